This design comes from an exercise in tuning for small area on the open sky130 flow, not from production work.
RTL that was checked went through simulation tests only; none was proved equivalent to the original.
The runs stand in the order in which they began. Some may have run side by side, so a run need not build on the results above it, and the first need not be the original design.
Not every run is shown, and edits may drop behaviour that the tests do not exercise.
Only the layout flow was run in runs 8, 13 and 14; the RTL was not checked for function there.
In runs 10 to 14 the design's own scripts or RTL, not TritonCTS, make the clock network.
The clock input has no modelled driver; a real chip could not lean on it and would need a root buffer or a full tree.
No activity file was given, so power comes from the tool's default toggle rates.

[flow/constraint.sdc]
create_clock -name core_clock -period 10.0 [get_ports {clk}]
set_input_delay 2.0000 -clock core_clock [delete_from_list [all_inputs] [get_ports {clk}]]
set_output_delay 2.0000 -clock core_clock [all_outputs]
set_load 0.01 [all_outputs]
[flow/config.mk]
export PLATFORM = sky130hd
export DESIGN_NAME = mainController
export DESIGN_NICKNAME = mainController
export VERILOG_FILES = /design/flow/design.v
export SDC_FILE = /design/flow/constraint.sdc
export NUM_CORES = 4
export LEC_CHECK = 0
export CAP_MARGIN = 20
export CORE_MARGIN = 2
export CORE_UTILIZATION = 40
export SLEW_MARGIN = 20
[flow/run.sh]
#!/bin/bash
# synth_recipe.tcl (not shown) runs the flow's synth.tcl, then flattens the netlist and writes it again
# the make line also repeats each setting of config.mk as NAME=value (left out here)
make -C /OpenROAD-flow-scripts/flow DESIGN_CONFIG=/design/flow/config.mk WORK_HOME=/design/flow/orfs CLKGATE_MAP_FILE= SYNTH_SCRIPT=/design/flow/synth_recipe.tcl finish
[flow/design.v]
module piezoController #(parameter FRQ = 1_000_000)
                        (input[2:0] octave,
                         input nOn,
                         input clk,
                         input nrst,
                         output reg piezo_wire);
    reg[29:0] cnt;
    localparam integer MATCH0 = FRQ / 262 / 2;
    localparam integer MATCH1 = FRQ / 294 / 2;
    localparam integer MATCH2 = FRQ / 330 / 2;
    localparam integer MATCH3 = FRQ / 349 / 2;
    localparam integer MATCH4 = FRQ / 392 / 2;
    localparam integer MATCH5 = FRQ / 440 / 2;
    localparam integer MATCH6 = FRQ / 494 / 2;
    localparam integer MATCH7 = FRQ / 523 / 2;
    reg[31:0] match_cnt;
    always @(*) begin
        case (octave)
            3'd0: match_cnt = MATCH0;
            3'd1: match_cnt = MATCH1;
            3'd2: match_cnt = MATCH2;
            3'd3: match_cnt = MATCH3;
            3'd4: match_cnt = MATCH4;
            3'd5: match_cnt = MATCH5;
            3'd6: match_cnt = MATCH6;
            default: match_cnt = MATCH7;
        endcase
    end
    always@(posedge clk)begin
        if (nrst == 0) begin
            piezo_wire <= 0;
            cnt        <= 0;
        end
        else if (nOn == 0)begin
            if (match_cnt < cnt) begin
                piezo_wire <= ~piezo_wire;
                cnt        <= 0;
            end
            else begin
                cnt <= cnt+1;
            end
        end
    end
endmodule
module displayController (input clk,
                          input nrst,
                          input[1:0]display,        
                          output reg[7:0] seg_com,
                          output reg[6:0] seg7);
    reg[6:0] segments[0:7];
    reg[2:0] cnt;
    always @(posedge clk) begin
        if (!nrst)
            cnt <= 0;
        else
            cnt <= cnt + 1;
        seg_com <= 8'b1111_1111 ^ (2 ** cnt);
        seg7    <= segments[7-cnt];
    end
    always @(*) begin
        if (!nrst)begin  
            segments[0] = 7'b000_0001;
            segments[1] = 7'b000_0001;
            segments[2] = 7'b000_0001;
            segments[3] = 7'b000_0101;
            segments[4] = 7'b100_1111;
            segments[5] = 7'b101_1011;
            segments[6] = 7'b100_1111;
            segments[7] = 7'b000_1111;
        end
        else begin
            case(display)
                2'd0:begin  
                    segments[0] = 7'b000_0001;
                    segments[1] = 7'b000_0001;
                    segments[2] = 7'b000_0001;
                    segments[3] = 7'b000_0001;
                    segments[4] = 7'b101_1011;
                    segments[5] = 7'b000_1111;
                    segments[6] = 7'b111_0111;
                    segments[7] = 7'b011_0011;
                end
                2'd1:begin  
                    segments[0] = 7'b000_0001;
                    segments[1] = 7'b000_0001;
                    segments[2] = 7'b000_0001;
                    segments[3] = 7'b000_0001;
                    segments[4] = 7'b110_0111;
                    segments[5] = 7'b000_1110;
                    segments[6] = 7'b111_0111;
                    segments[7] = 7'b011_0011;
                end
                2'd2:begin  
                    segments[0] = 7'b000_0001;
                    segments[1] = 7'b000_0001;
                    segments[2] = 7'b000_0001;
                    segments[3] = 7'b000_0001;
                    segments[4] = 7'b110_0111;
                    segments[5] = 7'b111_0111;
                    segments[6] = 7'b101_1011;
                    segments[7] = 7'b101_1011;
                end
                default:begin  
                    segments[0] = 7'b000_0001;
                    segments[1] = 7'b000_0001;
                    segments[2] = 7'b000_0001;
                    segments[3] = 7'b000_0001;
                    segments[4] = 7'b100_0111;
                    segments[5] = 7'b111_0111;
                    segments[6] = 7'b000_0110;
                    segments[7] = 7'b000_1110;
                end
            endcase
        end
    end
endmodule
module mainController #(parameter FRQ = 1_000_000)  
                       (input clk,
                        input[7:0] key,
                        input nrst,
                        output[7:0] seg_com,
                        output[6:0] seg7,
                        output piezo_wire);
    reg[2:0] state;
    reg[2:0] octave;  
    reg piezo_nOn;
    reg[1:0] display;  
    reg[29:0] cnt;
    reg[29:0] tmp_cnt;
    piezoController #(.FRQ(FRQ)) piezoController01(.octave(octave), .nOn(piezo_nOn), .clk(clk), .nrst(nrst), .piezo_wire(piezo_wire));
    displayController displayController01(.clk(clk), .nrst(nrst), .display(display), .seg_com(seg_com), .seg7(seg7));
    always @(posedge clk) begin
        if (nrst == 0) begin
            cnt       <= 0;
            tmp_cnt   <= 0;
            state     <= 0;
            octave    <= 0;
            piezo_nOn <= 1;
            display   <= 0;
        end
        else begin
            case(state)
                3'd0: begin
                    cnt <= cnt+1;
                    piezo_nOn <= 1;
                    display <= 0;
                    if (key[4] == 1) begin
                        state <= 1;
                    end
                end
                3'd1: begin
                    octave <= cnt % 8;
                    piezo_nOn <= 0;
                    tmp_cnt <= cnt;
                    state <= 2;
                    display <=1;
                end
                3'd2:begin
                    cnt <= cnt+1;
                    if((cnt-tmp_cnt) > FRQ)begin
                        state <=3;
                    end
                end
                3'd3: begin
                    piezo_nOn <= 1;
                    cnt <= cnt+1;
                    if(key != 0)begin
                        state <= 4;
                    end
                end
                3'd4: begin
                    tmp_cnt <= cnt;
                    if(key[octave] == 1) begin
                        display <=2;
                        state <=5;
                    end
                    else begin
                        display <=3;
                        state <=5;
                    end
                end
                3'd5:begin
                    cnt <= cnt+1;
                    if((cnt-tmp_cnt) > FRQ)begin
                        state <=1;
                    end
                end
            endcase
        end
    end
endmodule
==> results.cfg, run 1 <==
[die]
io_pins = 26
die_w_um = 139.4
dieHeight_um = 139.4
initial_core_util_pct = 40.82
core-area_um2 = 17960
rows = 49
design.die.area_um2 = 19430

[routing]
ant_nets = 0
dr_total_vias = 6396
dr.pass1.iters = 4
drtIter0Drc = 406
drcViolationCount = 0
drt_wl_total_mm = 16.44
post_drt_via_cell_ratio = 5.321
wl_per_cell_um = 13.67

[critical_path]
critPathLaunch = cnt[0]
worstPathArrival_ns = 4.17
crit_path_end_kind = register
path_cells = inv_1, ha_1, fa_1, nand2b_1, a21oi_2, o211ai_1, a2111oi_2, o211ai_1, or2_2, a21o_2, a2111oi_2, a21oi_1
crit_slowest_cell = a2111oi_2
cp_top_family = compound AO/OA/AOI/OAI gates
critPathKind = reg2reg
crit_path_max_fanout = 6
required_ns = 10.29
crit_buf_inv = 1
cpPeakStageDelay_ns = 0.54
start_kind = register
reg2reg_from = cnt[0]

[global_route]
use_met1_pct = 23.44
antenna_found_initial = 0
grt-ovfl-total = 0
grt.total_usage_pct = 17.63
grt_pass1_vias = 6051
grt_max_degree = 73
met2_usage_pct = 28.64
met3_usage_pct = 3.304
grt-busiest-layer = met2
grt_first_pass_wirelength_mm = 28.77

[final_layout]
final_cell_count_no_fill = 1202
drive_gt1_share_pct = 6.783
final_util_pct = 46.47
fillCellCount = 1807
final_nets = 1026
antenna-diode-count = 0
area_delta_synth_final_pct = 13.82

[placed_design]
placed_cells = 1170
post-place-ws_ns = 6.072
place.gp.congestion = 0.8397
dp_hpwl_mm = 12.08
port_buffers = 25

[synth]
synth_edf_count = 0
ys_seq_area_share_pct = 32.21
avgSynthCellArea_um2 = 7.768
yosys_warnings = 4
syn-num-nets = 1010
async_flop_share_pct = 0
synthFlopType = dfxtp_1
syn_inst = 944
synth_cell_type_count = 75
synth.cell_area_um2 = 7333
synth_seq_cells = 118

[clock_tree]
cts_tree = yes
post_cts_buffers = 0
clk_latency_ns = 0.42
cts_max_level = 4
root_buffer = clkbuf_16
holdBufCountCts = 0
clock_path_buffers = 2
cts_resized = 0
cts.clk_slew.worst_paths_ns = 0.06
numCtsBuffers = 17
cts_sinks = 118

[sta]
whs_ns = 0.4522
finalMaxSlewViolations = 0
fin_crit_sh_pct = 38.78
rsz0062_at_grt = no
fin_setup_tns_ns = 0
fmax_mhz = 257.9
slew-limit-headroom_pct = 38.60
setup_viol = 0
min_period_ns = 3.878
hold_viol = 0
worst_clock_skew_ns = 0.008639
worstMarginPinSlew_ns = 0.9126
setup_ws_ns = 6.122

[power_and_ir_drop]
p_leak_nw = 3.330
max-vdd-ir-drop_mv = 0.1289
p_per_area_nw_per_um2 = 170.7

[job]
max_cap_viol_count = 0

[outcome]
status = finished clean

[min_path]
min_path_type = reg2reg
min_from = tmp_cnt[3]
[synth_stat cells (5+ instances only)]
cell	instances	area [um2]
a211o_1	5	43.79
a211oi_1	5	37.54
a21o_1	11	82.58
a21oi_1	94	470.5
and2_1	7	43.79
and3_1	13	81.33
clkbuf_1	25	93.84
dfxtp_1	118	2362
ha_1	55	688.2
inv_1	72	270.3
nand2_1	129	484.2
nand2b_1	5	31.28
nand3_1	28	140.1
nand4_1	14	87.58
nor2_1	102	382.9
nor2b_1	8	50.05
nor3_1	14	70.07
nor4_1	10	62.56
o211ai_1	9	67.56
o21a_1	8	60.06
o21ai_0	40	200.2
o22ai_1	5	31.28
or3_1	9	56.30
xnor2_1	30	262.8
xor2_1	32	280.3
[cell type report]
cell class | instances | area [um2] | share of cell area [%]
Clock buffer | 17 | 425.4 | 5.097
Clock inverter | 15 | 167.7 | 2.009
Inverter | 72 | 270.3 | 3.238
Multi-Input combinational cell | 723 | 4562 | 54.65
Sequential cell | 118 | 2362 | 28.30
Tap cell | 229 | 286.5 | 3.433
Timing Repair Buffer | 28 | 272.8 | 3.268
[cell families (layout without fill, tap and decap cells)]
family | after synthesis | count (layout) | synth area share [%]
buffers and inverters | 103 | 132 | 5.818
XOR/XNOR | 62 | 62 | 7.405
adder cells (fa/ha/maj) | 56 | 56 | 9.657
flip-flops | 118 | 118 | 32.21
AO/OA/AOI/OAI | 225 | 225 | 19.25
AND/OR/NAND/NOR | 372 | 372 | 24.14
multiplexers | 8 | 8 | 1.518
[power breakdown]
group	internal [mW]	leakage [nW]	total [mW]	switching, mW
registers	0.488	0.956	0.509	0.0219
clock network	0.373	0.292	0.617	0.244
logic	0.127	2.08	0.299	0.171
[metal layers]
metal / up-vias / wire (um)
met5: - / 0
met4: 0 / 289
met3: 23 / 497
met2: 105 / 7528
met1: 2945 / 8121
li1: 3323 / -
[metrics by stage]
step | power, mW | cell area [um2]
4_1_cts | 1.442 | 8347
2_1_floorplan | 0.7364 | 7333
3_3_place_gp | 0.8159 | 7746
5_1_grt | 1.497 | 8347
3_5_place_dp | 0.8177 | 7754
6_report | 1.425 | 8347
[path summary, 6_finish.rpt]
kind,to,slack [ns],depth (start not counted)
setup / recovery,state[0],6.12,12
hold / removal,tmp_cnt[3],0.45,2
hold reg to reg,tmp_cnt[3],0.45,2
setup reg to reg,state[0],6.12,12
[state kept, by name, summed over array words and instances, names as in the netlist, 2 cells and up]
name and count:
displayController01.seg_com 8, displayController01.seg7 7, octave 3, displayController01.cnt 3, tmp_cnt 30, cnt 30
display 2, piezoController01.cnt 30, state 3
[worst register-to-register path: stages (launching register included)]
cell       delay (ns)
dfxtp_1          0.43
inv_1            0.10
ha_1             0.26
fa_1             0.41
nand2b_1         0.20
a21oi_2          0.30
o211ai_1         0.17
a2111oi_2        0.54
o211ai_1         0.17
or2_2            0.32
a21o_2           0.22
a2111oi_2        0.51
a21oi_1          0.12
[cells in the final DEF, fill, tap and decap left out, types with 4 or more instances in the layout]
cell type / count
a21oi_1: 94
nand3b_1: 4
a211oi_1: 5
a31oi_1: 4
dfxtp_1: 118
clkdlybuf4s50_1: 25
xnor2_1: 30
clkbuf_16: 17
nand4_1: 14
ha_1: 55
o211ai_1: 9
or4_1: 4
nor3_1: 14
a211o_1: 5
o22ai_1: 5
mux2i_1: 4
nor2_1: 101
nor4_1: 10
or2_2: 4
inv_1: 71
and4_1: 4
o21ai_0: 39
nor2b_1: 8
inv_6: 7
a41oi_1: 4
nand3_1: 28
a21o_1: 11
and2_1: 7
nand2b_1: 5
and3_1: 13
nand2_1: 129
xor2_1: 32
or3_1: 9
o21bai_1: 4
o21a_1: 8
==> run 2: changes to the inputs <==
==> flow/design.v (replaced) <==
module piezoController #(parameter FRQ = 1_000_000)
                        (input[2:0] octave,
                         input nOn,
                         input clk,
                         input nrst,
                         output reg piezo_wire);
    localparam integer MATCH0 = FRQ / 262 / 2;
    localparam integer MATCH1 = FRQ / 294 / 2;
    localparam integer MATCH2 = FRQ / 330 / 2;
    localparam integer MATCH3 = FRQ / 349 / 2;
    localparam integer MATCH4 = FRQ / 392 / 2;
    localparam integer MATCH5 = FRQ / 440 / 2;
    localparam integer MATCH6 = FRQ / 494 / 2;
    localparam integer MATCH7 = FRQ / 523 / 2;
    localparam integer W = (MATCH0 < 2047) ? 11 : 32;
    reg[W-1:0] cnt;
    reg[W-1:0] match_cnt;
    always @(*) begin
        case (octave)
            3'd0: match_cnt = MATCH0;
            3'd1: match_cnt = MATCH1;
            3'd2: match_cnt = MATCH2;
            3'd3: match_cnt = MATCH3;
            3'd4: match_cnt = MATCH4;
            3'd5: match_cnt = MATCH5;
            3'd6: match_cnt = MATCH6;
            default: match_cnt = MATCH7;
        endcase
    end
    always@(posedge clk)begin
        if (nrst == 0) begin
            piezo_wire <= 0;
            cnt        <= 0;
        end
        else if (nOn == 0)begin
            if (match_cnt < cnt) begin
                piezo_wire <= ~piezo_wire;
                cnt        <= 0;
            end
            else begin
                cnt <= cnt+1;
            end
        end
    end
endmodule
module displayController (input clk,
                          input nrst,
                          input[1:0]display,        
                          output[7:0] seg_com,
                          output reg[6:0] seg7);
    reg[2:0] cnt_d;
    reg nrst_d;
    reg[1:0] display_d;
    wire[2:0] cnt = nrst_d ? cnt_d + 3'd1 : 3'd0;
    always @(posedge clk) begin
        cnt_d     <= cnt;
        nrst_d    <= nrst;
        display_d <= display;
    end
    assign seg_com = 8'b1111_1111 ^ (8'd1 << cnt_d);
    always @(*) begin
        if (!nrst_d) begin  
            case (cnt_d)
                3'd7: seg7 = 7'b000_0001;
                3'd6: seg7 = 7'b000_0001;
                3'd5: seg7 = 7'b000_0001;
                3'd4: seg7 = 7'b000_0101;
                3'd3: seg7 = 7'b100_1111;
                3'd2: seg7 = 7'b101_1011;
                3'd1: seg7 = 7'b100_1111;
                default: seg7 = 7'b000_1111;
            endcase
        end
        else if (cnt_d[2])  
            seg7 = 7'b000_0001;
        else begin
            case ({display_d, cnt_d[1:0]})
                4'b00_11: seg7 = 7'b101_1011;  
                4'b00_10: seg7 = 7'b000_1111;
                4'b00_01: seg7 = 7'b111_0111;
                4'b00_00: seg7 = 7'b011_0011;
                4'b01_11: seg7 = 7'b110_0111;  
                4'b01_10: seg7 = 7'b000_1110;
                4'b01_01: seg7 = 7'b111_0111;
                4'b01_00: seg7 = 7'b011_0011;
                4'b10_11: seg7 = 7'b110_0111;  
                4'b10_10: seg7 = 7'b111_0111;
                4'b10_01: seg7 = 7'b101_1011;
                4'b10_00: seg7 = 7'b101_1011;
                4'b11_11: seg7 = 7'b100_0111;  
                4'b11_10: seg7 = 7'b111_0111;
                4'b11_01: seg7 = 7'b000_0110;
                default:  seg7 = 7'b000_1110;
            endcase
        end
    end
endmodule
module mainController #(parameter FRQ = 1_000_000)  
                       (input clk,
                        input[7:0] key,
                        input nrst,
                        output[7:0] seg_com,
                        output[6:0] seg7,
                        output piezo_wire);
    reg[2:0] state;
    reg[2:0] octave;
    reg piezo_nOn;
    reg[1:0] display;  
    reg[29:0] cnt;     
    reg wrap;          
    wire tload = (state == 3'd1) || (state == 3'd4);
    wire tdone;
    durationTimer #(.FRQ(FRQ)) timer01(.clk(clk), .load(tload), .done(tdone));
    piezoController #(.FRQ(FRQ)) piezoController01(.octave(octave), .nOn(piezo_nOn), .clk(clk), .nrst(nrst), .piezo_wire(piezo_wire));
    displayController displayController01(.clk(clk), .nrst(nrst), .display(display), .seg_com(seg_com), .seg7(seg7));
    wire inc = (state == 3'd0) || (state == 3'd2) || (state == 3'd3) || (state == 3'd5);
    always @(posedge clk) begin
        if (nrst == 0) begin
            cnt       <= 0;
            wrap      <= 0;
            state     <= 0;
            octave    <= 0;
            piezo_nOn <= 1;
            display   <= 0;
        end
        else begin
            wrap <= inc && (&cnt);
            if (inc)
                cnt <= cnt + 1;
            case(state)
                3'd0: begin
                    piezo_nOn <= 1;
                    display <= 0;
                    if (key[4] == 1)
                        state <= 1;
                end
                3'd1: begin
                    octave <= cnt[2:0];
                    piezo_nOn <= 0;
                    state <= 2;
                    display <= 1;
                end
                3'd2: begin
                    if (tdone || wrap)
                        state <= 3;
                end
                3'd3: begin
                    piezo_nOn <= 1;
                    if (key != 0)
                        state <= 4;
                end
                3'd4: begin
                    display <= key[octave] ? 2'd2 : 2'd3;
                    state <= 5;
                end
                3'd5: begin
                    if (tdone || wrap)
                        state <= 1;
                end
            endcase
        end
    end
endmodule
module durationTimer #(parameter FRQ = 1_000_000)
                      (input clk,
                       input load,
                       output done);
    generate
        if (FRQ == 1_000_000) begin : g_lfsr
            reg[19:0] e;
            always @(posedge clk)
                e <= load ? 20'hea668 : {e[18:0], e[19] ^ e[16]};
            assign done = &e;
        end
        else begin : g_bin
            reg[31:0] e;
            always @(posedge clk)
                e <= load ? 32'd0 : e + 1;
            assign done = (e > FRQ);
        end
    endgenerate
endmodule
==> run 2 against run 1 <==
Net effect: clock power fell by about 60%; global-route usage shrank 1.6 points; critical path depth fell by 5; utilization is 0.94 points higher; largest cell class unchanged; sequential share of layout area up 7.3 points; total power shrank 36%; largest power group is now sequential cells; die area down 47%; flip-flop and latch count down 40; first-iteration DRC count fell by 74%.
==> results.cfg, run 2 <==
[min_path]
min_from = display[1]
hold_depth = 0
min_path_type = reg2reg
hold-path-endpoint = displayController01.display_d[1]

[global_route]
grt_max_degree = 37
grt-ovfl-total = 0
grt_pass1_vias = 3091
grt.total_usage_pct = 16.03
antenna_found_initial = 0
grt_first_pass_wirelength_mm = 13.49

[power_and_ir_drop]
p_int_uw = 615.9
pwr-share-comb_pct = 24.7
p_leak_nw = 1.538
pwr-share-seq_pct = 48.3
clockPowerShare_pct = 27.1
max-vdd-ir-drop_mv = 0.06224
netSwitchingFraction_pct = 32.17
p_per_area_nw_per_um2 = 207.3
p_sw_uw = 292.1

[routing]
dr.pass1.iters = 4
met1_length_mm = 3.676
routed-wl-met2_mm = 3.476
post_drt_via_cell_ratio = 5.168
drt_wl_total_mm = 7.481
drcViolationCount = 0
wl_met3_um = 200
dr_total_vias = 3101
drtIter0Drc = 105
wl_per_cell_um = 12.47
ant_nets = 0
highest_layer = met4

[synth]
syn_inst = 447
synth.most_common_cell = dfxtp_1
yosys-top-cells-area = dfxtp_1 41%, ha_1 6.5%, a21oi_1 4.3%
yosys_warnings = 4
synth_edf_count = 0
synth_top_area_share_pct = 40.86
synth_commonest_cells = 78 x dfxtp_1, 44 x nor2_1, 35 x nand2_1, 33 x a21oi_1, 27 x inv_1
synth_cell_type_count = 54
synth_seq_cells = 78
synth.cell_area_um2 = 3821
synth_top_area_cell = dfxtp_1
syn-num-nets = 477
synthFlopType = dfxtp_1
ys_seq_area_share_pct = 40.86
avgSynthCellArea_um2 = 8.548
async_flop_share_pct = 0

[final_layout]
final_nets = 496
largest_reg_flops = 30
mostFrequentLayoutCells = 78 x dfxtp_1, 44 x nor2_1, 35 x nand2_1, 33 x a21oi_1, 27 x inv_1
drive_gt1_share_pct = 8.917
antenna-diode-count = 0
area_delta_synth_final_pct = 14.64
largest-register = cnt
largestRegisters = cnt (30), timer01.g_lfsr.e (20), piezoController01.cnt (11)
mostFrequentLayoutCell = dfxtp_1
final_util_pct = 47.41
finalInstanceArea_um2 = 4380

[critical_path]
reg2regPathDepth = 7
r2r_end = piezoController01.cnt[6]
crit_buf_inv = 2
worstPathArrival_ns = 2.39
crit_path_max_fanout = 9
start_kind = register
reg2reg_from = octave[1]
rrSetupSlack_ns = 7.09
path_cells = inv_1, ha_1, mux2i_1, o21ai_0, mux2i_1, o32ai_1, clkdlybuf4s50_1
cpPeakStageDelay_ns = 0.58
crit_path_end_kind = primary output
crit_slowest_cell = clkdlybuf4s50_1
cp_top_family = buffers and inverters
critPathKind = reg2out
required_ns = 8.00
cp_common_cell = mux2i_1
critPathLaunch = displayController01.cnt_d[1]

[sta]
finalMaxSlewViolations = 0
min_period_ns = 4.388
worst_clock_skew_ns = 0.01206
rsz0062_at_grt = no
fin_crit_sh_pct = 43.88
worstMarginPinSlew_ns = 0.9353
fin_setup_tns_ns = 0
fmax_mhz = 227.9
whs_ns = 0.3521
slew-limit-headroom_pct = 37.11
setup_ws_ns = 5.612
setup_viol = 0
hold_viol = 0

[clock_tree]
cts.clk_slew.worst_paths_ns = 0.09
cts_tree = yes
numCtsBuffers = 9
clk_latency_ns = 0.35
post_cts_buffers = 0
clock_path_buffers = 2
cts_resized = 0
cts_max_level = 3
holdBufCountCts = 0
cts_sinks = 78
root_buffer = clkbuf_8

[die]
rows = 35
core-area_um2 = 9240
io_pins = 26
initial_core_util_pct = 41.35
die_w_um = 101.7
design.die.area_um2 = 10350
dieHeight_um = 101.7

[job]
max_cap_viol_count = 0

[placed_design]
post-place-ws_ns = 5.965
dpl_cell_area_um2 = 4174
place.gp.congestion = 0.7745
port_buffers = 25
dp_hpwl_mm = 5.238

[outcome]
status = finished clean
## run 2: cell type report
| class | instances | area [um2] |
|---|---|---|
| clock inverters | 6 | 68.82 |
| repair buffers | 27 | 265.3 |
| inverters | 27 | 101.3 |
| multi-input cells | 323 | 2085 |
| flip-flops and latches | 78 | 1562 |
| clock buffers | 10 | 137.6 |
| well taps | 129 | 161.4 |
| fillers | 913 | 4860 |
## run 2: worst max path at each step
stage / to / slack, ns / cells past startpoint
floorplan: seg7[2] / 6.66 / 6
global placement: seg7[2] / 6.06 / 7
detailed placement: seg7[2] / 5.96 / 7
CTS: seg7[2] / 5.57 / 7
global route: seg7[2] / 5.45 / 7
finish: seg7[2] / 5.61 / 7
## run 2: worst reg2reg max path, cell delays in order (launching register included)
cell	delay, ns
dfxtp_1	0.59
o21ai_0	0.17
ha_1	0.31
a211oi_1	0.25
o211ai_1	0.13
a221o_1	0.43
o31ai_1	0.79
nor2_1	0.12
## run 2: power by group through the flow
stage	clock network, mW	registers (mW)	logic [mW]
after floorplan	0	0.409	0.198
after global placement	0	0.444	0.220
after detailed placement	0	0.445	0.225
after CTS	0.254	0.438	0.227
after global routing	0.265	0.450	0.259
final	0.246	0.438	0.224
## run 2: logic make-up after synthesis
| logic type | Yosys count | share of synthesized area, % |
|---|---|---|
| AND/OR/NAND/NOR | 182 | 25.51 |
| AO/OA/AOI/OAI | 89 | 14.21 |
| flip-flops | 78 | 40.86 |
| buffers and inverters | 46 | 4.584 |
| XOR/XNOR | 23 | 5.272 |
| adder cells (fa/ha/maj) | 20 | 6.549 |
| multiplexers | 9 | 3.012 |
## run 2: routing by layer
metal  global-route usage, %  vias to the layer above
li1                        -                     1605
met1                   20.05                     1445
met2                   27.18                       39
met3                   2.899                       12
met4                   6.549                        0
met5                       0                        -
## run 2: through the flow
| step | instances | power (mW) |
|---|---|---|
| 6_report | 600 | 0.9080 |
| 5_1_grt | 600 | 0.9739 |
| 4_1_cts | 600 | 0.9192 |
| 3_5_place_dp | 584 | 0.6701 |
| 3_3_place_gp | 584 | 0.6636 |
| 2_1_floorplan | 447 | 0.6079 |
==> run 3: changes to the inputs <==
==> flow/design.v (replaced) <==
module piezoController #(parameter FRQ = 1_000_000)
                        (input[2:0] octave,
                         input nOn,
                         input clk,
                         input nrst,
                         output reg piezo_wire);
    localparam integer MATCH0 = FRQ / 262 / 2;
    localparam integer MATCH1 = FRQ / 294 / 2;
    localparam integer MATCH2 = FRQ / 330 / 2;
    localparam integer MATCH3 = FRQ / 349 / 2;
    localparam integer MATCH4 = FRQ / 392 / 2;
    localparam integer MATCH5 = FRQ / 440 / 2;
    localparam integer MATCH6 = FRQ / 494 / 2;
    localparam integer MATCH7 = FRQ / 523 / 2;
    localparam integer W = (MATCH0 < 2047) ? 11 : 32;
    reg[W-1:0] cnt;
    reg[W-1:0] match_cnt;
    always @(*) begin
        case (octave)
            3'd0: match_cnt = MATCH0;
            3'd1: match_cnt = MATCH1;
            3'd2: match_cnt = MATCH2;
            3'd3: match_cnt = MATCH3;
            3'd4: match_cnt = MATCH4;
            3'd5: match_cnt = MATCH5;
            3'd6: match_cnt = MATCH6;
            default: match_cnt = MATCH7;
        endcase
    end
    reg gt;
    integer i;
    always @(*) begin
        gt = 1'b0;
        for (i = 0; i < W; i = i + 1)
            gt = match_cnt[i] ? (cnt[i] & gt) : (cnt[i] | gt);
    end
    reg[W-1:0] cnt_inc;
    reg c;
    always @(*) begin
        c = ~nOn;
        for (i = 0; i < W; i = i + 1) begin
            cnt_inc[i] = cnt[i] ^ c;
            c = c & cnt[i];
        end
    end
    wire clr = ~nrst | (~nOn & gt);
    always@(posedge clk)begin
        cnt <= clr ? {W{1'b0}} : cnt_inc;
        if (nrst == 0)
            piezo_wire <= 0;
        else if (~nOn & gt)
            piezo_wire <= ~piezo_wire;
    end
endmodule
module displayController (input clk,
                          input nrst,
                          input[1:0] display_d,  
                          output[7:0] seg_com,
                          output[6:0] seg7);
    reg[3:0] j;
    reg nrst_d;
    always @(posedge clk) begin
        j      <= {4{nrst_d}} & {j[2:0], ~j[3]};
        nrst_d <= nrst;
    end
    wire[7:0] dg;  
    assign dg[0] = ~j[0] & ~j[3];
    assign dg[1] = j[0] & ~j[1];
    assign dg[2] = j[1] & ~j[2];
    assign dg[3] = j[2] & ~j[3];
    assign dg[4] = j[3] & j[0];
    assign dg[5] = ~j[0] & j[1];
    assign dg[6] = ~j[1] & j[2];
    assign dg[7] = ~j[2] & j[3];
    assign seg_com = ~dg;
    wire[2:0] nd = {nrst_d, display_d};
    assign seg7[0] = (dg[0] & (nd == 3'd0 | nd == 3'd1 | nd == 3'd2 | nd == 3'd3 | nd == 3'd4 | nd == 3'd5 | nd == 3'd6)) |
                     (dg[1] & (nd == 3'd0 | nd == 3'd1 | nd == 3'd2 | nd == 3'd3 | nd == 3'd4 | nd == 3'd5 | nd == 3'd6)) |
                     (dg[2] & (nd == 3'd0 | nd == 3'd1 | nd == 3'd2 | nd == 3'd3 | nd == 3'd4 | nd == 3'd6 | nd == 3'd7)) |
                     dg[3] |
                     dg[4] |
                     dg[5] |
                     dg[6] |
                     dg[7];
    assign seg7[1] = dg[0] |
                     dg[1] |
                     dg[2] |
                     dg[3];
    assign seg7[2] = (dg[0] & (nd == 3'd0 | nd == 3'd1 | nd == 3'd2 | nd == 3'd3 | nd == 3'd7)) |
                     (dg[1] & (nd == 3'd0 | nd == 3'd1 | nd == 3'd2 | nd == 3'd3 | nd == 3'd4 | nd == 3'd5 | nd == 3'd7)) |
                     (dg[2] & (nd == 3'd4 | nd == 3'd5 | nd == 3'd6 | nd == 3'd7)) |
                     (dg[3] & (nd == 3'd0 | nd == 3'd1 | nd == 3'd2 | nd == 3'd3 | nd == 3'd5 | nd == 3'd6 | nd == 3'd7)) |
                     (dg[4] & (nd == 3'd0 | nd == 3'd1 | nd == 3'd2 | nd == 3'd3));
    assign seg7[3] = (dg[0] & (nd == 3'd0 | nd == 3'd1 | nd == 3'd2 | nd == 3'd3 | nd == 3'd6 | nd == 3'd7)) |
                     (dg[1] & (nd == 3'd0 | nd == 3'd1 | nd == 3'd2 | nd == 3'd3 | nd == 3'd6)) |
                     (dg[2] & (nd == 3'd0 | nd == 3'd1 | nd == 3'd2 | nd == 3'd3 | nd == 3'd4 | nd == 3'd5)) |
                     (dg[3] & (nd == 3'd0 | nd == 3'd1 | nd == 3'd2 | nd == 3'd3 | nd == 3'd4));
    assign seg7[4] = (dg[0] & (nd == 3'd4 | nd == 3'd5 | nd == 3'd6)) |
                     (dg[1] & (nd == 3'd4 | nd == 3'd5 | nd == 3'd6)) |
                     (dg[2] & (nd == 3'd0 | nd == 3'd1 | nd == 3'd2 | nd == 3'd3 | nd == 3'd6 | nd == 3'd7)) |
                     (dg[3] & (nd == 3'd4));
    assign seg7[5] = (dg[0] & (nd == 3'd4 | nd == 3'd5)) |
                     (dg[1] & (nd == 3'd4 | nd == 3'd5)) |
                     (dg[2] & (nd == 3'd6 | nd == 3'd7)) |
                     (dg[3] & (nd == 3'd5 | nd == 3'd6));
    assign seg7[6] = (dg[0] & (nd == 3'd6)) |
                     (dg[1] & (nd == 3'd0 | nd == 3'd1 | nd == 3'd2 | nd == 3'd3 | nd == 3'd4 | nd == 3'd5 | nd == 3'd6)) |
                     (dg[2] & (nd == 3'd0 | nd == 3'd1 | nd == 3'd2 | nd == 3'd3 | nd == 3'd6 | nd == 3'd7)) |
                     dg[3];
endmodule
module mainController #(parameter FRQ = 1_000_000)  
                       (input clk,
                        input[7:0] key,
                        input nrst,
                        output[7:0] seg_com,
                        output[6:0] seg7,
                        output piezo_wire);
    localparam[3:0] S0   = 4'b0000, S5   = 4'b0001, S3   = 4'b0010, S5F  = 4'b0011,
                    S1A  = 4'b0100, S1B  = 4'b0101, S4   = 4'b0110,
                    S2FA = 4'b1000, S2FB = 4'b1001, S2   = 4'b1010, S3F  = 4'b1011;
    reg[3:0] state;
    reg pass;          
    reg[2:0] octave;   
    wire[2:0] cnt_lo;
    wire cnt_zero;
    runCounter runCounter01(.clk(clk), .nrst(nrst), .inc(~state[2]), .lo(cnt_lo), .zero(cnt_zero));
    wire tdone;
    durationTimer #(.FRQ(FRQ)) timer01(.clk(clk), .load(state[2]), .done(tdone));
    wire tend = tdone | cnt_zero;
    wire[1:0] display_d = state[1] ? 2'd1 : (state[0] ? {1'b1, ~pass} : 2'd0);
    piezoController #(.FRQ(FRQ)) piezoController01(.octave(octave), .nOn(~state[3]), .clk(clk), .nrst(nrst), .piezo_wire(piezo_wire));
    displayController displayController01(.clk(clk), .nrst(nrst), .display_d(display_d), .seg_com(seg_com), .seg7(seg7));
    always @(posedge clk) begin
        if (state[2])
            octave <= cnt_lo;
        if (state == S4)
            pass <= key[octave];
        if (nrst == 0)
            state <= S0;
        else begin
            case (state)
                S0:   state <= key[4] ? S1A : S0;
                S1A:  state <= S2FA;
                S1B:  state <= S2FB;
                S2FA: state <= S2;
                S2FB: state <= S2;
                S2:   state <= tend ? S3F : S2;
                S3F:  state <= (key != 0) ? S4 : S3;
                S3:   state <= (key != 0) ? S4 : S3;
                S4:   state <= S5F;
                S5F:  state <= S5;
                S5:   state <= tend ? S1B : S5;
                default: state <= S0;
            endcase
        end
    end
endmodule
module runCounter (input clk,
                   input nrst,
                   input inc,
                   output reg[2:0] lo,
                   output zero);
    reg[26:0] hi;
    wire step = inc & lo[2] & lo[1] & lo[0];
    wire low0 = ~|hi[25:0];
    wire fb = hi[26] ^ hi[25] ^ hi[24] ^ hi[21] ^ low0;
    assign zero = low0 & ~hi[26] & ~lo[2] & ~lo[1] & ~lo[0];
    wire sh = nrst & step;
    wire hd = nrst & ~step;
    always @(posedge clk) begin
        lo[0] <= nrst & (lo[0] ^ inc);
        lo[1] <= nrst & (lo[1] ^ (inc & lo[0]));
        lo[2] <= nrst & (lo[2] ^ (inc & lo[1] & lo[0]));
        hi    <= ({27{sh}} & {hi[25:0], fb}) | ({27{hd}} & hi);
    end
endmodule
module durationTimer #(parameter FRQ = 1_000_000)
                      (input clk,
                       input load,
                       output done);
    generate
        if (FRQ == 1_000_000) begin : g_lfsr
            localparam[19:0] P = 20'haaaaa;
            reg[19:0] es;
            wire[19:0] e = es ^ P;
            always @(posedge clk)
                es <= load ? (20'hea668 ^ P) : ({e[18:0], e[19] ^ e[16]} ^ P);
            assign done = &e;
        end
        else begin : g_bin
            reg[31:0] e;
            always @(posedge clk)
                e <= load ? 32'd0 : e + 1;
            assign done = (e > FRQ);
        end
    endgenerate
endmodule
--- a/flow/config.mk
+++ b/flow/config.mk
@@ -6,4 +6,5 @@
 export NUM_CORES = 4
 export LEC_CHECK = 0
+export ABC_AREA = 1
 export CAP_MARGIN = 20
 export CORE_MARGIN = 2
==> run 3 against run 2 <==
Net effect: wire length shrank 23%; non-clock buffer count shrank 2; final area down 16%; flip-flop and latch count down 3; global-route usage decreased by 1.2 points; clock-buffer cell count grew 1; critical endpoint is now seg7[5]; highest routed layer unchanged.
==> results.cfg, run 3 <==
[sta]
setup_viol = 0
hold_viol = 0
whs_ns = 0.3981
finalMaxSlewViolations = 0
fin_setup_tns_ns = 0
min_period_ns = 4.250
fmax_mhz = 235.3
worst_clock_skew_ns = 0.009266
slew-limit-headroom_pct = 41.72
fin_crit_sh_pct = 42.50
rsz0062_at_grt = no
worstMarginPinSlew_ns = 0.8721

[die]
die_w_um = 92.33
core-area_um2 = 7647
dieHeight_um = 92.33
design.die.area_um2 = 8524
initial_core_util_pct = 40.80
io_pins = 26
rows = 32

[final_layout]
antenna-diode-count = 0
drive_gt1_share_pct = 8.551
largest_reg_flops = 27
mostFrequentLayoutCell = inv_1
area_delta_synth_final_pct = 18.00
largestRegisters = runCounter01.hi (27), timer01.g_lfsr.es (20), piezoController01.cnt (11)
largest-register = runCounter01.hi
fillCellCount = 757
final_nets = 437
mostFrequentLayoutCells = 72 x inv_1, 71 x dfxtp_1, 53 x nand2_1, 40 x nor2_1, 27 x o22ai_1
finalInstanceArea_um2 = 3682

[synth]
synth_top_area_cell = dfxtp_1
avgSynthCellArea_um2 = 8.001
yosys-top-cells-area = dfxtp_1 46%, inv_1 8.7%, nand2_1 6.4%
synthFlopType = dfxtp_1
synth_seq_cells = 75
syn-num-nets = 411
synth_top_area_share_pct = 45.55
syn_inst = 390
synth_cell_type_count = 33
synth.most_common_cell = inv_1
synth_commonest_cells = 72 x inv_1, 71 x dfxtp_1, 53 x nand2_1, 40 x nor2_1, 27 x o22ai_1
synth.cell_area_um2 = 3120
synth_edf_count = 4
ys_seq_area_share_pct = 49.40
yosys_warnings = 5
async_flop_share_pct = 0

[critical_path]
start_kind = register
crit_path_max_fanout = 11
worstPathArrival_ns = 2.25
critPathKind = reg2out
crit_path_end_kind = primary output
required_ns = 8.00

[global_route]
grt_first_pass_wirelength_mm = 10.01
antenna_found_initial = 0
grt.total_usage_pct = 14.87
grt_max_degree = 28
grt_pass1_vias = 2268
grt-ovfl-total = 0

[clock_tree]
root_buffer = clkbuf_8
post_cts_buffers = 0
holdBufCountCts = 0
cts_max_level = 3
cts_sinks = 75
numCtsBuffers = 9
cts.clk_slew.worst_paths_ns = 0.08
clock_path_buffers = 2
cts_tree = yes
clk_latency_ns = 0.35
cts_resized = 0

[routing]
dr.pass1.iters = 4
post_drt_via_cell_ratio = 4.753
met1_length_mm = 2.848
dr_total_vias = 2486
drtIter0Drc = 80
ant_nets = 0
drt_wl_total_mm = 5.746
wl_met3_um = 271
wl_per_cell_um = 10.99
highest_layer = met4
drcViolationCount = 0
routed-wl-met2_mm = 2.519

[min_path]
min_path_type = reg2reg

[power_and_ir_drop]
p_per_area_nw_per_um2 = 194.4
netSwitchingFraction_pct = 25.48
max-vdd-ir-drop_mv = 0.1197
p_leak_nw = 1.522
p_sw_uw = 182.4
clockPowerShare_pct = 37.1
pwr-share-seq_pct = 52.2
p_int_uw = 533.3
pwr-share-comb_pct = 10.7

[outcome]
status = finished clean

[placed_design]
port_buffers = 25
dpl_cell_area_um2 = 3448
dp_hpwl_mm = 4.075
place.gp.congestion = 0.8323

[job]
max_cap_viol_count = 0
==> run 3: per-stage QoR <==
step	power, mW	worst slack (ns)	std cells	utilization, %
after floorplan	0.4272	6.771	390	-
after global placement	0.4558	5.919	507	45.09
after detailed placement	0.4573	5.885	507	45.09
after CTS	0.7263	5.750	523	48.15
after global routing	0.7572	5.505	523	48.15
final	0.7157	5.750	523	48.15
==> run 3: path summary, 6_finish.rpt <==
path | start | cells past startpoint | endpoint | slack, ns
setup / recovery | displayController01.nrst_d | 9 | seg7[5] | 5.75
hold / removal | timer01.g_lfsr.es[6] | 1 | timer01.g_lfsr.es[7] | 0.40
setup reg to reg | state[3] | 12 | piezoController01.cnt[10] | 7.41
hold reg to reg | timer01.g_lfsr.es[6] | 1 | timer01.g_lfsr.es[7] | 0.40
==> run 3: worst max-delay path: stages, from the launching register on <==
cell	delay (ns)
dfxtp_1	0.40
inv_1	0.17
nor3_1	0.17
inv_1	0.11
nor2_1	0.18
inv_1	0.07
o21ai_0	0.09
nand2_1	0.07
o221ai_1	0.07
clkdlybuf4s50_1	0.58
==> run 3: power groups by stage <==
stage | Clock [mW] | Sequential (mW) | Combinational [mW]
after CTS | 0.275 | 0.374 | 0.0779
after floorplan | 0 | 0.369 | 0.0580
after global routing | 0.288 | 0.379 | 0.0899
final | 0.266 | 0.373 | 0.0766
after detailed placement | 0 | 0.380 | 0.0774
after global placement | 0 | 0.380 | 0.0754
==> run 3: area by class of cell <==
type	instances	area, um2	area share [%]
Clock buffer	11	151.4	4.111
Clock inverter	5	82.58	2.243
Inverter	76	285.3	7.747
Multi-Input combinational cell	229	1244	33.77
Sequential cell	75	1541	41.86
Tap cell	102	127.6	3.466
Timing Repair Buffer	25	250.2	6.796
==> run 3: per-layer routing <==
layer	track usage, %	vias up
li1	-	1325
met1	19.31	1104
met2	22.51	48
met3	3.662	9
met4	8.582	0
met5	0	-
==> run 3: kinds of logic (layout without fill, tap and decap cells) <==
family / Yosys count / after routing / synth area share, %
simple gates: 140 / 140 / 20.05
buf+inv: 86 / 117 / 10.75
flops: 75 / 75 / 49.40
compound gates: 73 / 73 / 13.99
fa+ha+maj: 11 / 11 / 4.411
xor+xnor: 5 / 5 / 1.403
==> run 4: changes to the inputs <==
==> flow/flow/run.sh (new file) <==
#!/bin/bash
# Own layout flow: the standard ORFS flow (standard.sh), with these
# changes to how the layout is made:
#  - synthesis maps with ABC's amap (abc_area.script here) and without the
#    full/half-adder extraction (ADDER_MAP_FILE empty); the registers are
#    those of the standard synthesis, as the same script makes them;
#  - ports are buffered with the smallest buffer, sky130_fd_sc_hd__buf_1;
#  - clock tree synthesis adds no dummy loads.
# Every tool's output goes to the ORFS logs under orfs/logs, and make's own
# output to flow_make.log, in the folder this runs in.
set -euo pipefail
W=$(pwd)
rm -rf "$W/orfs_scripts"
cp -r "$FLOW_HOME/scripts" "$W/orfs_scripts"
cp "$W/flow/abc_area.script" "$W/orfs_scripts/abc_area.script"
export SCRIPTS_DIR="$W/orfs_scripts"
export ADDER_MAP_FILE=
export BUFFER_PORTS_ARGS="-buffer_cell sky130_fd_sc_hd__buf_1"
export CTS_ARGS="-sink_clustering_enable -repair_clock_nets -dont_use_dummy_load"
bash "$W/standard.sh" > "$W/flow_make.log" 2>&1
==> flow/flow/abc_area.script (new file) <==
strash
dch
amap
topo
==> flow/standard.sh (new file) <==
#!/bin/bash
# synth_recipe.tcl (not shown) runs the flow's synth.tcl, then flattens the netlist and writes it again
# the make line also repeats each setting of config.mk as NAME=value (left out here)
make -C /OpenROAD-flow-scripts/flow DESIGN_CONFIG=/design/flow/config.mk WORK_HOME=/design/flow/orfs CLKGATE_MAP_FILE= SYNTH_SCRIPT=/design/flow/synth_recipe.tcl "${@:-finish}"
removed: flow/run.sh
==> run 4 against run 3 <==
Net effect: wire length decreased by 8.0%; first-iteration DRC count decreased by 14%; synthesized cell count decreased by 11%; sequential share of layout area increased by 6.2 points; combinational power decreased by about 10%; global-route usage increased by 0.11 points; sequential power about the same; area after synthesis decreased by 8.3%; total power decreased by 15%; worst hold slack got worse by 0.020 ns; maximum frequency decreased by 4.8%; clock power decreased by 36%.
==> results.cfg, run 4 <==
[sta]
setup_viol = 0
rsz0062_at_grt = no
finalMaxSlewViolations = 0
fin_setup_tns_ns = 0
worst_clock_skew_ns = 0.01736
fin_crit_sh_pct = 44.66
fmax_mhz = 223.9
worstMarginPinSlew_ns = 0.9530
slew-limit-headroom_pct = 36.29
hold_viol = 0
min_period_ns = 4.466

[power_and_ir_drop]
p_sw_uw = 159.7
finalPower_uw = 611.0
pwr-share-seq_pct = 61.0
p_leak_nw = 1.095
max-vdd-ir-drop_mv = 0.07966
p_per_area_nw_per_um2 = 190.5
netSwitchingFraction_pct = 26.13
clockPowerShare_pct = 27.8
pwr-share-comb_pct = 11.3
p_int_uw = 451.4

[critical_path]
crit_path_max_fanout = 5
crit_path_end_kind = primary output
critPathKind = reg2out
reg2regPathDepth = 18
worstPathArrival_ns = 2.47
reg2reg_from = octave[2]
required_ns = 8.00
rrSetupSlack_ns = 6.91
start_kind = register
r2r_end = piezoController01.cnt[2]

[clock_tree]
holdBufCountCts = 0
numCtsBuffers = 9
cts_resized = 0
cts.clk_slew.worst_paths_ns = 0.08
cts_tree = yes
cts_sinks = 75
clock_path_buffers = 2
post_cts_buffers = 0
clk_latency_ns = 0.33
cts_max_level = 3
root_buffer = clkbuf_8

[global_route]
grt.total_usage_pct = 14.98
grt-ovfl-total = 0
grt_pass1_vias = 2179
antenna_found_initial = 0
grt_first_pass_wirelength_mm = 9.183
grt_max_degree = 29

[synth]
synth.most_common_cell = dfxtp_1
synth_edf_count = 4
synthFlopType = dfxtp_1
yosys_warnings = 5
synth_seq_cells = 75
synth_top_area_cell = dfxtp_1
synth_top_area_share_pct = 49.65
yosys-top-cells-area = dfxtp_1 50%, nor2_1 9.2%, clkinv_1 7.1%
syn_inst = 348
ys_seq_area_share_pct = 53.85
async_flop_share_pct = 0
syn-num-nets = 358
synth.cell_area_um2 = 2863
synth_cell_type_count = 30
synth_commonest_cells = 71 x dfxtp_1, 70 x nor2_1, 54 x clkinv_1, 32 x o22ai_1, 25 x nand2_1
avgSynthCellArea_um2 = 8.226

[final_layout]
fillCellCount = 714
antenna-diode-count = 0
area_delta_synth_final_pct = 12.06
mostFrequentLayoutCells = 71 x dfxtp_1, 70 x nor2_1, 54 x clkinv_1, 32 x o22ai_1
largest_reg_flops = 27
drive_gt1_share_pct = 2.611
final_nets = 395
final_util_pct = 46.70
final_cell_count_no_fill = 479
largest-register = runCounter01.hi
largestRegisters = runCounter01.hi (27), timer01.g_lfsr.es (20), piezoController01.cnt (11)
mostFrequentLayoutCell = dfxtp_1

[die]
dieHeight_um = 88.60
die_w_um = 88.60
io_pins = 26
rows = 30
initial_core_util_pct = 41.68
design.die.area_um2 = 7850
core-area_um2 = 6869

[routing]
drt_wl_total_mm = 5.284
wl_per_cell_um = 11.03
ant_nets = 0
drtIter0Drc = 69
wl_met3_um = 231
met1_length_mm = 2.703
highest_layer = met4
drcViolationCount = 0
routed-wl-met2_mm = 2.294
post_drt_via_cell_ratio = 4.983
dr_total_vias = 2387
dr.pass1.iters = 4

[min_path]
hold-path-endpoint = timer01.g_lfsr.es[10]
min_path_type = reg2reg
min_from = timer01.g_lfsr.es[9]
hold_depth = 1

[job]
max_cap_viol_count = 0

[placed_design]
placed_cells = 470
dp_hpwl_mm = 3.812
place.gp.congestion = 0.9318
port_buffers = 25

[outcome]
status = finished clean
[run 4: per-layer routing]
metal,vias to the layer above,global-route usage [%]
li1,1294,-
met1,1048,18.55
met2,41,24.20
met3,4,4.478
met4,0,6.612
met5,-,0
[run 4: power by group through the flow]
stage	clock network (mW)	logic [mW]	registers (mW)
floorplan	0	0.0536	0.371
global placement	0	0.0688	0.379
detailed placement	0	0.0698	0.379
CTS	0.178	0.0698	0.373
global route	0.190	0.0811	0.378
finish	0.170	0.0688	0.373
[run 4: cell type report]
class                           instances  area, um2  area share, %
Sequential cell                        75       1541          48.05
Multi-Input combinational cell        219       1119          34.87
Inverter                               54      202.7          6.318
Clock buffer                            9      123.9          3.861
Tap cell                               96      120.1          3.744
Timing Repair Buffer                   26      101.3          3.159
[run 4: worst max path at each step]
stage / from / to / slack [ns] / cells after the start
floorplan: state[0] / seg7[0] / 6.18 / 9
global placement: state[0] / seg7[0] / 5.92 / 10
detailed placement: state[0] / seg7[0] / 5.86 / 10
CTS: state[0] / seg7[0] / 5.50 / 10
global route: state[0] / seg7[0] / 5.29 / 10
finish: state[0] / seg7[0] / 5.53 / 10
[run 4: per-stage QoR]
step | instance area, um2 | hold slack [ns] | setup WS (ns)
3_5_place_dp | 3084 | 0.3772 | 5.863
5_1_grt | 3208 | 0.3909 | 5.286
6_report | 3208 | 0.3778 | 5.534
4_1_cts | 3208 | 0.3745 | 5.501
2_1_floorplan | 2863 | 0.3662 | 6.179
3_3_place_gp | 3084 | 0.3718 | 5.922
[run 4: worst max-delay path, cell delays in order, from the launching register on]
cell and delay [ns]:
dfxtp_1 0.38, clkinv_1 0.15, nor2_1 0.23, clkinv_1 0.16
nor2_1 0.18, clkinv_1 0.11, nor2_1 0.20, o22ai_1 0.12
a2111oi_0 0.36, nand3_1 0.12, buf_1 0.14
[run 4: kinds of logic after synthesis]
| group | after synthesis | share of synthesized area [%] |
|---|---|---|
| simple gates | 133 | 20.15 |
| compound gates | 86 | 18.93 |
| buf+inv | 54 | 7.080 |
| flops | 75 | 53.85 |
==> run 5: changes to the inputs <==
--- a/flow/flow/run.sh
+++ b/flow/flow/run.sh
@@ -17,4 +17,4 @@
 export ADDER_MAP_FILE=
 export BUFFER_PORTS_ARGS="-buffer_cell sky130_fd_sc_hd__buf_1"
-export CTS_ARGS="-sink_clustering_enable -repair_clock_nets -dont_use_dummy_load"
+export CTS_ARGS="-sink_clustering_enable -repair_clock_nets -dont_use_dummy_load -buf_list sky130_fd_sc_hd__clkbuf_16 -sink_clustering_size 80 -sink_clustering_max_diameter 500"
 bash "$W/standard.sh" > "$W/flow_make.log" 2>&1
==> run 5 against run 4 <==
Net effect: sequential share of layout area fell by 1.5 points; clock-buffer cell count stayed put; total power grew 14%; flip-flop and latch count unchanged; via count increased by 0.13%; final area is 3.2% higher; die area is the same; still clean; worst hold slack improved by 0.00063 ns; non-clock buffer count stayed put; area after synthesis unchanged; wire length is 0.13% lower.
==> results.cfg, run 5 <==
[final_layout]
final_nets = 395
largest-register = runCounter01.hi
drive_gt1_share_pct = 2.611
mostFrequentLayoutCells = 71 x dfxtp_1, 70 x nor2_1, 54 x clkinv_1, 32 x o22ai_1
largestRegisters = runCounter01.hi (27), timer01.g_lfsr.es (20), piezoController01.cnt (11)
area_delta_synth_final_pct = 15.60
largest_reg_flops = 27
final_util_pct = 48.18
final_cell_count_no_fill = 479
antenna-diode-count = 0
mostFrequentLayoutCell = dfxtp_1

[sta]
finalMaxSlewViolations = 0
whs_ns = 0.3784
hold_viol = 0
rsz0062_at_grt = no
worst_clock_skew_ns = 0.01058
min_period_ns = 4.458
slew-limit-headroom_pct = 36.67
fmax_mhz = 224.3
worstMarginPinSlew_ns = 0.9473
fin_crit_sh_pct = 44.58
setup_viol = 0
fin_setup_tns_ns = 0

[die]
rows = 30
initial_core_util_pct = 41.68
io_pins = 26
dieHeight_um = 88.60
core-area_um2 = 6869
die_w_um = 88.60
design.die.area_um2 = 7850

[synth]
synth_commonest_cells = 71 x dfxtp_1, 70 x nor2_1, 54 x clkinv_1, 32 x o22ai_1, 25 x nand2_1
synth_cell_type_count = 30
avgSynthCellArea_um2 = 8.226
synth.cell_area_um2 = 2863
syn-num-nets = 358
ys_seq_area_share_pct = 53.85
synth_top_area_cell = dfxtp_1
synthFlopType = dfxtp_1
syn_inst = 348
synth_edf_count = 4
synth.most_common_cell = dfxtp_1
yosys_warnings = 5
yosys-top-cells-area = dfxtp_1 50%, nor2_1 9.2%, clkinv_1 7.1%
synth_seq_cells = 75
async_flop_share_pct = 0
synth_top_area_share_pct = 49.65

[power_and_ir_drop]
p_leak_nw = 1.142
finalPower_uw = 698.5
p_per_area_nw_per_um2 = 211.1
max-vdd-ir-drop_mv = 0.09136

[critical_path]
crit_buf_inv = 4
critPathLaunch = state[0]
start_kind = register
cp_top_family = simple AND/OR/NAND/NOR gates
required_ns = 8.00
crit_slowest_cell = dfxtp_1
crit_path_max_fanout = 5
cpPeakStageDelay_ns = 0.38
worstPathArrival_ns = 2.46
critPathKind = reg2out
path_cells = clkinv_1, nor2_1, clkinv_1, nor2_1, clkinv_1, nor2_1, o22ai_1, a2111oi_0, nand3_1, buf_1
crit_path_end_kind = primary output
reg2reg_from = octave[2]

[global_route]
grt_pass1_vias = 2195
grt_first_pass_wirelength_mm = 9.266
grt.total_usage_pct = 15.19
grt_max_degree = 29
grt-ovfl-total = 0
antenna_found_initial = 0

[routing]
ant_nets = 0
post_drt_via_cell_ratio = 4.990
dr_total_vias = 2390
wl_per_cell_um = 11.02
dr.pass1.iters = 4
drtIter0Drc = 49
drcViolationCount = 0
drt_wl_total_mm = 5.277

[placed_design]
dp_hpwl_mm = 3.812
port_buffers = 25
placed_cells = 470
place.gp.congestion = 0.9318

[clock_tree]
cts_max_level = 3
cts_sinks = 75
root_buffer = clkbuf_16
cts.clk_slew.worst_paths_ns = 0.06
clock_path_buffers = 2
numCtsBuffers = 9
cts_resized = 0
post_cts_buffers = 0
clk_latency_ns = 0.32
cts_tree = yes
holdBufCountCts = 0

[outcome]
status = finished clean

[job]
max_cap_viol_count = 0

[min_path]
min_path_type = reg2reg
min_from = timer01.g_lfsr.es[9]
==> run 5: cell counts after synthesis <==
No cell type changed its count.
==> run 5: logic make-up (layout without fill, tap and decap cells) <==
kind of cell           count (synthesis)  after routing  share of synthesized area [%]
AOI/OAI and AO/OA                     86             86                          18.93
DFF                                   75             75                          53.85
and+or+nand+nor                      133            133                          20.15
buffers and inverters                 54             89                          7.080
==> run 5: final timing paths <==
kind | to | slack [ns] | depth (start not counted)
worst min-delay path | timer01.g_lfsr.es[10] | 0.38 | 1
worst min register to register | timer01.g_lfsr.es[10] | 0.38 | 1
worst max register to register | piezoController01.cnt[2] | 6.91 | 18
worst max-delay path | seg7[0] | 5.54 | 10
==> run 5: metal layers <==
layer | track usage [%] | part of all wire, % | vias to the layer above
li1 | - | - | 1294
met1 | 18.67 | 52 | 1051
met2 | 24.40 | 44 | 38
met3 | 4.198 | 2.9 | 7
met4 | 7.851 | 1.8 | 0
met5 | 0 | 0 | -
==> run 5: report_power, final <==
part | internal (mW) | switching (mW)
Combinational | 0.0273 | 0.0415
Clock | 0.157 | 0.0992
Sequential | 0.344 | 0.0288
Total | 0.529 | 0.170
==> run 5: area by class of cell <==
| class | instances | area, um2 |
|---|---|---|
| flip-flops and latches | 75 | 1541 |
| inverters | 54 | 202.7 |
| clock buffers | 9 | 225.2 |
| fillers | 704 | 3560 |
| well taps | 96 | 120.1 |
| multi-input cells | 219 | 1119 |
| repair buffers | 26 | 101.3 |
==> run 5: per-stage QoR <==
step	setup slack, ns	cell area (um2)
global route	5.304	3309
CTS	5.516	3309
detailed placement	5.863	3084
global placement	5.922	3084
finish	5.542	3309
floorplan	6.179	2863
==> run 6: changes to the inputs <==
--- a/flow/flow/run.sh
+++ b/flow/flow/run.sh
@@ -17,4 +17,4 @@
 export ADDER_MAP_FILE=
 export BUFFER_PORTS_ARGS="-buffer_cell sky130_fd_sc_hd__buf_1"
-export CTS_ARGS="-sink_clustering_enable -repair_clock_nets -dont_use_dummy_load -buf_list sky130_fd_sc_hd__clkbuf_16 -sink_clustering_size 80 -sink_clustering_max_diameter 500"
+export CTS_ARGS="-sink_clustering_enable -repair_clock_nets -dont_use_dummy_load -buf_list sky130_fd_sc_hd__clkbuf_4"
 bash "$W/standard.sh" > "$W/flow_make.log" 2>&1
==> run 6 against run 5 <==
Net effect: still clean on timing, DRC and antenna; register-to-register slack hardly changed; combinational power hardly changed; critical path depth stayed put; final area is 4.8% lower; area after synthesis stayed put; total power is 19% lower; wire length hardly changed; cell count stayed put; sequential share of layout area is 2.3 points higher; flip-flop and latch count stayed put; die area stayed put.
==> results.cfg, run 6 <==
[critical_path]
path_cells = clkinv_1, nor2_1, clkinv_1, nor2_1, clkinv_1, nor2_1, o22ai_1, a2111oi_0, nand3_1, buf_1
required_ns = 8.00
worstPathArrival_ns = 2.54
crit_slowest_cell = dfxtp_1
crit_path_end_kind = primary output
cpPeakStageDelay_ns = 0.39
crit_path_max_fanout = 5
critPathKind = reg2out
start_kind = register

[job]
max_cap_viol_count = 0

[clock_tree]
holdBufCountCts = 0
clk_latency_ns = 0.40
cts_tree = yes
root_buffer = clkbuf_4
cts_sinks = 75
cts.clk_slew.worst_paths_ns = 0.12
numCtsBuffers = 9
cts_max_level = 3
post_cts_buffers = 0
clock_path_buffers = 2
cts_resized = 0

[sta]
finalMaxSlewViolations = 0
worstMarginPinSlew_ns = 0.9587
hold_viol = 0
setup_ws_ns = 5.463
fin_setup_tns_ns = 0
min_period_ns = 4.537
fmax_mhz = 220.4
fin_crit_sh_pct = 45.37
worst_clock_skew_ns = 0.02998
rsz0062_at_grt = no
slew-limit-headroom_pct = 35.91
setup_viol = 0
whs_ns = 0.3727

[routing]
drtIter0Drc = 70
post_drt_via_cell_ratio = 5.008
ant_nets = 0
dr_total_vias = 2399
dr.pass1.iters = 4
drcViolationCount = 0
drt_wl_total_mm = 5.274
wl_per_cell_um = 11.01

[final_layout]
finalInstanceArea_um2 = 3152
largest_reg_flops = 27
largestRegisters = runCounter01.hi (27), timer01.g_lfsr.es (20), piezoController01.cnt (11)
mostFrequentLayoutCell = dfxtp_1
fillCellCount = 725
area_delta_synth_final_pct = 10.10
final_nets = 395
antenna-diode-count = 0
largest-register = runCounter01.hi
drive_gt1_share_pct = 2.611
mostFrequentLayoutCells = 71 x dfxtp_1, 70 x nor2_1, 54 x clkinv_1, 32 x o22ai_1

[die]
core-area_um2 = 6869
initial_core_util_pct = 41.68
dieHeight_um = 88.60
rows = 30
io_pins = 26
design.die.area_um2 = 7850
die_w_um = 88.60

[synth]
yosys_warnings = 5
synth_commonest_cells = 71 x dfxtp_1, 70 x nor2_1, 54 x clkinv_1, 32 x o22ai_1, 25 x nand2_1
syn_inst = 348
synth_edf_count = 4
yosys-top-cells-area = dfxtp_1 50%, nor2_1 9.2%, clkinv_1 7.1%
syn-num-nets = 358
synth_top_area_cell = dfxtp_1
synth_xor_area_share_pct = 0
synthFlopType = dfxtp_1
synth_compound_gate_area_share_pct = 18.92
ys_seq_area_share_pct = 53.85
synth_top_family_by_area = simple AND/OR/NAND/NOR gates
synth_cell_type_count = 30
async_flop_share_pct = 0
synth_top_area_share_pct = 49.65
synthMuxAreaShare_pct = 0
synthSimpleGateAreaFrac_pct = 20.15
synth.cell_area_um2 = 2863
synth_seq_cells = 75
avgSynthCellArea_um2 = 8.226
synth.most_common_cell = dfxtp_1
synth_fa_ha_area_share_pct = 0

[global_route]
grt_max_degree = 29
antenna_found_initial = 0
grt_pass1_vias = 2195
grt_first_pass_wirelength_mm = 9.197
grt-ovfl-total = 0
grt.total_usage_pct = 14.94

[power_and_ir_drop]
finalPower_uw = 567.0
max-vdd-ir-drop_mv = 0.08114
p_leak_nw = 1.072
p_per_area_nw_per_um2 = 179.9

[placed_design]
post-place-ws_ns = 5.863
port_buffers = 25
dpl_cell_area_um2 = 3084
dp_hpwl_mm = 3.812
place.gp.congestion = 0.9318

[min_path]
min_path_type = reg2reg

[outcome]
status = finished clean
==> run 6: per-stage QoR <==
stage | std cells | util (%)
after floorplan | 348 | -
after global placement | 470 | 44.90
after detailed placement | 470 | 44.90
after CTS | 479 | 45.88
after global routing | 479 | 45.88
final | 479 | 45.88
==> run 6: final cells by class <==
class	count	area (um2)	share of cell area, %
clock buffers	9	67.56	2.144
inverters	54	202.7	6.431
multi-input cells	219	1119	35.49
flip-flops and latches	75	1541	48.91
well taps	96	120.1	3.811
repair buffers	26	101.3	3.216
==> run 6: critical path: cells and delay by family (launching register included) <==
family / cells / cell delay, ns
AND/OR/NAND/NOR: 4 / 0.74
flip-flops: 1 / 0.39
AO/OA/AOI/OAI: 2 / 0.48
buffers and inverters: 4 / 0.56
==> run 6: cells by family (layout without fill, tap and decap cells) <==
family,count (synthesis),after routing
buffers and inverters,54,89
AND/OR/NAND/NOR,133,133
AO/OA/AOI/OAI,86,86
flip-flops,75,75
==> run 6: worst paths after layout <==
| kind | cells after the start | end | startpoint | slack [ns] |
|---|---|---|---|---|
| worst max-delay path | 10 | seg7[0] | state[0] | 5.46 |
| worst min-delay path | 1 | timer01.g_lfsr.es[10] | timer01.g_lfsr.es[9] | 0.37 |
| worst max register to register | 18 | piezoController01.cnt[2] | octave[2] | 6.90 |
| worst min register to register | 1 | timer01.g_lfsr.es[10] | timer01.g_lfsr.es[9] | 0.37 |
==> run 6: report_power, final <==
| part | total, mW | switching, mW | internal, mW | leakage [nW] |
|---|---|---|---|---|
| registers | 0.372 | 0.0288 | 0.343 | 0.619 |
| logic | 0.0688 | 0.0415 | 0.0273 | 0.411 |
| clock network | 0.126 | 0.0841 | 0.0419 | 0.0414 |
==> run 6: layer usage <==
metal  share of wire, %  vias to the layer above  global-route usage [%]
li1                   -                     1298                       -
met1                 51                     1054                   18.55
met2                 43                       38                   24.27
met3                3.5                        9                   3.358
met4                1.9                        0                   7.851
met5                  0                        -                       0
==> run 7: changes to the inputs <==
--- a/flow/flow/run.sh
+++ b/flow/flow/run.sh
@@ -17,4 +17,4 @@
 export ADDER_MAP_FILE=
 export BUFFER_PORTS_ARGS="-buffer_cell sky130_fd_sc_hd__buf_1"
-export CTS_ARGS="-sink_clustering_enable -repair_clock_nets -dont_use_dummy_load -buf_list sky130_fd_sc_hd__clkbuf_4"
+export CTS_ARGS="-sink_clustering_enable -repair_clock_nets -dont_use_dummy_load -root_buf sky130_fd_sc_hd__clkbuf_8 -buf_list sky130_fd_sc_hd__clkbuf_4"
 bash "$W/standard.sh" > "$W/flow_make.log" 2>&1
==> run 7 against run 6 <==
Net effect: clock power up 35%; flip-flop and latch count unchanged; still clean; largest power group unchanged; wire length up 0.19%.
==> results.cfg, run 7 <==
[sta]
fin_setup_tns_ns = 0
finalMaxSlewViolations = 0
min_period_ns = 4.466
fmax_mhz = 223.9
setup_viol = 0
slew-limit-headroom_pct = 36.29
whs_ns = 0.3778
rsz0062_at_grt = no
worstMarginPinSlew_ns = 0.9530
worst_clock_skew_ns = 0.01736
hold_viol = 0
fin_crit_sh_pct = 44.66

[min_path]
hold_depth = 1
min_path_type = reg2reg
min_from = timer01.g_lfsr.es[9]
hold-path-endpoint = timer01.g_lfsr.es[10]

[final_layout]
final_util_pct = 46.70
final_nets = 395
mostFrequentLayoutCell = dfxtp_1
drive_gt1_share_pct = 2.611
largestRegisters = runCounter01.hi (27), timer01.g_lfsr.es (20), piezoController01.cnt (11)
antenna-diode-count = 0
finalInstanceArea_um2 = 3208
area_delta_synth_final_pct = 12.06
final_cell_count_no_fill = 479
largest_reg_flops = 27
mostFrequentLayoutCells = 71 x dfxtp_1, 70 x nor2_1, 54 x clkinv_1, 32 x o22ai_1
largest-register = runCounter01.hi

[clock_tree]
cts_sinks = 75
clock_path_buffers = 2
cts_tree = yes
holdBufCountCts = 0
cts_max_level = 3
root_buffer = clkbuf_8
cts_resized = 0
numCtsBuffers = 9
cts.clk_slew.worst_paths_ns = 0.08
post_cts_buffers = 0
clk_latency_ns = 0.33

[synth]
synth_cell_type_count = 30
ys_seq_area_share_pct = 53.85
syn_inst = 348
avgSynthCellArea_um2 = 8.226
yosys_warnings = 5
synth_edf_count = 4
synth_top_area_cell = dfxtp_1
synth.most_common_cell = dfxtp_1
synth_seq_cells = 75
synth_commonest_cells = 71 x dfxtp_1, 70 x nor2_1, 54 x clkinv_1, 32 x o22ai_1, 25 x nand2_1
syn-num-nets = 358
synth.cell_area_um2 = 2863
synthFlopType = dfxtp_1
synth_top_area_share_pct = 49.65
async_flop_share_pct = 0
yosys-top-cells-area = dfxtp_1 50%, nor2_1 9.2%, clkinv_1 7.1%

[routing]
drtIter0Drc = 69
dr.pass1.iters = 4
drt_wl_total_mm = 5.284
dr_total_vias = 2387
drcViolationCount = 0
ant_nets = 0
post_drt_via_cell_ratio = 4.983
wl_per_cell_um = 11.03

[outcome]
status = finished clean

[die]
design.die.area_um2 = 7850
core-area_um2 = 6869
dieHeight_um = 88.60
die_w_um = 88.60
rows = 30
io_pins = 26
initial_core_util_pct = 41.68

[job]
max_cap_viol_count = 0

[global_route]
grt_pass1_vias = 2179
antenna_found_initial = 0
grt_max_degree = 29
grt-ovfl-total = 0
met3_usage_pct = 4.478
use_met1_pct = 18.55
grt.total_usage_pct = 14.98
grt_first_pass_wirelength_mm = 9.183
grt-busiest-layer = met2
met2_usage_pct = 24.20

[placed_design]
place.gp.congestion = 0.9318
placed_cells = 470
port_buffers = 25
dpl_cell_area_um2 = 3084
dp_hpwl_mm = 3.812

[critical_path]
reg2regPathDepth = 18
path_cells = clkinv_1, nor2_1, clkinv_1, nor2_1, clkinv_1, nor2_1, o22ai_1, a2111oi_0, nand3_1, buf_1
rrSetupSlack_ns = 6.91
worstPathArrival_ns = 2.47
crit_path_end_kind = primary output
crit_path_max_fanout = 5
reg2reg_from = octave[2]
crit_slowest_cell = dfxtp_1
r2r_end = piezoController01.cnt[2]
critPathKind = reg2out
crit_buf_inv = 4
start_kind = register
cp_top_family = simple AND/OR/NAND/NOR gates
required_ns = 8.00
cpPeakStageDelay_ns = 0.38

[power_and_ir_drop]
p_leak_nw = 1.095
max-vdd-ir-drop_mv = 0.07966
p_per_area_nw_per_um2 = 190.5
==> run 7: cells by family after synthesis <==
group	count (synthesis)	share of synthesized area [%]
compound gates	86	18.93
simple gates	133	20.15
buf+inv	54	7.080
flops	75	53.85
==> run 7: how the worst max path moves through the flow <==
stage                     startpoint  endpoint  slack (ns)  cells past startpoint
after floorplan             state[0]   seg7[0]        6.18                      9
after global placement      state[0]   seg7[0]        5.92                     10
after detailed placement    state[0]   seg7[0]        5.86                     10
after CTS                   state[0]   seg7[0]        5.50                     10
after global routing        state[0]   seg7[0]        5.29                     10
final                       state[0]   seg7[0]        5.53                     10
==> run 7: worst register-to-register path: cells and delay by family (launching register included) <==
| kind | cells | cell delay [ns] |
|---|---|---|
| compound gates | 13 | 1.93 |
| flops | 1 | 0.51 |
| buf+inv | 2 | 0.32 |
| simple gates | 3 | 0.27 |
==> run 7: metal layers <==
metal	routed length, um	vias to the layer above
met3	231	4
met2	2294	41
met5	0	-
met4	54	0
met1	2703	1048
li1	-	1294
==> run 7: report_power, final <==
part	internal, mW	switching (mW)	total [mW]
registers	0.344	0.0288	0.373
clock network	0.0803	0.0894	0.170
logic	0.0273	0.0415	0.0688
total	0.451	0.160	0.611
==> run 7: final cells by class <==
cell class	instances	area, um2
Tap cell	96	120.1
Multi-Input combinational cell	219	1119
Inverter	54	202.7
Fill cell	714	3661
Timing Repair Buffer	26	101.3
Sequential cell	75	1541
Clock buffer	9	123.9
==> run 7: stage by stage <==
step,worst slack [ns],power (mW)
2_1_floorplan,6.179,0.4245
5_1_grt,5.286,0.6491
3_5_place_dp,5.863,0.4486
3_3_place_gp,5.922,0.4479
6_report,5.534,0.6110
4_1_cts,5.501,0.6204
==> run 8: changes to the inputs <==
--- a/flow/design.v
+++ b/flow/design.v
@@ -116,39 +116,46 @@
                         output[6:0] seg7,
                         output piezo_wire);
-    localparam[3:0] S0   = 4'b0000, S5   = 4'b0001, S3   = 4'b0010, S5F  = 4'b0011,
-                    S1A  = 4'b0100, S1B  = 4'b0101, S4   = 4'b0110,
-                    S2FA = 4'b1000, S2FB = 4'b1001, S2   = 4'b1010, S3F  = 4'b1011;
+    localparam[3:0] S5FP = 4'b0000, S5FF = 4'b0001, S5P  = 4'b0010, S5F  = 4'b0011,
+                    S1A  = 4'b0100, S4   = 4'b0101, S1BP = 4'b0110, S1BF = 4'b0111,
+                    S2FA = 4'b1000, S2   = 4'b1001, S2FBP= 4'b1010, S2FBF= 4'b1011,
+                    S3F  = 4'b1100, S3   = 4'b1101, S0   = 4'b1110;
     reg[3:0] state;
-    reg pass;          
     reg[2:0] octave;   
+    wire load = ~state[3] & state[2];
+    wire tone = (state[3] & ~state[2]) | (state == S3F);
+    wire fgrp = state[1] & ~(state[3] & state[2]);
+    wire zgrp = (state == S0) || (state == S1A) || (state == S2FA);
+    wire[1:0] display_d = fgrp ? {1'b1, state[0]} : (zgrp ? 2'd0 : 2'd1);
     wire[2:0] cnt_lo;
     wire cnt_zero;
-    runCounter runCounter01(.clk(clk), .nrst(nrst), .inc(~state[2]), .lo(cnt_lo), .zero(cnt_zero));
+    runCounter runCounter01(.clk(clk), .nrst(nrst), .inc(~load), .lo(cnt_lo), .zero(cnt_zero));
     wire tdone;
-    durationTimer #(.FRQ(FRQ)) timer01(.clk(clk), .load(state[2]), .done(tdone));
+    durationTimer #(.FRQ(FRQ)) timer01(.clk(clk), .load(load), .done(tdone));
     wire tend = tdone | cnt_zero;
-    wire[1:0] display_d = state[1] ? 2'd1 : (state[0] ? {1'b1, ~pass} : 2'd0);
-    piezoController #(.FRQ(FRQ)) piezoController01(.octave(octave), .nOn(~state[3]), .clk(clk), .nrst(nrst), .piezo_wire(piezo_wire));
+    piezoController #(.FRQ(FRQ)) piezoController01(.octave(octave), .nOn(~tone), .clk(clk), .nrst(nrst), .piezo_wire(piezo_wire));
     displayController displayController01(.clk(clk), .nrst(nrst), .display_d(display_d), .seg_com(seg_com), .seg7(seg7));
+    wire fail = ~key[octave];
     always @(posedge clk) begin
-        if (state[2])
+        if (load)
             octave <= cnt_lo;
-        if (state == S4)
-            pass <= key[octave];
         if (nrst == 0)
             state <= S0;
         else begin
             case (state)
-                S0:   state <= key[4] ? S1A : S0;
-                S1A:  state <= S2FA;
-                S1B:  state <= S2FB;
-                S2FA: state <= S2;
-                S2FB: state <= S2;
-                S2:   state <= tend ? S3F : S2;
-                S3F:  state <= (key != 0) ? S4 : S3;
-                S3:   state <= (key != 0) ? S4 : S3;
-                S4:   state <= S5F;
-                S5F:  state <= S5;
-                S5:   state <= tend ? S1B : S5;
+                S0:    state <= key[4] ? S1A : S0;
+                S1A:   state <= S2FA;
+                S1BP:  state <= S2FBP;
+                S1BF:  state <= S2FBF;
+                S2FA:  state <= S2;
+                S2FBP: state <= S2;
+                S2FBF: state <= S2;
+                S2:    state <= tend ? S3F : S2;
+                S3F:   state <= (key != 0) ? S4 : S3;
+                S3:    state <= (key != 0) ? S4 : S3;
+                S4:    state <= {3'b000, fail};             
+                S5FP:  state <= S5P;
+                S5FF:  state <= S5F;
+                S5P:   state <= tend ? S1BP : S5P;
+                S5F:   state <= tend ? S1BF : S5F;
                 default: state <= S0;
             endcase
@@ -181,10 +188,10 @@
     generate
         if (FRQ == 1_000_000) begin : g_lfsr
-            localparam[19:0] P = 20'haaaaa;
+            localparam[19:0] P = 20'h55555;
             reg[19:0] es;
             wire[19:0] e = es ^ P;
             always @(posedge clk)
-                es <= load ? (20'hea668 ^ P) : ({e[18:0], e[19] ^ e[16]} ^ P);
-            assign done = &e;
+                es <= load ? 20'd0 : ({e[18:0], e[19] ^ e[16]} ^ P);
+            assign done = (e == 20'h5e7cd);
         end
         else begin : g_bin
==> flow/flow/run.sh (replaced) <==
#!/bin/bash
# Own layout flow: the standard ORFS flow (standard.sh), with these
# changes to how the layout is made:
#  - synthesis runs without the full/half-adder extraction (ADDER_MAP_FILE
#    empty) and maps with each of the ABC scripts abc_*.script here in turn
#    (as ORFS's abc_area.script); the layout is made from the one whose
#    netlist has the smallest cell area. The registers are those of the
#    standard synthesis, as the same synthesis script makes them;
#  - ports are buffered with the smallest buffer, sky130_fd_sc_hd__buf_1;
#  - clock tree synthesis uses clkbuf_4 and adds no dummy loads.
# Every tool's output goes to the ORFS logs under orfs/ (and try_N/ for the
# trial syntheses), and make's own output to flow_make.log and
# try_N.log, in the folder this runs in.
set -euo pipefail
W=$(pwd)
rm -rf "$W/orfs_scripts"
cp -r "$FLOW_HOME/scripts" "$W/orfs_scripts"
export SCRIPTS_DIR="$W/orfs_scripts"
export ADDER_MAP_FILE=
export BUFFER_PORTS_ARGS="-buffer_cell sky130_fd_sc_hd__buf_1"
export CTS_ARGS="-sink_clustering_enable -repair_clock_nets -dont_use_dummy_load -buf_list sky130_fd_sc_hd__clkbuf_4"

best=""; best_area=""
for s in "$W"/flow/abc_*.script; do
  n=$(basename "$s" .script)
  cp "$s" "$W/orfs_scripts/abc_area.script"
  rm -rf "$W/try_$n"
  sed "s|WORK_HOME=[^ ]*|WORK_HOME=$W/try_$n|" "$W/standard.sh" > "$W/try_$n.sh"
  if bash "$W/try_$n.sh" synth > "$W/try_$n.log" 2>&1; then
    a=$(awk '/Chip area for module/ {print $NF}' "$W"/try_$n/reports/*/mainController/base/synth_stat.txt | head -1)
    echo "$n: $a" >> "$W/synth_choice.log"
    if [[ -n "$a" ]] && { [[ -z "$best_area" ]] || awk -v a="$a" -v b="$best_area" 'BEGIN{exit !(a<b)}'; }; then
      best=$s; best_area=$a
    fi
  else
    echo "$n: failed" >> "$W/synth_choice.log"
  fi
done
[[ -n "$best" ]] || best="$W/flow/abc_1.script"
echo "chosen: $(basename "$best")" >> "$W/synth_choice.log"
cp "$best" "$W/orfs_scripts/abc_area.script"
bash "$W/standard.sh" > "$W/flow_make.log" 2>&1
==> flow/flow/abc_1.script (new file) <==
strash
dch
amap
topo
==> flow/flow/abc_2.script (new file) <==
strash
&get -n
&fraig -x
&put
scorr
dc2
dretime
strash
&get -n
&dch -f
&nf
&put
==> flow/flow/abc_3.script (new file) <==
strash
dc2
&get -n
&dch -f
&nf -a
&put
==> flow/flow/abc_4.script (new file) <==
strash
&get -n
&dch -f
&nf -a -F 5 -A 5
&put
topo
==> flow/flow/abc_5.script (new file) <==
strash
dc2
dch -f
map -a
topo
removed: flow/flow/abc_area.script
==> run 8 against run 7 <==
Net effect: still clean; clock-buffer cell count is the same; worst hold slack gained 0.022 ns; total power grew 20%; critical path type unchanged; critical endpoint is now seg7[4].
==> results.cfg, run 8 <==
[clock_tree]
cts_max_level = 3
clock_path_buffers = 2
cts.clk_slew.worst_paths_ns = 0.12
clk_latency_ns = 0.42
root_buffer = clkbuf_4
holdBufCountCts = 0
cts_sinks = 74
numCtsBuffers = 9
cts_resized = 0
cts_tree = yes
post_cts_buffers = 0

[die]
design.die.area_um2 = 7850
initial_core_util_pct = 41.68
rows = 30
die_w_um = 88.60
io_pins = 26
dieHeight_um = 88.60
core-area_um2 = 6869

[routing]
ant_nets = 0
drtIter0Drc = 125
dr.pass1.iters = 4
post_drt_via_cell_ratio = 5.326
drcViolationCount = 0
drt_wl_total_mm = 5.227
dr_total_vias = 2274
wl_per_cell_um = 12.24

[synth]
synth_commonest_cells = 71 x dfxtp_1, 45 x nor2_1, 26 x a22o_1, 22 x a21oi_1, 14 x o21ai_0
synth.most_common_cell = dfxtp_1
synth_seq_cells = 74
synth_edf_count = 3
async_flop_share_pct = 0
synth_top_area_cell = dfxtp_1
synth.cell_area_um2 = 2863
ys_seq_area_share_pct = 52.80
avgSynthCellArea_um2 = 9.671
syn_inst = 296
synth_top_area_share_pct = 49.65
synthFlopType = dfxtp_1
yosys-top-cells-area = dfxtp_1 50%, a22o_1 8.0%, nor2_1 5.9%
yosys_warnings = 5
syn-num-nets = 306
synth_cell_type_count = 39

[global_route]
antenna_found_initial = 0
grt.total_usage_pct = 14.55
grt_pass1_vias = 1962
grt_max_degree = 29
grt-ovfl-total = 0
grt_first_pass_wirelength_mm = 8.804

[sta]
fmax_mhz = 209.7
worstMarginPinSlew_ns = 0.9209
setup_viol = 0
hold_viol = 0
setup_ws_ns = 5.232
slew-limit-headroom_pct = 38.61
whs_ns = 0.3993
min_period_ns = 4.768
worst_clock_skew_ns = 0.03225
fin_crit_sh_pct = 47.68
finalMaxSlewViolations = 0
rsz0062_at_grt = no
fin_setup_tns_ns = 0

[critical_path]
cpPeakStageDelay_ns = 0.57
cp_num_cells = 8
reg2reg_from = state[3]
crit_path_end_kind = primary output
crit_slowest_cell = clkinv_1
critPathKind = reg2out
critPathLaunch = state[3]
rrSetupSlack_ns = 7.44
cp_top_family = simple AND/OR/NAND/NOR gates
reg2regPathDepth = 9
worstPathArrival_ns = 2.77
critPathCapture = seg7[4]
crit_path_max_fanout = 25
r2r_end = piezoController01.cnt[9]
start_kind = register
crit_buf_inv = 2
required_ns = 8.00
path_cells = nand2b_1, clkinv_1, nor3_1, nor2_1, nand3_1, o211ai_1, a21o_1, buf_1

[final_layout]
largest-register = runCounter01.hi
drive_gt1_share_pct = 3.927
area_delta_synth_final_pct = 10.49
mostFrequentLayoutCell = dfxtp_1
largest_reg_flops = 27
antenna-diode-count = 0
final_util_pct = 46.05
final_nets = 343
largestRegisters = runCounter01.hi (27), timer01.g_lfsr.es (20), piezoController01.cnt (11)
mostFrequentLayoutCells = 71 x dfxtp_1, 45 x nor2_1, 26 x a22o_1, 25 x buf_1, 22 x a21oi_1

[placed_design]
dp_hpwl_mm = 3.551
place.gp.congestion = 0.8398
port_buffers = 25
post-place-ws_ns = 5.669

[min_path]
min_path_type = reg2reg

[power_and_ir_drop]
p_per_area_nw_per_um2 = 231.3
p_leak_nw = 1.154
max-vdd-ir-drop_mv = 0.08350

[job]
max_cap_viol_count = 0

[outcome]
status = finished clean
-- run 8: changes by cell type in the layout (fill, tap and decap cells not counted), sizes merged, moves of 6 or more --
cell    delta
a22o      +26
nand2     -15
a211oi     -6
o22ai     -30
clkinv    -50
nor2      -25
a21oi      +8
nand2b     +9
xnor2      +6
-- run 8: report_power, final --
group | internal, mW | total [mW] | switching [mW]
sequential | 0.363 | 0.421 | 0.0578
clock | 0.0418 | 0.126 | 0.0838
combinational | 0.0772 | 0.185 | 0.108
-- run 8: final cells by class --
cell class	count	area, um2
Multi-Input combinational cell	218	1348
Clock buffer	9	67.56
Tap cell	96	120.1
Sequential cell	74	1511
Inverter	4	15.01
Fill cell	669	3706
Timing Repair Buffer	26	101.3
-- run 8: worst min path at each step --
stage / start / to / slack (ns) / cells past startpoint
final: timer01.g_lfsr.es[9] / timer01.g_lfsr.es[10] / 0.40 / 1
after global routing: timer01.g_lfsr.es[15] / timer01.g_lfsr.es[16] / 0.42 / 1
after CTS: timer01.g_lfsr.es[9] / timer01.g_lfsr.es[10] / 0.40 / 1
after detailed placement: timer01.g_lfsr.es[4] / timer01.g_lfsr.es[5] / 0.40 / 1
after global placement: timer01.g_lfsr.es[15] / timer01.g_lfsr.es[16] / 0.39 / 1
after floorplan: timer01.g_lfsr.es[15] / timer01.g_lfsr.es[16] / 0.38 / 1
-- run 8: cell families after synthesis --
kind of cell	after synthesis	synth area share (%)
AOI/OAI and AO/OA	86	20.63
DFF	74	52.80
xor gates and xnor gates	10	3.059
muxes	3	1.923
and+or+nand+nor	119	21.07
buffers and inverters	4	0.5243
-- run 8: through the flow --
stage,instances,total power [mW],area [um2]
after global placement,418,0.6106,3088
after floorplan,296,0.5588,2863
final,427,0.7317,3163
after global routing,427,0.7930,3163
after CTS,427,0.7409,3156
after detailed placement,418,0.6122,3088
-- run 8: per-layer routing --
metal	track usage (%)	vias up	wire length [um]
li1	-	1173	-
met1	18.96	1039	2555
met2	21.39	52	2299
met3	5.597	10	266
met4	6.612	0	106
met5	0	-	0
-- run 8: worst reg2reg max path, delay by kind of cell, from the launching register on --
kind	cells	cell delay, ns
compound gates	1	0.16
xor+xnor	1	0.12
simple gates	7	1.74
flops	1	0.43
==> run 9: changes to the inputs <==
--- a/flow/design.v
+++ b/flow/design.v
@@ -116,46 +116,39 @@
                         output[6:0] seg7,
                         output piezo_wire);
-    localparam[3:0] S5FP = 4'b0000, S5FF = 4'b0001, S5P  = 4'b0010, S5F  = 4'b0011,
-                    S1A  = 4'b0100, S4   = 4'b0101, S1BP = 4'b0110, S1BF = 4'b0111,
-                    S2FA = 4'b1000, S2   = 4'b1001, S2FBP= 4'b1010, S2FBF= 4'b1011,
-                    S3F  = 4'b1100, S3   = 4'b1101, S0   = 4'b1110;
+    localparam[3:0] S0   = 4'b0000, S5   = 4'b0001, S3   = 4'b0010, S5F  = 4'b0011,
+                    S1A  = 4'b0100, S1B  = 4'b0101, S4   = 4'b0110,
+                    S2FA = 4'b1000, S2FB = 4'b1001, S2   = 4'b1010, S3F  = 4'b1011;
     reg[3:0] state;
+    reg pass;          
     reg[2:0] octave;   
-    wire load = ~state[3] & state[2];
-    wire tone = (state[3] & ~state[2]) | (state == S3F);
-    wire fgrp = state[1] & ~(state[3] & state[2]);
-    wire zgrp = (state == S0) || (state == S1A) || (state == S2FA);
-    wire[1:0] display_d = fgrp ? {1'b1, state[0]} : (zgrp ? 2'd0 : 2'd1);
     wire[2:0] cnt_lo;
     wire cnt_zero;
-    runCounter runCounter01(.clk(clk), .nrst(nrst), .inc(~load), .lo(cnt_lo), .zero(cnt_zero));
+    runCounter runCounter01(.clk(clk), .nrst(nrst), .inc(~state[2]), .lo(cnt_lo), .zero(cnt_zero));
     wire tdone;
-    durationTimer #(.FRQ(FRQ)) timer01(.clk(clk), .load(load), .done(tdone));
+    durationTimer #(.FRQ(FRQ)) timer01(.clk(clk), .load(state[2]), .done(tdone));
     wire tend = tdone | cnt_zero;
-    piezoController #(.FRQ(FRQ)) piezoController01(.octave(octave), .nOn(~tone), .clk(clk), .nrst(nrst), .piezo_wire(piezo_wire));
+    wire[1:0] display_d = state[1] ? 2'd1 : (state[0] ? {1'b1, ~pass} : 2'd0);
+    piezoController #(.FRQ(FRQ)) piezoController01(.octave(octave), .nOn(~state[3]), .clk(clk), .nrst(nrst), .piezo_wire(piezo_wire));
     displayController displayController01(.clk(clk), .nrst(nrst), .display_d(display_d), .seg_com(seg_com), .seg7(seg7));
-    wire fail = ~key[octave];
     always @(posedge clk) begin
-        if (load)
+        if (state[2])
             octave <= cnt_lo;
+        if (state == S4)
+            pass <= key[octave];
         if (nrst == 0)
             state <= S0;
         else begin
             case (state)
-                S0:    state <= key[4] ? S1A : S0;
-                S1A:   state <= S2FA;
-                S1BP:  state <= S2FBP;
-                S1BF:  state <= S2FBF;
-                S2FA:  state <= S2;
-                S2FBP: state <= S2;
-                S2FBF: state <= S2;
-                S2:    state <= tend ? S3F : S2;
-                S3F:   state <= (key != 0) ? S4 : S3;
-                S3:    state <= (key != 0) ? S4 : S3;
-                S4:    state <= {3'b000, fail};             
-                S5FP:  state <= S5P;
-                S5FF:  state <= S5F;
-                S5P:   state <= tend ? S1BP : S5P;
-                S5F:   state <= tend ? S1BF : S5F;
+                S0:   state <= key[4] ? S1A : S0;
+                S1A:  state <= S2FA;
+                S1B:  state <= S2FB;
+                S2FA: state <= S2;
+                S2FB: state <= S2;
+                S2:   state <= tend ? S3F : S2;
+                S3F:  state <= (key != 0) ? S4 : S3;
+                S3:   state <= (key != 0) ? S4 : S3;
+                S4:   state <= S5F;
+                S5F:  state <= S5;
+                S5:   state <= tend ? S1B : S5;
                 default: state <= S0;
             endcase
--- a/flow/flow/run.sh
+++ b/flow/flow/run.sh
@@ -8,5 +8,6 @@
 #    standard synthesis, as the same synthesis script makes them;
 #  - ports are buffered with the smallest buffer, sky130_fd_sc_hd__buf_1;
-#  - clock tree synthesis uses clkbuf_4 and adds no dummy loads.
+#  - in place of clock tree synthesis, one clock buffer (clock_buffer.tcl)
+#    drives all the registers' clock pins.
 # Every tool's output goes to the ORFS logs under orfs/ (and try_N/ for the
 # trial syntheses), and make's own output to flow_make.log and
@@ -19,5 +20,13 @@
 export ADDER_MAP_FILE=
 export BUFFER_PORTS_ARGS="-buffer_cell sky130_fd_sc_hd__buf_1"
-export CTS_ARGS="-sink_clustering_enable -repair_clock_nets -dont_use_dummy_load -buf_list sky130_fd_sc_hd__clkbuf_4"
+export CLOCK_BUFFER_CELL=sky130_fd_sc_hd__clkbuf_8
+python3 - "$W/orfs_scripts/cts.tcl" "$W/flow/clock_buffer.tcl" <<'PY'
+import sys
+p, t = sys.argv[1], sys.argv[2]
+s = open(p).read()
+old = "log_cmd clock_tree_synthesis {*}$cts_args"
+assert s.count(old) == 1
+open(p, "w").write(s.replace(old, "source " + t))
+PY
 
 best=""; best_area=""
==> flow/flow/clock_buffer.tcl (new file) <==
# Replaces clock_tree_synthesis in cts.tcl: the clock port's net is split
# by one clock buffer (CLOCK_BUFFER_CELL), placed at the centre of the
# flip-flops it drives, which then drives every clock sink. The clock thus
# reaches every register through the same single buffer.
proc single_clock_buffer { cell } {
  set db [ord::get_db]
  set block [ord::get_db_block]
  set clk_port [lindex [get_ports [get_property [lindex [all_clocks] 0] sources]] 0]
  set net [$block findNet [get_full_name [get_nets -of_objects $clk_port]]]
  set master [$db findMaster $cell]
  set inst [odb::dbInst_create $block $master "clkbuf_0_clk"]
  set newnet [odb::dbNet_create $block "clknet_0_clk"]
  $newnet setSigType CLOCK
  $net setSigType CLOCK
  set xs 0
  set ys 0
  set n 0
  foreach it [$net getITerms] {
    lassign [[$it getInst] getLocation] x y
    set xs [expr {$xs + $x}]
    set ys [expr {$ys + $y}]
    incr n
    $it disconnect
    $it connect $newnet
  }
  [$inst findITerm A] connect $net
  [$inst findITerm X] connect $newnet
  [$inst findITerm VPWR] connect [$block findNet VDD]
  [$inst findITerm VGND] connect [$block findNet VSS]
  $inst setLocation [expr {$xs / $n}] [expr {$ys / $n}]
  $inst setPlacementStatus PLACED
  puts "single_clock_buffer: $cell drives $n clock sinks"
}
single_clock_buffer $::env(CLOCK_BUFFER_CELL)
set_propagated_clock [all_clocks]
==> run 9 against run 8 <==
Net effect: the flow now stops in clock tree synthesis; area after synthesis decreased by 0.35%; synthesized cell count increased by 15%.
==> results.cfg, run 9 <==
[synth]
async_flop_share_pct = 0
yosys_warnings = 5
synthFlopType = dfxtp_1
ys_seq_area_share_pct = 54.04
synth_top_area_share_pct = 49.82
avgSynthCellArea_um2 = 8.366
syn-num-nets = 351
syn_inst = 341
synth_edf_count = 4
yosys-top-cells-area = dfxtp_1 50%, nor2_1 10%, o22ai_1 7.0%
synth.most_common_cell = nor2_1
synth_commonest_cells = 76 x nor2_1, 71 x dfxtp_1, 51 x clkinv_1, 32 x o22ai_1, 20 x nand2_1
synth.cell_area_um2 = 2853
synth_cell_type_count = 33
synth_seq_cells = 75
synth_top_area_cell = dfxtp_1

[die]
die_w_um = 88.45
io_pins = 26
rows = 30
dieHeight_um = 88.45
initial_core_util_pct = 41.76

[outcome]
tool.error = [ERROR STA-0333] object '_c21a523b217f0000_p_Pin' is not a port.
stop_stage = clock tree synthesis
status = did not finish

[placed_design]
port_buffers = 25
place.gp.congestion = 0.8017
dp_hpwl_mm = 3.806
-- run 9: cell types whose count changed after synthesis, sizes merged, moves of 6 or more --
cell	change
xnor2	-6
a22o	-26
a211oi	+7
nor2	+31
a21oi	-8
o22ai	+30
clkinv	+47
nand2	+10
nand2b	-9
-- run 9: power groups by stage --
stage | clock network (mW) | registers (mW) | logic, mW
2_1_floorplan | 0 | 0.372 | 0.0533
3_3_place_gp | 0 | 0.380 | 0.0683
3_5_place_dp | 0 | 0.381 | 0.0699
-- run 9: per-stage QoR --
stage               std cells  area [um2]  utilization [%]  worst slack [ns]  hold slack, ns
detailed placement        463        3074            45.00             6.075          0.3961
global placement          463        3074            45.00             6.146          0.3902
floorplan                 341        2853                -             6.380          0.3775
-- run 9: cells by family after synthesis --
kind of cell | Yosys count | share of synthesized area (%)
flops | 75 | 54.04
simple gates | 132 | 20.48
buf+inv | 51 | 6.710
compound gates | 83 | 18.77
-- run 9: worst max path at each step --
stage | slack [ns] | depth (start not counted) | end | from
global placement | 6.15 | 10 | seg7[0] | state[0]
detailed placement | 6.07 | 10 | seg7[0] | state[0]
floorplan | 6.38 | 9 | seg7[0] | state[0]
==> run 10: changes to the inputs <==
--- a/flow/flow/run.sh
+++ b/flow/flow/run.sh
@@ -8,6 +8,8 @@
 #    standard synthesis, as the same synthesis script makes them;
 #  - ports are buffered with the smallest buffer, sky130_fd_sc_hd__buf_1;
-#  - in place of clock tree synthesis, one clock buffer (clock_buffer.tcl)
-#    drives all the registers' clock pins.
+#  - in place of clock tree synthesis, clock_buffer.tcl splits the
+#    registers by location into CLOCK_COLS x CLOCK_ROWS equal groups, each
+#    driven by one CLOCK_LEAF_CELL buffer, driven in turn by the clock port
+#    (or by a CLOCK_ROOT_CELL buffer, if set).
 # Every tool's output goes to the ORFS logs under orfs/ (and try_N/ for the
 # trial syntheses), and make's own output to flow_make.log and
@@ -20,5 +22,8 @@
 export ADDER_MAP_FILE=
 export BUFFER_PORTS_ARGS="-buffer_cell sky130_fd_sc_hd__buf_1"
-export CLOCK_BUFFER_CELL=sky130_fd_sc_hd__clkbuf_8
+export CLOCK_LEAF_CELL=sky130_fd_sc_hd__buf_6
+export CLOCK_ROOT_CELL=
+export CLOCK_COLS=2
+export CLOCK_ROWS=2
 python3 - "$W/orfs_scripts/cts.tcl" "$W/flow/clock_buffer.tcl" <<'PY'
 import sys
==> flow/flow/clock_buffer.tcl (replaced) <==
proc clock_buffer_place { block master name innet outnet x y } {
  set inst [odb::dbInst_create $block $master $name]
  [$inst findITerm A] connect $innet
  [$inst findITerm X] connect $outnet
  [$inst findITerm VPWR] connect [$block findNet VDD]
  [$inst findITerm VGND] connect [$block findNet VSS]
  $inst setLocation $x $y
  $inst setPlacementStatus PLACED
  return $inst
}

proc clock_leaf_buffers { leaf_cell root_cell cols rows } {
  set db [ord::get_db]
  set block [ord::get_db_block]
  set src [lindex [get_property [lindex [all_clocks] 0] sources] 0]
  set net [[$block findBTerm [get_full_name $src]] getNet]
  $net setSigType CLOCK
  set sinks {}
  foreach it [$net getITerms] {
    lassign [[$it getInst] getLocation] x y
    lappend sinks [list $it $x $y]
  }
  set n [llength $sinks]
  set groups {}
  set by_x [lsort -integer -index 1 $sinks]
  for {set c 0} {$c < $cols} {incr c} {
    set col [lrange $by_x [expr {$c * $n / $cols}] [expr {($c + 1) * $n / $cols - 1}]]
    set m [llength $col]
    set by_y [lsort -integer -index 2 $col]
    for {set r 0} {$r < $rows} {incr r} {
      lappend groups [lrange $by_y [expr {$r * $m / $rows}] [expr {($r + 1) * $m / $rows - 1}]]
    }
  }
  if {$root_cell ne ""} {
    set leaf_in [odb::dbNet_create $block "clknet_0_clk"]
    $leaf_in setSigType CLOCK
  } else {
    set leaf_in $net
  }
  set leaf_master [$db findMaster $leaf_cell]
  set lx 0
  set ly 0
  set g 0
  foreach grp $groups {
    set newnet [odb::dbNet_create $block "clknet_leaf_${g}_clk"]
    $newnet setSigType CLOCK
    set sx 0
    set sy 0
    foreach s $grp {
      set it [lindex $s 0]
      $it disconnect
      $it connect $newnet
      set sx [expr {$sx + [lindex $s 1]}]
      set sy [expr {$sy + [lindex $s 2]}]
    }
    set cx [expr {$sx / [llength $grp]}]
    set cy [expr {$sy / [llength $grp]}]
    clock_buffer_place $block $leaf_master "clkbuf_leaf_${g}_clk" $leaf_in $newnet $cx $cy
    puts "clock_leaf_buffers: $leaf_cell $g drives [llength $grp] clock sinks"
    set lx [expr {$lx + $cx}]
    set ly [expr {$ly + $cy}]
    incr g
  }
  if {$root_cell ne ""} {
    clock_buffer_place $block [$db findMaster $root_cell] "clkbuf_0_clk" $net $leaf_in \
      [expr {$lx / $g}] [expr {$ly / $g}]
    puts "clock_leaf_buffers: root $root_cell drives $g leaf buffers"
  }
}
clock_leaf_buffers $::env(CLOCK_LEAF_CELL) $::env(CLOCK_ROOT_CELL) \
  $::env(CLOCK_COLS) $::env(CLOCK_ROWS)
set_propagated_clock [all_clocks]
==> run 10 against run 9 <==
Net effect: the run now finishes clean; area after synthesis stayed put; synthesized cell count is the same.
==> results.cfg, run 10 <==
[clock_tree]
cts.clk_slew.worst_paths_ns = 0.12
clk_latency_ns = 0.15
cts_resized = 0
post_cts_buffers = 0
holdBufCountCts = 0

[critical_path]
crit_slowest_cell = dfxtp_1
crit_buf_inv = 4
reg2reg_from = octave[2]
path_cells = clkinv_1, nor2_1, clkinv_1, nor2_1, clkinv_1, nor2_1, o22ai_1, a211oi_1, nand4_1, buf_1
cp_top_family = simple AND/OR/NAND/NOR gates
reg2regPathDepth = 21
critPathKind = reg2out
r2r_end = piezoController01.cnt[5]
cpPeakStageDelay_ns = 0.40
crit_path_max_fanout = 4
crit_path_end_kind = primary output
worstPathArrival_ns = 2.11
required_ns = 8.00
rrSetupSlack_ns = 6.64
start_kind = register
critPathCapture = seg7[0]
cp_num_cells = 10
critPathLaunch = state[0]

[job]
max_cap_viol_count = 0

[synth]
synth.cell_area_um2 = 2853
syn_inst = 341
synth_top_area_share_pct = 49.82
synth_top_area_cell = dfxtp_1
synth_cell_type_count = 33
yosys_warnings = 5
ys_seq_area_share_pct = 54.04
async_flop_share_pct = 0
synthFlopType = dfxtp_1
avgSynthCellArea_um2 = 8.366
synth.most_common_cell = nor2_1
yosys-top-cells-area = dfxtp_1 50%, nor2_1 10%, o22ai_1 7.0%
synth_edf_count = 4
synth_commonest_cells = 76 x nor2_1, 71 x dfxtp_1, 51 x clkinv_1, 32 x o22ai_1, 20 x nand2_1
syn-num-nets = 351
synth_seq_cells = 75

[routing]
drt_wl_total_mm = 5.239
dr.pass1.iters = 4
drcViolationCount = 0
drtIter0Drc = 120
post_drt_via_cell_ratio = 5.124
dr_total_vias = 2393
ant_nets = 0
wl_per_cell_um = 11.22

[final_layout]
seq_area_um2 = 1541
area_delta_synth_final_pct = 9.342
antenna-diode-count = 0
final_util_pct = 45.66
mostFrequentLayoutCell = nor2_1
largest-register = runCounter01.hi
fillCellCount = 726
largest_reg_flops = 27
multiInputGateArea_um2 = 1120
largestRegisters = runCounter01.hi (27), timer01.g_lfsr.es (20), piezoController01.cnt (11)
final_cell_count_no_fill = 467
mostFrequentLayoutCells = 76 x nor2_1, 71 x dfxtp_1, 51 x clkinv_1, 32 x o22ai_1, 25 x buf_1
drive_gt1_share_pct = 1.348
final_nets = 383

[global_route]
grt_max_degree = 29
grt-ovfl-total = 0
antenna_found_initial = 0
grt_pass1_vias = 2041
grt_first_pass_wirelength_mm = 8.694
grt.total_usage_pct = 12.97

[sta]
finalMaxSlewViolations = 0
fmax_mhz = 243.2
hold_viol = 0
slew-limit-headroom_pct = 34.25
rsz0062_at_grt = no
fin_setup_tns_ns = 0
min_period_ns = 4.112
worstMarginPinSlew_ns = 0.9834
setup_viol = 0
setup_ws_ns = 5.888
fin_crit_sh_pct = 41.12
worst_clock_skew_ns = 0.01244

[die]
design.die.area_um2 = 7823
dieHeight_um = 88.45
io_pins = 26
core-area_um2 = 6832
initial_core_util_pct = 41.76
rows = 30
die_w_um = 88.45

[power_and_ir_drop]
max-vdd-ir-drop_mv = 0.1064
p_leak_nw = 1.071
finalPower_uw = 548.9
p_per_area_nw_per_um2 = 176.0

[outcome]
status = finished clean

[placed_design]
dp_hpwl_mm = 3.806
place.gp.congestion = 0.8017
port_buffers = 25
placed_cells = 463
post-place-ws_ns = 6.075

[min_path]
min_path_type = reg2reg
-- run 10: cell counts after synthesis --
Identical to the previous run, type by type.
-- run 10: worst min-delay path by stage --
stage	start	to	slack [ns]	cells after the start
floorplan	timer01.g_lfsr.es[12]	timer01.g_lfsr.es[13]	0.38	1
global placement	timer01.g_lfsr.es[0]	timer01.g_lfsr.es[1]	0.39	1
detailed placement	timer01.g_lfsr.es[0]	timer01.g_lfsr.es[1]	0.40	1
CTS	timer01.g_lfsr.es[17]	timer01.g_lfsr.es[18]	0.42	1
global route	timer01.g_lfsr.es[12]	timer01.g_lfsr.es[13]	0.43	1
finish	timer01.g_lfsr.es[0]	timer01.g_lfsr.es[1]	0.41	1
-- run 10: through the flow --
step | area, um2 | hold WS [ns]
global route | 3119 | 0.4289
finish | 3119 | 0.4112
CTS | 3119 | 0.4182
global placement | 3074 | 0.3902
detailed placement | 3074 | 0.3961
floorplan | 2853 | 0.3775
-- run 10: cell families after synthesis --
family / count (synthesis) / synth area share, %
compound gates: 83 / 18.77
simple gates: 132 / 20.48
flops: 75 / 54.04
buf+inv: 51 / 6.710
-- run 10: worst reg2reg max path, cell delays in order, from the launching register on --
cell	delay, ns
edfxtp_1	0.48
clkinv_1	0.15
nor2_1	0.09
a21oi_1	0.31
nor2b_1	0.22
nor2_1	0.06
a21oi_1	0.11
nor2_1	0.07
a21oi_1	0.13
o21ai_0	0.09
a221o_1	0.28
o21ai_0	0.07
o21a_1	0.14
a221oi_1	0.04
a21oi_1	0.12
o21ai_0	0.09
o21ai_0	0.08
nor2_1	0.05
a21oi_1	0.19
o21ai_0	0.11
buf_4	0.19
a211oi_1	0.21
-- run 10: layer usage --
| metal | track usage [%] | vias up | share of wire (%) |
|---|---|---|---|
| met3 | 1.399 | 6 | 4.5 |
| li1 | - | 1266 | - |
| met4 | 1.928 | 0 | 1.3 |
| met1 | 17.41 | 1072 | 52 |
| met2 | 23.10 | 49 | 43 |
| met5 | 0 | - | 0 |
-- run 10: layout make-up --
type / count / area share, %
Timing Repair Buffer: 26 / 3.249
Tap cell: 96 / 3.851
Buffer: 4 / 1.444
Multi-Input combinational cell: 215 / 35.90
Inverter: 51 / 6.137
Sequential cell: 75 / 49.42
-- run 10: power breakdown --
group          switching (mW)  internal, mW
clock network          0.0728        0.0326
registers              0.0296         0.344
logic                  0.0408        0.0286
==> run 11: changes to the inputs <==
--- a/flow/flow/run.sh
+++ b/flow/flow/run.sh
@@ -22,5 +22,5 @@
 export ADDER_MAP_FILE=
 export BUFFER_PORTS_ARGS="-buffer_cell sky130_fd_sc_hd__buf_1"
-export CLOCK_LEAF_CELL=sky130_fd_sc_hd__buf_6
+export CLOCK_LEAF_CELL=sky130_fd_sc_hd__buf_8
 export CLOCK_ROOT_CELL=
 export CLOCK_COLS=2
==> run 11 against run 10 <==
Net effect: combinational power barely moved; worst hold slack got worse by 0.0029 ns; utilization rose by 0.22 points; largest power group unchanged; highest routed layer unchanged.
==> results.cfg, run 11 <==
[final_layout]
antenna-diode-count = 0
largest_reg_flops = 27
mostFrequentLayoutCells = 76 x nor2_1, 71 x dfxtp_1, 51 x clkinv_1, 32 x o22ai_1, 25 x buf_1
final_cell_count_no_fill = 467
mostFrequentLayoutCell = nor2_1
largestRegisters = runCounter01.hi (27), timer01.g_lfsr.es (20), piezoController01.cnt (11)
largest-register = runCounter01.hi
area_delta_synth_final_pct = 9.869
final_nets = 383
drive_gt1_share_pct = 1.348

[routing]
ant_nets = 0
dr_total_vias = 2388
dr.pass1.iters = 4
wl_per_cell_um = 11.19
post_drt_via_cell_ratio = 5.113
drtIter0Drc = 97
drt_wl_total_mm = 5.225
drcViolationCount = 0

[critical_path]
reg2reg_from = octave[2]
start_kind = register
crit_path_end_kind = primary output
required_ns = 8.00
critPathKind = reg2out
critPathCapture = seg7[0]
crit_path_max_fanout = 4
r2r_end = piezoController01.cnt[5]
critPathLaunch = state[0]
reg2regPathDepth = 21
worstPathArrival_ns = 2.09
rrSetupSlack_ns = 6.65

[synth]
syn-num-nets = 351
synth_cell_type_count = 33
yosys_warnings = 5
synth.cell_area_um2 = 2853
synth_edf_count = 4
syn_inst = 341
synthFlopType = dfxtp_1
yosys-top-cells-area = dfxtp_1 50%, nor2_1 10%, o22ai_1 7.0%
async_flop_share_pct = 0
synth_seq_cells = 75
synth_commonest_cells = 76 x nor2_1, 71 x dfxtp_1, 51 x clkinv_1, 32 x o22ai_1, 20 x nand2_1
synth.most_common_cell = nor2_1
ys_seq_area_share_pct = 54.04
synth_top_area_share_pct = 49.82
avgSynthCellArea_um2 = 8.366
synth_top_area_cell = dfxtp_1

[die]
core-area_um2 = 6832
design.die.area_um2 = 7823
die_w_um = 88.45
rows = 30
initial_core_util_pct = 41.76
io_pins = 26
dieHeight_um = 88.45

[global_route]
grt_first_pass_wirelength_mm = 8.673
grt.total_usage_pct = 12.95
grt-ovfl-total = 0
grt_max_degree = 29
grt_pass1_vias = 2034
antenna_found_initial = 0

[sta]
worst_clock_skew_ns = 0.01127
fin_setup_tns_ns = 0
fmax_mhz = 244.5
min_period_ns = 4.091
whs_ns = 0.4083
fin_crit_sh_pct = 40.91
slew-limit-headroom_pct = 34.26
setup_ws_ns = 5.909
hold_viol = 0
setup_viol = 0
rsz0062_at_grt = no
worstMarginPinSlew_ns = 0.9833
finalMaxSlewViolations = 0

[power_and_ir_drop]
p_leak_nw = 1.076
finalPower_uw = 562.1
pwr-share-comb_pct = 12.3
p_int_uw = 419.2
pwr-share-seq_pct = 66.5
max-vdd-ir-drop_mv = 0.1136
p_per_area_nw_per_um2 = 179.3
p_sw_uw = 143.0
netSwitchingFraction_pct = 25.43
clockPowerShare_pct = 21.1

[placed_design]
port_buffers = 25
placed_cells = 463
post-place-ws_ns = 6.075
place.gp.congestion = 0.8017
dp_hpwl_mm = 3.806

[min_path]
min_path_type = reg2reg
min_from = timer01.g_lfsr.es[0]

[clock_tree]
holdBufCountCts = 0
clk_latency_ns = 0.13
cts_resized = 0
cts.clk_slew.worst_paths_ns = 0.10
post_cts_buffers = 0

[outcome]
status = finished clean

[job]
max_cap_viol_count = 0
## run 11: cell counts after synthesis
Identical to the previous run, type by type.
## run 11: kinds of logic after synthesis
family / share of synthesized area, %
buffers and inverters: 6.710
AND/OR/NAND/NOR: 20.48
AO/OA/AOI/OAI: 18.77
flip-flops: 54.04
## run 11: routing by layer
layer | global-route usage, % | wire length, um | up-vias
met1 | 17.46 | 2689 | 1069
li1 | - | - | 1267
met3 | 1.306 | 229 | 6
met4 | 1.928 | 69 | 0
met2 | 23.03 | 2236 | 46
met5 | 0 | 0 | -
## run 11: final cells by class
cell class / instances / area, um2
plain buffers: 4 / 60.06
fillers: 723 / 3697
inverters: 51 / 191.4
multi-input cells: 215 / 1120
flip-flops and latches: 75 / 1541
well taps: 96 / 120.1
repair buffers: 26 / 101.3
## run 11: worst min-delay path by stage
stage                                  to  slack (ns)  cells after the start
finish               timer01.g_lfsr.es[1]        0.41                      1
global route        timer01.g_lfsr.es[13]        0.43                      1
CTS                  timer01.g_lfsr.es[1]        0.42                      1
detailed placement   timer01.g_lfsr.es[1]        0.40                      1
global placement     timer01.g_lfsr.es[1]        0.39                      1
floorplan           timer01.g_lfsr.es[13]        0.38                      1
## run 11: power by group through the flow
stage / registers, mW / clock network (mW) / logic (mW)
floorplan: 0.372 / 0 / 0.0533
global placement: 0.380 / 0 / 0.0683
detailed placement: 0.381 / 0 / 0.0699
CTS: 0.374 / 0.123 / 0.0702
global route: 0.380 / 0.132 / 0.0791
finish: 0.374 / 0.119 / 0.0693
## run 11: stage by stage
step / area [um2] / utilization, %
after global placement: 3074 / 45.00
after CTS: 3134 / 45.88
after detailed placement: 3074 / 45.00
after global routing: 3134 / 45.88
final: 3134 / 45.88
after floorplan: 2853 / -
## run 11: critical path, stage by stage (launching register included)
cell and delay [ns]:
dfxtp_1 0.39, clkinv_1 0.13, nor2_1 0.23, clkinv_1 0.15, nor2_1 0.18, clkinv_1 0.12
nor2_1 0.19, o22ai_1 0.12, a211oi_1 0.19, nand4_1 0.11, buf_1 0.14
==> run 12: changes to the inputs <==
--- a/flow/flow/run.sh
+++ b/flow/flow/run.sh
@@ -22,7 +22,7 @@
 export ADDER_MAP_FILE=
 export BUFFER_PORTS_ARGS="-buffer_cell sky130_fd_sc_hd__buf_1"
-export CLOCK_LEAF_CELL=sky130_fd_sc_hd__buf_8
-export CLOCK_ROOT_CELL=
-export CLOCK_COLS=2
+export CLOCK_LEAF_CELL=sky130_fd_sc_hd__buf_4
+export CLOCK_ROOT_CELL=sky130_fd_sc_hd__clkbuf_2
+export CLOCK_COLS=3
 export CLOCK_ROWS=2
 python3 - "$W/orfs_scripts/cts.tcl" "$W/flow/clock_buffer.tcl" <<'PY'
==> run 12 against run 11 <==
Net effect: clock skew rose by 0.0014 ns; first-iteration DRC count fell by 23%; wire length rose by 1.5%; worst hold slack got worse by 0.0020 ns; via count did not move; sequential power barely moved; critical endpoint unchanged; combinational power barely moved; die area did not move; sequential share of layout area rose by 0.16 points; register-to-register slack barely moved; total power fell by 0.27%; still clean on timing, DRC and antenna.
==> results.cfg, run 12 <==
[outcome]
status = finished clean

[final_layout]
mostFrequentLayoutCell = nor2_1
final_util_pct = 45.73
fillCellCount = 725
largest-register = runCounter01.hi
largestRegisters = runCounter01.hi (27), timer01.g_lfsr.es (20), piezoController01.cnt (11)
final_nets = 386
mostFrequentLayoutCells = 76 x nor2_1, 71 x dfxtp_1, 51 x clkinv_1, 32 x o22ai_1, 25 x buf_1
largest_reg_flops = 27
drive_gt1_share_pct = 2.139
area_delta_synth_final_pct = 9.518
multiInputGateArea_um2 = 1120
seq_area_um2 = 1541
antenna-diode-count = 0

[synth]
synth_fa_ha_area_share_pct = 0
syn-num-nets = 351
synthSimpleGateAreaFrac_pct = 20.48
synth_top_area_share_pct = 49.82
synth_cell_type_count = 33
synth_top_family_by_area = simple AND/OR/NAND/NOR gates
yosys_warnings = 5
synth.most_common_cell = nor2_1
synthMuxAreaShare_pct = 0
async_flop_share_pct = 0
avgSynthCellArea_um2 = 8.366
yosys-top-cells-area = dfxtp_1 50%, nor2_1 10%, o22ai_1 7.0%
synth_commonest_cells = 76 x nor2_1, 71 x dfxtp_1, 51 x clkinv_1, 32 x o22ai_1, 20 x nand2_1
synth.cell_area_um2 = 2853
ys_seq_area_share_pct = 54.04
synthFlopType = dfxtp_1
synth_seq_cells = 75
syn_inst = 341
synth_compound_gate_area_share_pct = 18.77
synth_edf_count = 4
synth_top_area_cell = dfxtp_1
synth_xor_area_share_pct = 0

[placed_design]
place.gp.congestion = 0.8017
port_buffers = 25
post-place-ws_ns = 6.075
dp_hpwl_mm = 3.806

[critical_path]
crit_path_max_fanout = 4
critPathKind = reg2out
start_kind = register
cp_top_family = simple AND/OR/NAND/NOR gates
rrSetupSlack_ns = 6.66
path_cells = clkinv_1, nor2_1, clkinv_1, nor2_1, clkinv_1, nor2_1, o22ai_1, a211oi_1, nand4_1, buf_1
crit_slowest_cell = dfxtp_1
required_ns = 8.00
worstPathArrival_ns = 2.39
cpPeakStageDelay_ns = 0.40
crit_path_end_kind = primary output
crit_buf_inv = 4

[global_route]
grt_max_degree = 29
antenna_found_initial = 0
grt_pass1_vias = 2085
grt_first_pass_wirelength_mm = 8.735
grt.total_usage_pct = 13.15
grt-ovfl-total = 0

[routing]
drcViolationCount = 0
ant_nets = 0
drt_wl_total_mm = 5.302
drtIter0Drc = 75
wl_per_cell_um = 11.28
dr_total_vias = 2388
post_drt_via_cell_ratio = 5.081
dr.pass1.iters = 4

[sta]
fin_setup_tns_ns = 0
min_period_ns = 4.390
finalMaxSlewViolations = 0
worst_clock_skew_ns = 0.01264
hold_viol = 0
setup_viol = 0
setup_ws_ns = 5.610
rsz0062_at_grt = no
fin_crit_sh_pct = 43.90
worstMarginPinSlew_ns = 0.9850
slew-limit-headroom_pct = 34.15
fmax_mhz = 227.8

[job]
max_cap_viol_count = 0

[power_and_ir_drop]
max-vdd-ir-drop_mv = 0.09363
p_leak_nw = 1.080
finalPower_uw = 560.6
p_per_area_nw_per_um2 = 179.4

[die]
die_w_um = 88.45
design.die.area_um2 = 7823
io_pins = 26
rows = 30
core-area_um2 = 6832
initial_core_util_pct = 41.76
dieHeight_um = 88.45

[clock_tree]
cts.clk_slew.worst_paths_ns = 0.11
post_cts_buffers = 0
holdBufCountCts = 0
clk_latency_ns = 0.43
cts_resized = 0

[min_path]
min_path_type = reg2reg
-- run 12: cell count changes in the layout (fill, tap and decap cells not counted), sizes merged --
cell	change
clkbuf	+1
buf	+2
-- run 12: final cells by class --
| type | instances | share of cell area [%] |
|---|---|---|
| buffer | 7 | 1.602 |
| inverter | 51 | 6.127 |
| multi-input combinational | 215 | 35.84 |
| sequential | 75 | 49.34 |
| tap | 96 | 3.845 |
| timing repair buffer | 26 | 3.244 |
-- run 12: routing by layer --
metal	track usage (%)	part of all wire, %
met1	16.88	50
met3	1.866	5.0
met5	0	0
met4	2.617	1.3
met2	23.65	43
-- run 12: report_power, final --
part           switching [mW]  leakage (nW)  internal [mW]
clock                  0.0841        0.0330         0.0331
sequential             0.0296         0.619          0.344
combinational          0.0407         0.427         0.0286
total                   0.154          1.08          0.406
-- run 12: worst paths after layout --
check	cells after the start	from	endpoint
setup reg to reg	21	octave[2]	piezoController01.cnt[2]
hold / removal	1	timer01.g_lfsr.es[17]	timer01.g_lfsr.es[18]
setup / recovery	10	state[0]	seg7[0]
hold reg to reg	1	timer01.g_lfsr.es[17]	timer01.g_lfsr.es[18]
-- run 12: cell families (layout without fill, tap and decap cells) --
kind of cell / Yosys count / after routing
buffers and inverters: 51 / 84
AO/OA/AOI/OAI: 83 / 83
flip-flops: 75 / 75
AND/OR/NAND/NOR: 132 / 132
-- run 12: through the flow --
stage          std cells  cell area [um2]  hold WS [ns]
2_1_floorplan        341             2853        0.3775
3_3_place_gp         463             3074        0.3902
3_5_place_dp         463             3074        0.3961
4_1_cts              470             3124        0.4119
5_1_grt              470             3124        0.4280
6_report             470             3124        0.4062
==> run 13: changes to the inputs <==
--- a/flow/design.v
+++ b/flow/design.v
@@ -58,19 +58,17 @@
                           output[7:0] seg_com,
                           output[6:0] seg7);
-    reg[3:0] j;
+    reg[2:0] cnt_d;
     reg nrst_d;
     always @(posedge clk) begin
-        j      <= {4{nrst_d}} & {j[2:0], ~j[3]};
+        cnt_d  <= {3{nrst_d}} & (cnt_d + 3'd1);
         nrst_d <= nrst;
     end
     wire[7:0] dg;  
-    assign dg[0] = ~j[0] & ~j[3];
-    assign dg[1] = j[0] & ~j[1];
-    assign dg[2] = j[1] & ~j[2];
-    assign dg[3] = j[2] & ~j[3];
-    assign dg[4] = j[3] & j[0];
-    assign dg[5] = ~j[0] & j[1];
-    assign dg[6] = ~j[1] & j[2];
-    assign dg[7] = ~j[2] & j[3];
+    genvar g;
+    generate
+        for (g = 0; g < 8; g = g + 1) begin : g_dg
+            assign dg[g] = (cnt_d == g);
+        end
+    endgenerate
     assign seg_com = ~dg;
     wire[2:0] nd = {nrst_d, display_d};
--- a/flow/flow/run.sh
+++ b/flow/flow/run.sh
@@ -22,7 +22,7 @@
 export ADDER_MAP_FILE=
 export BUFFER_PORTS_ARGS="-buffer_cell sky130_fd_sc_hd__buf_1"
-export CLOCK_LEAF_CELL=sky130_fd_sc_hd__buf_4
-export CLOCK_ROOT_CELL=sky130_fd_sc_hd__clkbuf_2
-export CLOCK_COLS=3
+export CLOCK_LEAF_CELL=sky130_fd_sc_hd__buf_8
+export CLOCK_ROOT_CELL=
+export CLOCK_COLS=2
 export CLOCK_ROWS=2
 python3 - "$W/orfs_scripts/cts.tcl" "$W/flow/clock_buffer.tcl" <<'PY'
==> flow/flow/abc_6.script (new file) <==
strash
dch -f
amap
topo
==> flow/flow/abc_7.script (new file) <==
strash
&get -n
&dch
&nf -a
&put
topo
==> run 13 against run 12 <==
Net effect: critical path depth fell by 5; sequential share of layout area down 0.99 points; combinational power decreased by 6.9%; maximum frequency rose by 18%; cell count down 8.9%; area after synthesis about the same; still clean on timing, DRC and antenna; critical endpoint is now seg7[6]; flip-flop and latch count down 1; synthesized cell count fell by 11%; die area about the same; utilization increased by 0.33 points; via count down 5.9%.
==> results.cfg, run 13 <==
[sta]
fin_crit_sh_pct = 37.23
hold_viol = 0
min_period_ns = 3.723
finalMaxSlewViolations = 0
rsz0062_at_grt = no
slew-limit-headroom_pct = 38.78
worstMarginPinSlew_ns = 0.9171
worst_clock_skew_ns = 0.01092
fin_setup_tns_ns = 0
fmax_mhz = 268.6
setup_viol = 0

[synth]
yosys-top-cells-area = dfxtp_1 49%, a22o_1 8.0%, nor2_1 6.3%
synth_commonest_cells = 70 x dfxtp_1, 48 x nor2_1, 26 x a22o_1, 19 x a21oi_1, 19 x nand2_1
synth.cell_area_um2 = 2854
ys_seq_area_share_pct = 53.31
synth_seq_cells = 74
syn-num-nets = 312
syn_inst = 302
synth_top_area_share_pct = 49.10
synth_cell_type_count = 37
synth_edf_count = 4
synth_top_area_cell = dfxtp_1
synthFlopType = dfxtp_1
avgSynthCellArea_um2 = 9.450
synth.most_common_cell = dfxtp_1
yosys_warnings = 5
async_flop_share_pct = 0

[placed_design]
placed_cells = 424
place.gp.congestion = 0.8751
port_buffers = 25
dp_hpwl_mm = 3.541

[global_route]
grt_first_pass_wirelength_mm = 8.611
grt_max_degree = 29
antenna_found_initial = 0
grt.total_usage_pct = 12.77
grt-ovfl-total = 0
grt_pass1_vias = 1975

[critical_path]
cp_top_family = flip-flops
crit_buf_inv = 2
critPathLaunch = displayController01.nrst_d
crit_path_max_fanout = 11
path_cells = clkinv_1, or2_0, o21ai_0, o211ai_1, buf_1
reg2reg_from = octave[1]
worstPathArrival_ns = 1.72
crit_path_end_kind = primary output
crit_slowest_cell = dfxtp_1
cpPeakStageDelay_ns = 0.54
start_kind = register
required_ns = 8.00
critPathKind = reg2out

[final_layout]
drive_gt1_share_pct = 2.108
largest-register = runCounter01.hi
area_delta_synth_final_pct = 10.26
mostFrequentLayoutCells = 70 x dfxtp_1, 48 x nor2_1, 26 x a22o_1, 25 x buf_1
largest_reg_flops = 27
final_cell_count_no_fill = 428
antenna-diode-count = 0
mostFrequentLayoutCell = dfxtp_1
largestRegisters = runCounter01.hi (27), timer01.g_lfsr.es (20), piezoController01.cnt (11)
final_nets = 344

[die]
core-area_um2 = 6832
dieHeight_um = 88.47
initial_core_util_pct = 41.78
die_w_um = 88.47
design.die.area_um2 = 7827
rows = 30
io_pins = 26

[routing]
dr.pass1.iters = 5
drcViolationCount = 0
drtIter0Drc = 110
drt_wl_total_mm = 5.089
ant_nets = 0
post_drt_via_cell_ratio = 5.252
dr_total_vias = 2248
wl_per_cell_um = 11.89

[clock_tree]
cts.clk_slew.worst_paths_ns = 0.10
cts_resized = 0
holdBufCountCts = 0
post_cts_buffers = 0
clk_latency_ns = 0.13

[min_path]
min_path_type = reg2reg
min_from = timer01.g_lfsr.es[14]

[outcome]
status = finished clean

[power_and_ir_drop]
finalPower_uw = 548.1
p_per_area_nw_per_um2 = 174.2
max-vdd-ir-drop_mv = 0.1175
p_leak_nw = 1.135

[job]
max_cap_viol_count = 0
[run 13: stage by stage]
stage | setup slack (ns) | utilization, % | hold WS, ns | cell area (um2)
4_1_cts | 6.265 | 45.95 | 0.4002 | 3139
5_1_grt | 6.046 | 46.06 | 0.4085 | 3147
3_5_place_dp | 6.382 | 45.07 | 0.3867 | 3079
2_1_floorplan | 6.048 | - | 0.3777 | 2854
6_report | 6.277 | 46.06 | 0.3981 | 3147
3_3_place_gp | 6.373 | 45.07 | 0.3839 | 3079
[run 13: cell families after synthesis]
| kind of cell | count (synthesis) | share of synthesized area, % |
|---|---|---|
| compound gates | 84 | 20.21 |
| mux | 1 | 0.7891 |
| flops | 74 | 53.31 |
| simple gates | 126 | 21.70 |
| xor+xnor | 10 | 3.069 |
| buf+inv | 7 | 0.9208 |
[run 13: worst paths after layout]
| check | end | slack [ns] | cells after the start |
|---|---|---|---|
| setup / recovery | seg7[6] | 6.28 | 5 |
| hold / removal | timer01.g_lfsr.es[15] | 0.40 | 1 |
| hold reg to reg | timer01.g_lfsr.es[15] | 0.40 | 1 |
| setup reg to reg | piezoController01.cnt[6] | 7.37 | 11 |
[run 13: final cells by class]
class,count,area [um2]
Fill cell,679,3685
Sequential cell,74,1521
Multi-Input combinational cell,221,1318
Tap cell,96,120.1
Timing Repair Buffer,26,101.3
Buffer,4,60.06
Inverter,7,26.28
[run 13: per-layer routing]
layer  vias up  wire length [um]  GRT usage (%)
li1       1169                 -              -
met1      1031              2696          19.12
met2        43              2140          20.78
met3         5               191          1.119
met4         0                60          1.515
met5         -                 0              0
[run 13: where the power goes]
| part | internal [mW] | total, mW | switching, mW |
|---|---|---|---|
| Clock | 0.0459 | 0.117 | 0.0710 |
| Sequential | 0.336 | 0.367 | 0.0303 |
| Combinational | 0.0294 | 0.0645 | 0.0351 |
==> run 14: changes to the inputs <==
==> flow/design.v: back to that of run 8 <==
==> run 14 against run 13 <==
Net effect: wire length is 4.5% higher; total power rose by 28%; sequential share of layout area down 0.16 points; maximum frequency decreased by 17%; combinational power grew to 2.6 times the previous value; worst setup slack worse by 0.74 ns; area after synthesis hardly changed; via count is 0.49% lower; global-route usage is 0.85 points higher; critical path depth is 4 higher; utilization shrank 0.15 points; worst hold slack improved by 0.0083 ns; critical path type unchanged.
==> results.cfg, run 14 <==
[outcome]
status = finished clean

[final_layout]
area_delta_synth_final_pct = 10.00
final_cell_count_no_fill = 420
largest-register = runCounter01.hi
fillCellCount = 676
mostFrequentLayoutCells = 71 x dfxtp_1, 38 x nor2_1, 28 x a22o_1, 25 x buf_1, 19 x nand2_1
largest_reg_flops = 27
mostFrequentLayoutCell = dfxtp_1
largestRegisters = runCounter01.hi (27), timer01.g_lfsr.es (20), piezoController01.cnt (11)
antenna-diode-count = 0
final_util_pct = 45.92
final_nets = 336
drive_gt1_share_pct = 2.160

[routing]
dr_total_vias = 2237
drt_wl_total_mm = 5.317
drcViolationCount = 0
drtIter0Drc = 109
met1_length_mm = 2.654
routed-wl-met2_mm = 2.393
dr.pass1.iters = 5
wl_met3_um = 216
post_drt_via_cell_ratio = 5.326
ant_nets = 0
highest_layer = met4
wl_per_cell_um = 12.66

[power_and_ir_drop]
p_per_area_nw_per_um2 = 224.0
p_leak_nw = 1.153
netSwitchingFraction_pct = 32.08
pwr-share-seq_pct = 59.4
p_sw_uw = 225.3
max-vdd-ir-drop_mv = 0.1103
pwr-share-comb_pct = 23.8
clockPowerShare_pct = 16.7
p_int_uw = 477.2

[die]
initial_core_util_pct = 41.74
die_w_um = 88.43
io_pins = 26
dieHeight_um = 88.43
core-area_um2 = 6832
design.die.area_um2 = 7820
rows = 30

[sta]
finalMaxSlewViolations = 0
slew-limit-headroom_pct = 39.94
setup_viol = 0
whs_ns = 0.4064
rsz0062_at_grt = no
hold_viol = 0
fin_setup_tns_ns = 0
setup_ws_ns = 5.535
worstMarginPinSlew_ns = 0.9009
fmax_mhz = 224.0
fin_crit_sh_pct = 44.65
min_period_ns = 4.465
worst_clock_skew_ns = 0.003741

[synth]
ys_seq_area_share_pct = 53.01
async_flop_share_pct = 0
syn_inst = 295
synth_top_area_cell = dfxtp_1
synth_commonest_cells = 71 x dfxtp_1, 38 x nor2_1, 28 x a22o_1, 19 x nand2_1, 16 x a21oi_1
syn-num-nets = 305
avgSynthCellArea_um2 = 9.666
synth_cell_type_count = 37
synth_top_area_share_pct = 49.85
synth_edf_count = 3
yosys_warnings = 5
yosys-top-cells-area = dfxtp_1 50%, a22o_1 8.6%, nor2_1 5.0%
synth.most_common_cell = dfxtp_1
synth_seq_cells = 74
synth.cell_area_um2 = 2851
synthFlopType = dfxtp_1

[min_path]
min_path_type = reg2reg
min_from = timer01.g_lfsr.es[18]
hold_depth = 1
hold-path-endpoint = timer01.g_lfsr.es[19]

[critical_path]
rrSetupSlack_ns = 7.32
crit_path_end_kind = primary output
crit_path_max_fanout = 24
start_kind = register
reg2reg_from = state[1]
worstPathArrival_ns = 2.46
critPathKind = reg2out
r2r_end = piezoController01.cnt[10]
required_ns = 8.00
reg2regPathDepth = 10

[placed_design]
place.gp.congestion = 0.8558
post-place-ws_ns = 5.708
placed_cells = 416
dp_hpwl_mm = 3.749
port_buffers = 25

[global_route]
grt_max_degree = 29
antenna_found_initial = 0
grt_first_pass_wirelength_mm = 9.032
grt.total_usage_pct = 13.62
grt-ovfl-total = 0
grt_pass1_vias = 2027

[job]
max_cap_viol_count = 0

[clock_tree]
post_cts_buffers = 0
cts.clk_slew.worst_paths_ns = 0.10
cts_resized = 0
holdBufCountCts = 0
clk_latency_ns = 0.13
run 14: cell types whose count changed after synthesis, sizes merged, moves of 4 or more:
cell,previous run,this run
or2,4,0
nor2,48,38
nand4,1,5
and2,5,9
run 14: area by class of cell:
type / count / area [um2] / area share [%]
buffer: 4 / 60.06 / 1.915
inverter: 7 / 26.28 / 0.8377
multi-input combinational: 214 / 1325 / 42.24
sequential: 74 / 1511 / 48.19
tap: 96 / 120.1 / 3.829
timing repair buffer: 25 / 93.84 / 2.992
run 14: worst max-delay path by stage:
stage | from | endpoint | slack [ns]
after floorplan | state[3] | seg7[2] | 6.19
after global placement | state[3] | seg7[2] | 5.74
after detailed placement | state[3] | seg7[2] | 5.71
after CTS | state[3] | seg7[2] | 5.54
after global routing | state[3] | seg7[2] | 5.21
final | state[3] | seg7[2] | 5.54
run 14: per-layer routing:
metal	global-route usage (%)	up-vias
met2	23.65	39
met3	1.119	5
met5	0	-
li1	-	1157
met4	1.240	0
met1	19.33	1036
run 14: logic make-up after synthesis:
group	Yosys count	share of synthesized area (%)
AOI/OAI and AO/OA	80	19.83
xor gates and xnor gates	10	3.072
buffers and inverters	7	0.9216
DFF	74	53.01
muxes	3	1.974
and+or+nand+nor	121	21.19
run 14: power groups by stage:
stage	sequential (mW)	clock, mW	combinational [mW]
finish	0.417	0.118	0.167
global route	0.429	0.134	0.190
CTS	0.417	0.122	0.168
detailed placement	0.424	0	0.168
global placement	0.424	0	0.165
floorplan	0.408	0	0.131
run 14: critical path, cell delays in order, from the launching register on:
cell      delay (ns)
dfxtp_1         0.44
nand2b_1        0.29
clkinv_1        0.59
nor2_1          0.25
a21oi_1         0.14
nor2b_1         0.17
o21ai_0         0.14
a221oi_1        0.07
o21ai_0         0.09
buf_1           0.17
run 14: metrics by stage:
stage	area (um2)	power, mW
floorplan	2851	0.5394
global placement	3069	0.5890
detailed placement	3077	0.5912
CTS	3137	0.7073
global route	3137	0.7531
finish	3137	0.7025

port drivers added, routing unchanged:
In the flow no input, the clock included, has a driving cell. The finished layouts below were timed again as built, in two steps. Step 1, drivers: a clkbuf_16 drives clk and a buf_2 each remaining input, both assumed. Step 2, shift: input delay + t, output delay - t, t = (earliest + latest rising clock arrival at the registers) / 2. This alone moves slack from input paths to output paths. Slacks: ideal ports / drivers / drivers and shift; pairs: ideal ports / drivers.
| run | t, ns | setup WS [ns] | slew at the worst register clock pin (ns) |
|---|---|---|---|
| run 1 | 0.458 | 6.122 / 6.122 / 6.055 | 0.07 / 0.07 |
| run 2 | 0.376 | 5.612 / 5.581 / 5.957 | 0.09 / 0.09 |
| run 3 | 0.372 | 5.750 / 5.718 / 5.865 | 0.08 / 0.08 |
| run 4 | 0.351 | 5.534 / 5.505 / 5.856 | 0.08 / 0.08 |
| run 5 | 0.347 | 5.542 / 5.508 / 5.855 | 0.06 / 0.06 |
| run 6 | 0.407 | 5.463 / 5.437 / 5.845 | 0.12 / 0.12 |
| run 7 | 0.351 | 5.534 / 5.505 / 5.856 | 0.08 / 0.08 |
| run 8 | 0.432 | 5.232 / 5.204 / 5.636 | 0.12 / 0.12 |
| run 10 | 0.199 | 5.888 / 5.829 / 6.028 | 0.12 / 0.12 |
| run 11 | 0.195 | 5.909 / 5.840 / 6.035 | 0.10 / 0.10 |
| run 12 | 0.447 | 5.610 / 5.585 / 6.032 | 0.12 / 0.12 |
| run 13 | 0.192 | 6.277 / 6.209 / 6.344 | 0.10 / 0.10 |
| run 14 | 0.196 | 5.535 / 5.465 / 5.661 | 0.10 / 0.10 |
After both steps setup and hold are still met in every run listed. For run 1, which loses most, drivers alone change the setup slack by 0.000 ns; drivers and shift together by -0.067 ns.
